This is an optimization exercise on Yosys and OpenROAD, whose aim is small area, a short achievable clock period and few clock cycles, not a production implementation.
Only simulation tests tie the RTL to the original design; equivalence was not proved.
The runs stand in the order in which they began. Some may have run side by side, so a run need not build on the results above it, and the first need not be the original design.
The series may have gaps, and a smaller design here may also do less where the tests do not look.
Power is estimated from default activity; no workload was simulated.

==> flow/design.v <==
module alu(input [31:0] op1,op2,
           input [3:0] alu_op,
           output reg [31:0] result,          
           output  zero);                      
parameter [3:0] ALUOP_AND = 4'b0000;          
parameter [3:0] ALUOP_OR = 4'b0001;           
parameter [3:0] ALUOP_ADD = 4'b0010;          
parameter [3:0] ALUOP_SUB = 4'b0110;          
parameter [3:0] ALUOP_SLT = 4'b0100;          
parameter [3:0] ALUOP_SLR = 4'b1000;          
parameter [3:0] ALUOP_SLL = 4'b1001;          
parameter [3:0] ALUOP_SAR = 4'b1010;          
parameter [3:0] ALUOP_XOR = 4'b0101;          
always @(*) begin                             
case(alu_op)
ALUOP_AND : result = op1 & op2;
ALUOP_OR  : result = op1 | op2;
ALUOP_SUB : result = op1 - op2;
ALUOP_XOR : result = op1 ^ op2;
ALUOP_SLT : result = ($signed(op1) < $signed(op2))? 32'b1:32'b0;  
ALUOP_SLR : result = op1 >> op2[4:0];
ALUOP_SLL : result = op1 << op2[4:0];
ALUOP_SAR : result = $unsigned($signed(op1) >>> op2[4:0]);
ALUOP_ADD : result = op1 + op2;
default result = 32'bX;
endcase
end
assign zero = (result == 0)?1:0;
endmodule
module regfile
             #(parameter DATAWIDTH = 32)
              (input clk, write,
               input [4:0] readReg1,
               input [4:0] readReg2,
               input [4:0] writeReg,
               input [DATAWIDTH-1:0] writeData,
               output reg [DATAWIDTH-1:0] readData1,
               output reg [DATAWIDTH-1:0] readData2);
reg [DATAWIDTH-1:0] register[31:1];  
always @(posedge clk) 
begin 
     if(write && writeReg != 5'd0) begin
      register[writeReg] <= writeData;
     end
      readData1 <= (readReg1 == 5'd0) ? {DATAWIDTH{1'b0}} : register[readReg1];
      readData2 <= (readReg2 == 5'd0) ? {DATAWIDTH{1'b0}} : register[readReg2];
end
endmodule
module datapath
             #(parameter [31:0] INITIAL_PC = 32'h00400000)
              (input clk,rst,PCSrc,ALUSrc,RegWrite,MemToReg,loadPC,
               input [3:0] ALUCtrl,
               input [31:0] instr,
               input [31:0] dReadData,
               output zero,
               output reg [31:0] PC,
               output [31:0] dAddress,              
               output [31:0] dWriteData,
               output reg [31:0] WriteBackData);
parameter [2:0] R_type = 0;      
parameter [2:0] I_type = 1;      
parameter [2:0] S_type = 2;      
parameter [2:0] L_type = 3;      
parameter [2:0] B_type = 4;      
wire [31:0] RegRead1,RegRead2,branch_offset,result;         
reg [2:0] itype;
reg [31:0] immediate,op2;
always @(posedge clk)
begin
      if(rst)
        PC <= INITIAL_PC;     
      else if(loadPC) begin
              if(PCSrc)
                 PC <= PC + branch_offset;
              else
                 PC <= PC + 4;
         end
end
always @(*)
begin
 if(instr[6:0] == 7'b0110011)
    itype = 0;             
 else if(instr[6:0] == 7'b0100011)
    itype = 2;             
 else if(instr[6:0] == 7'b0000011)
    itype = 3;             
 else if(instr[6:0] == 7'b0010011)
    itype = 1;             
 else if(instr[6:0] == 7'b1100011)
    itype = 4;             
else 
     itype = 3'd7;          
end
regfile  R_F(clk,RegWrite,instr[19:15],instr[24:20],instr[11:7],WriteBackData,RegRead1,RegRead2);
always @(*) begin                            
  if(itype == L_type || itype == I_type)
                immediate = {{20{instr[31]}},instr[31:20]};
  else if(itype == S_type)
                immediate = {{20{instr[31]}},instr[31:25],instr[11:7]};
  else if(itype == B_type)
                immediate = {{20{instr[31]}},instr[31],instr[7],instr[30:25],instr[11:8]};               
  else
                immediate = 32'b0;
end
assign branch_offset = immediate << 1 ;
always @(*) begin
     case(ALUSrc)
          1'b1 : op2 = immediate;
          1'b0 : op2 = RegRead2;
          default : op2 = 32'bx;
     endcase
end
alu  A_L_U(RegRead1,op2,ALUCtrl,result,zero);
always @(*) begin
     case(MemToReg)
          1'b1 : WriteBackData = dReadData;
          1'b0 : WriteBackData = result;
          default : WriteBackData = 32'bx;
     endcase
end
assign dAddress = result;
assign dWriteData = RegRead2;
endmodule
module top_proc
             #(parameter INITIAL_PC = 32'h00400000)
              (input clk,rst,
               input [31:0] instr,
               input [31:0] dReadData,
               output [31:0] PC,
               output [31:0] dAddress,
               output [31:0] dWriteData,
               output reg MemWrite,MemRead);
parameter [2:0] IF = 3'b000;       
parameter [2:0] ID = 3'b001;       
parameter [2:0] EX = 3'b010;       
parameter [2:0] MEM = 3'b011;      
parameter [2:0] WB = 3'b100;       
parameter [2:0] R_type = 0;      
parameter [2:0] I_type = 1;      
parameter [2:0] S_type = 2;      
parameter [2:0] L_type = 3;      
parameter [2:0] B_type = 4;      
parameter [3:0] ALUOP_AND = 4'b0000;          
parameter [3:0] ALUOP_OR = 4'b0001;           
parameter [3:0] ALUOP_ADD = 4'b0010;          
parameter [3:0] ALUOP_SUB = 4'b0110;          
parameter [3:0] ALUOP_SLT = 4'b0100;          
parameter [3:0] ALUOP_SLR = 4'b1000;          
parameter [3:0] ALUOP_SLL = 4'b1001;          
parameter [3:0] ALUOP_SAR = 4'b1010;          
parameter [3:0] ALUOP_XOR = 4'b0101;          
wire zero;
wire [31:0] WriteBackData;
reg [2:0] current_state,next_state,itype;    
reg loadPC,PCSrc,MemToReg,RegWrite,ALUSrc;  
reg [3:0] ALUCtrl;
always @(posedge clk)                              
begin
       if(rst)
          current_state <= IF;
       else
          current_state <= next_state;
end
always @(*)                                                
begin
   case(current_state)
       IF :  next_state = ID;
       ID :  next_state = EX;
       EX : if(itype == L_type || itype == S_type)
             next_state = MEM;
            else 
             next_state = WB;    
       MEM : next_state = WB;
       WB : next_state = IF;
       default : next_state = IF;
    endcase
end
always @(*) 
 begin
     MemRead = 1'b0;
     MemWrite = 1'b0;
     RegWrite = 1'b0;
     MemToReg = 1'b0;
     loadPC = 1'b0;
     PCSrc = 1'b0;
     case(current_state)
        MEM : begin
                  if(itype == L_type) begin          
                             MemRead = 1'b1;
                             MemWrite = 1'b0;
                   end
                   else if(itype == S_type) begin
                              MemRead = 1'b0;
                              MemWrite = 1'b1;
                   end
                   else  begin
                              MemRead = 1'b0;
                              MemWrite = 1'b0;
                   end
               end
        WB : begin
                     loadPC = 1;
                     PCSrc = (itype == B_type && zero == 1)?1:0;
                     if(itype == L_type) begin
                           RegWrite = 1'b1;
                           MemToReg = 1'b1;
                     end             
                     else if(itype == R_type || itype == I_type) begin
                           RegWrite = 1'b1;
                           MemToReg = 1'b0;
                     end
                     else begin
                     RegWrite = 1'b0;
                     MemToReg = 1'b0;
                     end
              end  
        default : begin
                  end          
    endcase
end
always @(*)
begin
 if(instr[6:0] == 7'b0110011)
    itype = 0;             
 else if(instr[6:0] == 7'b0100011)
    itype = 2;             
 else if(instr[6:0] == 7'b0000011)
    itype = 3;             
 else if(instr[6:0] == 7'b0010011)
    itype = 1;             
 else if(instr[6:0] == 7'b1100011)
    itype = 4;             
else 
     itype = 3'd7;          
end
datapath D_P(clk,rst,PCSrc,ALUSrc,RegWrite,MemToReg,loadPC,ALUCtrl,instr,
                          dReadData,zero,PC,dAddress,dWriteData,WriteBackData);
always @(*)
begin
      if(itype == L_type || itype == S_type)
              ALUCtrl = ALUOP_ADD;
      else if(itype == B_type)
              ALUCtrl = ALUOP_SUB;
      else begin
            if(instr[14:12] == 3'b010)
              ALUCtrl = ALUOP_SLT;
             else if(instr[14:12] == 3'b100)
              ALUCtrl = ALUOP_XOR;
             else if(instr[14:12] == 3'b110)
              ALUCtrl = ALUOP_OR;
             else if(instr[14:12] == 3'b111)
              ALUCtrl = ALUOP_AND;
             else if(instr[14:12] == 3'b001)
              ALUCtrl = ALUOP_SLL;
             else if(instr[14:12] == 3'b101 && instr[31:25] == 7'b0)
              ALUCtrl = ALUOP_SLR;
             else if(instr[14:12] == 3'b101 && instr[31:25] == 7'b0100000)
              ALUCtrl = ALUOP_SAR;
             else if(instr[14:12] == 3'b000 && instr[31:25] == 7'b0100000)
              ALUCtrl = ALUOP_SUB;
             else 
              ALUCtrl = ALUOP_ADD;
      end
end
always @(*)
begin
        if(itype == R_type || itype == B_type)
            ALUSrc = 1'b0;
        else
            ALUSrc = 1'b1;
end
endmodule
==> flow/run.sh <==
#!/bin/bash
# synth_recipe.tcl (not shown) runs the flow's synth.tcl, then flattens the netlist and writes it again
# the make line also repeats each setting of config.mk as NAME=value (left out here)
make -C /OpenROAD-flow-scripts/flow DESIGN_CONFIG=/design/flow/config.mk WORK_HOME=/design/flow/orfs CLKGATE_MAP_FILE= SYNTH_SCRIPT=/design/flow/synth_recipe.tcl finish
==> flow/config.mk <==
export PLATFORM = sky130hd
export DESIGN_NAME = top_proc
export DESIGN_NICKNAME = top_proc
export VERILOG_FILES = /design/flow/design.v
export SDC_FILE = /design/flow/constraint.sdc
export NUM_CORES = 8
export LEC_CHECK = 0
export CAP_MARGIN = 20
export CORE_MARGIN = 2
export CORE_UTILIZATION = 40
export SLEW_MARGIN = 20
==> flow/constraint.sdc <==
create_clock -name core_clock -period 12.0 [get_ports {clk}]
set_input_delay 2.4000 -clock core_clock [delete_from_list [all_inputs] [get_ports {clk}]]
set_output_delay 2.4000 -clock core_clock [all_outputs]
set_load 0.01 [all_outputs]
==> results of run 1 <==
-- metal layers --
layer	global-route usage [%]	share of wire (%)
met3	4.48	8.9
met5	0	0.0035
met4	14.9	5.7
met1	37.9	38
met2	46.2	47
-- where the power goes --
| part | total (W) | internal, W | switching (W) |
|---|---|---|---|
| Clock | 0.00355 | 0.00204 | 0.00151 |
| Sequential | 0.00450 | 0.00440 | 0.0000974 |
| Combinational | 0.00177 | 0.000621 | 0.00115 |
-- cell type report --
cell class,instances,area share (%)
inverter,112,0.604
tap,2030,3.65
timing repair buffer,318,4.08
sequential,1090,45.6
clock inverter,54,0.994
antenna,4,0.0144
clock buffer,147,4.31
multi-input combinational,2919,40.7
-- cell usage after synthesis (all sizes together) (30+ instances only) --
cell type / number / share of area, %
edfxtp: 992 / 48
mux4: 564 / 21
nor2: 382 / 2.3
a21oi: 235 / 1.9
nand2: 222 / 1.4
clkbuf: 203 / 1.2
mux2i: 163 / 2.7
buf: 138 / 0.98
ha: 128 / 2.6
o21ai: 127 / 1.0
inv: 111 / 0.68
nand3: 107 / 0.87
nor3: 105 / 0.91
dfxtp: 98 / 3.2
a21o: 60 / 0.73
nor4: 59 / 0.60
a211oi: 55 / 0.67
a31oi: 49 / 0.50
o211ai: 43 / 0.53
nand4: 36 / 0.37
xnor2: 36 / 0.51
o31ai: 30 / 0.40
-- kinds of logic after synthesis --
group	after synthesis	share of synthesized area (%)
and+or+nand+nor	1108	8.65
DFF	1090	51.6
AOI/OAI and AO/OA	891	9.86
muxes	740	23.6
buffers and inverters	453	2.91
adders and majority gates	132	2.72
xor gates and xnor gates	47	0.670
other	1	0.00610
-- worst max-delay path by stage --
| stage | depth (start not counted) | from | slack, ps | end |
|---|---|---|---|---|
| final | 24 | instr[5] | 520 | dAddress[27] |
| after floorplan | 22 | instr[5] | 2320 | dAddress[27] |
| after global placement | 24 | instr[5] | 690 | dAddress[27] |
| after global routing | 24 | instr[5] | 100 | dAddress[27] |
| after CTS | 22 | instr[5] | 570 | dAddress[30] |
| after detailed placement | 22 | instr[5] | 600 | dAddress[30] |
-- worst max-delay path: stages --
cell	delay, ps
clkdlybuf4s50_1	780
inv_1	140
nor2_1	400
nand2_1	110
a21oi_1	180
nor2_1	60
nor2_1	240
inv_1	130
ha_1	350
nor3b_1	80
o41ai_1	490
a21o_1	250
a311oi_1	100
buf_4	190
a211o_1	340
a31oi_1	360
a221oi_1	130
buf_4	180
nor4b_1	140
o31ai_1	390
o211ai_1	140
o21ai_1	610
inv_1	290
clkdlybuf4s50_1	560
-- cells in the final DEF, fill, tap and decap left out, types with 57 or more instances in the layout --
| cell | Yosys | routed |
|---|---|---|
| dfxtp_1 | 98 | 98 |
| edfxtp_1 | 992 | 992 |
| nor2_1 | 382 | 344 |
| buf_4 | 5 | 157 |
| mux4_2 | 564 | 564 |
| nor3_1 | 101 | 98 |
| mux2i_1 | 163 | 163 |
| o21ai_0 | 122 | 115 |
| nand2_1 | 222 | 213 |
| ha_1 | 128 | 128 |
| inv_1 | 108 | 107 |
| clkbuf_16 | 0 | 110 |
| a21o_1 | 60 | 60 |
| nand3_1 | 107 | 106 |
| nor4_1 | 59 | 57 |
| a21oi_1 | 234 | 231 |
| clkdlybuf4s50_1 | 0 | 151 |
-- registers in the layout, summed over array words and instances, names as in the netlist --
signal and flops:
D_P.PC 31, D_P.R_F.register 992, D_P.R_F.readData1 32, current_state 3, D_P.R_F.readData2 32
-- per-stage QoR --
stage                     setup slack (ps)  hold WS, ps  power [W]  instances  util (%)
final                                  523          532    0.00982       6674      45.7
after floorplan                       2320          463    0.00554       4462         -
after detailed placement               602          518    0.00631       6469      43.3
after CTS                              571          527    0.00982       6670      45.7
after global placement                 692          519    0.00630       6468      43.2
after global routing                  98.6          573     0.0101       6670      45.7
==> flow_metrics.py, run 1 <==
metrics = {
    "timing": {
        "final_worst_path_period_need_ps": 11480,
        "grt_setup_unrepaired": "no",
        "slew_headroom_pct": 23.7,
        "worst_margin_pin_slew_ps": 1130,
        "clock-skew-final_ps": 65.7,
        "final_hold_viol_count": 0,
        "period_share_pct": 95.6,
        "fin_tns_setup_ps": 0,
        "max_freq_mhz": 87.1,
        "slew_violations": 0,
        "count_of_endpoints_failing_setup_in_the_final_report": 0,
    },
    "cts": {
        "cts.reportedPaths.clkPinSlew_ps": 60,
        "cts-resized-gates": 0,
        "hold_bufs_at_cts": 0,
        "cts_max_path_buffers": 3,
        "cts.sink_count": 1090,
        "clk_latency_ps": 760,
        "tritoncts": "yes",
        "ctsHtreeMaxLevel": 3,
        "tritoncts.num_buffers": 110,
        "clockRootBuffer": "clkbuf_16",
        "post_cts.repair.setup_buffers": 0,
    },
    "floorplan": {
        "floorplan.initialDensity_pct": 40.4,
        "fp-row-count": 143,
        "total_die_area_um2": 157000,
        "die_height_um": 396,
        "ioPinCount": 164,
        "chip_width_um": 396,
        "fp.coreArea_um2": 152000,
    },
    "grt": {
        "gr-usage-all-layers_pct": 28.8,
        "global_route.overflow_total": 0,
        "vias_in_the_first_global_route": 43364,
        "grt_pass1_wl_um": 323000,
        "grt_start_max_net_pins": 132,
        "antenna_found_initial": 3,
    },
    "critical_path": {
        "timing.critical_path.fanout_max": 13,
        "timing.critical_path.required_ps": 9600,
        "path_class": "in2out",
        "timing.critical_path.to_type": "output pin",
        "crit-reg2reg-capture": "D_P.PC[18]$_SDFFE_PP0N_",
        "cp_data_arrival_time_ps": 9080,
        "ff2ff_path_depth": 20,
        "r2r_start": "D_P.R_F.readData2[0]$_SDFF_PN0_",
        "setup.reg_to_reg.worst_slack_ps": 4810,
        "worstSetupStartpointType": "input pin",
    },
    "drt": {
        "wl_um": 229000,
        "drt-pass1-iter-count": 8,
        "wl_per_cell_um": 34.4,
        "route.detailed.drc": 0,
        "dr_total_vias": 44356,
        "final_antenna_net_count": 0,
        "drt_iter0_drc": 5718,
        "detail_route.vias_per_cell": 6.65,
    },
    "status": {
        "outcome": "complete, no violations",
    },
    "finish": {
        "ff_latch_area_um2": 31800,
        "stdcell_area_um2": 69600,
        "layout-drive-gt1-share_pct": 22.2,
        "area.growth.synth_to_final_pct": 13.2,
        "multi_input_comb_area_um2": 28400,
        "layout.nets": 4748,
        "fillerInstances": 13375,
    },
    "place": {
        "dp_hpwl_um": 143000,
        "gpl.final_weighted_congestion": 1.06,
        "placed_area_um2": 65900,
        "port_buffers": 162,
    },
    "synth": {
        "count_of_flip_flops_with_a_built_in_enable_after_synthesis": 992,
        "yosysWarnings": 4,
        "seq_area_frac_synth_pct": 51.6,
        "netlist-cell-type-count": 100,
        "share_of_flip_flops_with_an_asynchronous_set_or_reset_after_synthesis_pct": 0,
        "synth_seq_cells": 1090,
        "postSynthCellCount": 4462,
        "ys.flop_type": "edfxtp_1",
        "synth.cell_area_um2": 61500,
        "synth_area_per_cell_um2": 13.8,
    },
    "power": {
        "cellPowerDensity_nw_per_um2": 141,
        "max_vdd_drop_uv": 108,
        "total_leakage_power_nw": 23.4,
    },
    "hold_path": {
        "min_path_cells": 1,
        "type_of_the_tightest_min_delay_check": "reg2reg",
        "hold_start": "current_state[0]$_SDFF_PP0_",
        "holdPathEnd": "current_state[0]$_SDFF_PP0_",
    },
    "flow_run": {
        "cap_viol_max_count": 0,
    },
}
Testbench counts, summed over its fixed seeds: cycles 142,232.
==> run 2: changes to the inputs <==
==> flow/design.v (replaced) <==
module alu(input [31:0] op1,op2,
           input sub,                  
           input sel_add, sel_slt, sel_xor, sel_or, sel_and, sel_sll, sel_sr,
           input arith,                
           output [31:0] result);
wire [31:0] sum = op1 + (sub ? ~op2 : op2) + {31'b0, sub};
wire lt = (op1[31] ^ op2[31]) ? op1[31] : sum[31];
wire [31:0] shl = op1 << op2[4:0];
wire signed [32:0] sext = {arith & op1[31], op1};
wire [32:0] shr_x = sext >>> op2[4:0];
wire [31:0] shr = shr_x[31:0];
assign result = ({32{sel_add}} & sum)
              | ({32{sel_slt}} & {31'b0, lt})
              | ({32{sel_xor}} & (op1 ^ op2))
              | ({32{sel_or}}  & (op1 | op2))
              | ({32{sel_and}} & (op1 & op2))
              | ({32{sel_sll}} & shl)
              | ({32{sel_sr}}  & shr);
endmodule
module regfile
             #(parameter DATAWIDTH = 32)
              (input clk, write,
               input [4:0] readReg1,
               input [4:0] readReg2,
               input [4:0] writeReg,
               input [DATAWIDTH-1:0] writeData,
               output [DATAWIDTH-1:0] readData1,
               output [DATAWIDTH-1:0] readData2);
reg [DATAWIDTH-1:0] register[31:1];  
always @(posedge clk)
     if(write && writeReg != 5'd0)
          register[writeReg] <= writeData;
assign readData1 = (readReg1 == 5'd0) ? {DATAWIDTH{1'b0}} : register[readReg1];
assign readData2 = (readReg2 == 5'd0) ? {DATAWIDTH{1'b0}} : register[readReg2];
endmodule
module datapath
             #(parameter [31:0] INITIAL_PC = 32'h00400000)
              (input clk,rst,
               input [31:0] instr,
               input [31:0] dReadData,
               output reg [31:0] PC,
               output reg [31:0] dAddress,
               output reg [31:0] dWriteData,
               output reg MemWrite,MemRead);
localparam [6:0] OP_R = 7'b0110011, OP_I = 7'b0010011, OP_L = 7'b0000011,
                 OP_S = 7'b0100011, OP_B = 7'b1100011;
reg [31:0] pc_i;       
reg        v_i;        
reg        v_d;
reg [31:0] ir_d, pc_d;
reg        redir_d;    
reg        v_e, we_e, ld_e, st_e, br_e, pred_e;
reg [4:0]  rd_e;
reg [31:0] a_e, b_e, s_e, alt_e;
reg        sub_e, sel_add_e, sel_slt_e, sel_xor_e, sel_or_e, sel_and_e, sel_sll_e, sel_sr_e, arith_e;
reg        we_m, ld_m;
reg [4:0]  rd_m;
reg        we_w, ld_w;
reg [4:0]  rd_w;
reg [31:0] res_w;
wire [6:0] opc_d = ir_d[6:0];
wire d_r = opc_d == OP_R;
wire d_i = opc_d == OP_I;
wire d_l = opc_d == OP_L;
wire d_s = opc_d == OP_S;
wire d_b = opc_d == OP_B;
wire [4:0] rs1_d = ir_d[19:15];
wire [4:0] rs2_d = ir_d[24:20];
wire [4:0] rd_d  = ir_d[11:7];
wire [2:0] f3_d  = ir_d[14:12];
wire [6:0] f7_d  = ir_d[31:25];
wire use1_d = d_r | d_i | d_l | d_s | d_b;
wire use2_d = d_r | d_s | d_b;
wire wr_d   = (d_r | d_i | d_l) & (rd_d != 5'd0);
wire [31:0] imm_i = {{20{ir_d[31]}}, ir_d[31:20]};
wire [31:0] imm_s = {{20{ir_d[31]}}, ir_d[31:25], ir_d[11:7]};
wire [31:0] imm_b = {{19{ir_d[31]}}, ir_d[31], ir_d[7], ir_d[30:25], ir_d[11:8], 1'b0};
wire [31:0] imm_d = d_s ? imm_s : imm_i;
wire alu_d = d_r | d_i;
wire op_slt = alu_d & (f3_d == 3'b010);
wire op_xor = alu_d & (f3_d == 3'b100);
wire op_or  = alu_d & (f3_d == 3'b110);
wire op_and = alu_d & (f3_d == 3'b111);
wire op_sll = alu_d & (f3_d == 3'b001);
wire op_srl = alu_d & (f3_d == 3'b101) & (f7_d == 7'b0000000);
wire op_sra = alu_d & (f3_d == 3'b101) & (f7_d == 7'b0100000);
wire op_sub = alu_d & (f3_d == 3'b000) & (f7_d == 7'b0100000);
wire op_add = ~(op_slt | op_xor | op_or | op_and | op_sll | op_srl | op_sra);
wire pred_d   = d_b & ((rs1_d == rs2_d) | ir_d[31]);
wire [31:0] target_d = pc_d + imm_b;
wire [31:0] pc4_d    = pc_d + 32'd4;
wire        wen_w;
wire [31:0] wdata_w = ld_w ? dReadData : res_w;
wire [31:0] rf1, rf2;
assign wen_w = we_w;
regfile R_F(.clk(clk), .write(wen_w), .readReg1(rs1_d), .readReg2(rs2_d),
            .writeReg(rd_w), .writeData(wdata_w), .readData1(rf1), .readData2(rf2));
wire [31:0] alu_out;
alu A_L_U(.op1(a_e), .op2(b_e), .sub(sub_e),
          .sel_add(sel_add_e), .sel_slt(sel_slt_e), .sel_xor(sel_xor_e), .sel_or(sel_or_e),
          .sel_and(sel_and_e), .sel_sll(sel_sll_e), .sel_sr(sel_sr_e), .arith(arith_e),
          .result(alu_out));
wire eq_e = (a_e == s_e);
wire mispredict = v_e & br_e & (eq_e != pred_e);
wire f1_e = v_e & we_e & (rd_e == rs1_d);
wire f1_m = we_m & (rd_m == rs1_d);
wire f1_w = we_w & (rd_w == rs1_d);
wire f2_e = v_e & we_e & (rd_e == rs2_d);
wire f2_m = we_m & (rd_m == rs2_d);
wire f2_w = we_w & (rd_w == rs2_d);
wire [31:0] rs1_old = f1_m ? dAddress : f1_w ? wdata_w : rf1;
wire [31:0] rs2_old = f2_m ? dAddress : f2_w ? wdata_w : rf2;
wire [31:0] rs1_v   = f1_e ? alu_out : rs1_old;
wire [31:0] rs2_v   = f2_e ? alu_out : rs2_old;
wire stall_d = v_d & ((use1_d & ((f1_e & ld_e) | (f1_m & ld_m))) |
                      (use2_d & ((f2_e & ld_e) | (f2_m & ld_m))));
wire pred_redirect = v_d & pred_d & ~redir_d;
wire        redirect = mispredict | pred_redirect | (stall_d & v_i);
wire [31:0] new_pc   = mispredict ? alt_e : pred_redirect ? target_d : pc_i;
always @(posedge clk) begin
     if (rst) begin
          PC  <= INITIAL_PC;
          v_i <= 1'b0;
     end else begin
          PC  <= redirect ? new_pc : PC + 32'd4;
          v_i <= ~redirect;
     end
     pc_i <= PC;
end
always @(posedge clk) begin
     if (rst | mispredict)
          v_d <= 1'b0;
     else if (stall_d)
          redir_d <= redir_d | pred_redirect;
     else begin
          v_d     <= v_i & ~pred_redirect;
          ir_d    <= instr;
          pc_d    <= pc_i;
          redir_d <= 1'b0;
     end
end
always @(posedge clk) begin
     if (rst | mispredict | stall_d)
          v_e <= 1'b0;
     else
          v_e <= v_d;
     we_e      <= wr_d;
     ld_e      <= d_l;
     st_e      <= d_s;
     br_e      <= d_b;
     pred_e    <= pred_d;
     rd_e      <= rd_d;
     a_e       <= rs1_v;
     b_e       <= (d_r | d_b) ? rs2_v : imm_d;
     s_e       <= rs2_v;
     alt_e     <= pred_d ? pc4_d : target_d;
     sub_e     <= op_sub | op_slt;
     sel_add_e <= op_add | op_sub;
     sel_slt_e <= op_slt;
     sel_xor_e <= op_xor;
     sel_or_e  <= op_or;
     sel_and_e <= op_and;
     sel_sll_e <= op_sll;
     sel_sr_e  <= op_srl | op_sra;
     arith_e   <= op_sra;
end
always @(posedge clk) begin
     if (rst) begin
          MemRead  <= 1'b0;
          MemWrite <= 1'b0;
          we_m     <= 1'b0;
     end else begin
          MemRead  <= v_e & ld_e;
          MemWrite <= v_e & st_e;
          we_m     <= v_e & we_e;
     end
     ld_m       <= ld_e;
     rd_m       <= rd_e;
     dAddress   <= alu_out;
     dWriteData <= s_e;
end
always @(posedge clk) begin
     if (rst)
          we_w <= 1'b0;
     else
          we_w <= we_m;
     ld_w  <= ld_m;
     rd_w  <= rd_m;
     res_w <= dAddress;
end
endmodule
module top_proc
             #(parameter INITIAL_PC = 32'h00400000)
              (input clk,rst,
               input [31:0] instr,
               input [31:0] dReadData,
               output [31:0] PC,
               output [31:0] dAddress,
               output [31:0] dWriteData,
               output MemWrite,MemRead);
datapath #(.INITIAL_PC(INITIAL_PC)) D_P(
    .clk(clk), .rst(rst), .instr(instr), .dReadData(dReadData),
    .PC(PC), .dAddress(dAddress), .dWriteData(dWriteData),
    .MemWrite(MemWrite), .MemRead(MemRead));
endmodule
==> run 2 against run 1 <==
  * Still clean on timing, DRC and antenna
  * Sequential share of layout area rose by 3.2 points
  * Largest cell class unchanged
  * Clock skew fell by 35 ps
  * Sequential cell count rose by 303
  * Combinational power rose by 67%
  * Maximum frequency rose by 130%
  * Sequential power rose by 42%
  * Critical path depth fell by 18
==> flow_metrics.py, run 2 <==
metrics = {
    "status": {
        "outcome": "complete, no violations",
    },
    "grt": {
        "vias_in_the_first_global_route": 44461,
        "grt_start_max_net_pins": 130,
        "antenna_found_initial": 10,
        "global_route.overflow_total": 0,
        "grt_pass1_wl_um": 323000,
        "gr-usage-all-layers_pct": 25.0,
    },
    "hold_path": {
        "type_of_the_tightest_min_delay_check": "reg2reg",
    },
    "flow_run": {
        "cap_viol_max_count": 0,
    },
    "critical_path": {
        "worstSetupStartpointType": "input pin",
        "crit-reg2reg-capture": "D_P.ir_d[20]$_DFFE_PP_",
        "worst_path_most_repeated_cell": "inv_2",
        "setup.reg_to_reg.worst_slack_ps": 6990,
        "cpMaxStageDelayCell": "clkdlybuf4s50_1",
        "critPathCapture": "D_P.ir_d[20]$_DFFE_PP_",
        "setup.worst_path.start": "rst",
        "r2r_start": "D_P.a_e[1]$_DFF_P_",
        "path_class": "in2reg",
        "cpPeakStageDelay_ps": 820,
        "timing.critical_path.fanout_max": 47,
        "ff2ff_path_depth": 10,
        "cp_data_arrival_time_ps": 5500,
        "crit_chain": "clkdlybuf4s50_1 > or3_1 > inv_2 > nand2b_1 > inv_2 > buf_4",
        "timing.critical_path.to_type": "flip-flop",
        "timing.critical_path.required_ps": 12430,
    },
    "finish": {
        "postLayoutCoreUtil_pct": 45.5,
        "number_of_flip_flops_in_the_largest_register": 992,
        "largest_register": "D_P.R_F.register",
        "layout-drive-gt1-share_pct": 21.6,
        "layout.nets": 5080,
        "area.growth.synth_to_final_pct": 13.0,
        "mostFrequentLayoutCell": "edfxtp_1",
        "fillerInstances": 15240,
        "layout.cells.most_common_list": "edfxtp_1 (1,057), mux4_2 (595), dfxtp_1 (320), nor2_1 (295), nand2_1 (265)",
    },
    "synth": {
        "synth_area_per_cell_um2": 14.4,
        "synth_seq_cells": 1393,
        "netlist.top_cell.by_area": "edfxtp_1",
        "fraction_of_synthesized_cell_area_taken_by_the_top_area_cell_type_pct": 45.5,
        "synth.top_cells.by_area": "edfxtp_1 (45%), mux4_2 (19%), dfxtp_1 (9.6%), mux2i_1 (3.0%), ha_1 (2.3%)",
        "top_post_synthesis_cells_by_count": "edfxtp_1 (1,057), mux4_2 (595), dfxtp_1 (336)",
        "count_of_flip_flops_with_a_built_in_enable_after_synthesis": 1057,
        "yosys.cell_count.top_type": "edfxtp_1",
        "postSynthCellCount": 4837,
        "yosysWarnings": 2,
        "synth.cell_area_um2": 69800,
        "share_of_flip_flops_with_an_asynchronous_set_or_reset_after_synthesis_pct": 0,
        "ys.flop_type": "edfxtp_1",
        "netlist-cell-type-count": 78,
        "seq_area_frac_synth_pct": 55.1,
    },
    "drt": {
        "final_antenna_net_count": 0,
        "detail_route.vias_per_cell": 6.21,
        "dr_total_vias": 45500,
        "route.detailed.drc": 0,
        "wl_per_cell_um": 30.8,
        "wl_um": 226000,
        "drt-pass1-iter-count": 5,
        "drt_iter0_drc": 5461,
    },
    "floorplan": {
        "floorplan.initialDensity_pct": 40.2,
        "die_height_um": 422,
        "chip_width_um": 422,
        "fp.coreArea_um2": 174000,
        "fp-row-count": 153,
        "ioPinCount": 164,
        "total_die_area_um2": 178000,
    },
    "timing": {
        "final_worst_path_period_need_ps": 5070,
        "slew_violations": 0,
        "max_freq_mhz": 197,
        "final_hold_viol_count": 0,
        "fin_tns_setup_ps": 0,
        "period_share_pct": 42.3,
        "clock-skew-final_ps": 30.2,
        "slew_headroom_pct": 25.6,
        "count_of_endpoints_failing_setup_in_the_final_report": 0,
        "grt_setup_unrepaired": "no",
        "worst_margin_pin_slew_ps": 1110,
    },
    "cts": {
        "clockRootBuffer": "clkbuf_16",
        "clk_latency_ps": 810,
        "cts.sink_count": 1393,
        "hold_bufs_at_cts": 0,
        "tritoncts.num_buffers": 150,
        "tritoncts": "yes",
        "cts-resized-gates": 0,
        "post_cts.repair.setup_buffers": 0,
        "ctsHtreeMaxLevel": 4,
        "cts_max_path_buffers": 3,
        "cts.reportedPaths.clkPinSlew_ps": 60,
    },
    "power": {
        "max_vdd_drop_uv": 165,
        "total_leakage_power_nw": 26.8,
        "cellPowerDensity_nw_per_um2": 178,
        "power_w": 0.0141,
    },
    "place": {
        "gpl.final_weighted_congestion": 0.961,
        "dp_hpwl_um": 142000,
        "port_buffers": 163,
    },
}
-- run 2: changes by cell type after synthesis, sizes merged, moves of 58 or more --
cell	change
a211oi	+60
edfxtp	+65
o21ai	+60
nor2	-61
xor2	+114
mux2	+58
dfxtp	+238
-- run 2: critical path: cells and delay by family --
kind	cells	cell delay [ps]
buffers and inverters	4	2100
and+or+nand+nor	2	940
-- run 2: cell families (layout without fill, tap and decap cells) --
| kind of cell | after synthesis | count (layout) | synth area share [%] |
|---|---|---|---|
| muxes | 873 | 873 | 23.3 |
| AOI/OAI and AO/OA | 894 | 894 | 8.34 |
| adders and majority gates | 129 | 129 | 2.33 |
| buffers and inverters | 480 | 642 | 2.83 |
| xor gates and xnor gates | 203 | 203 | 2.57 |
| other | 0 | 2 | 0 |
| DFF | 1393 | 1393 | 55.1 |
| and+or+nand+nor | 865 | 865 | 5.54 |
-- run 2: per-stage QoR --
step	instance area, µm²	cells	setup slack [ps]	hold slack, ps
finish	78900	7326	6930	355
global route	78900	7324	6810	368
CTS	78900	7323	6980	354
detailed placement	73900	7057	6160	352
global placement	73900	7057	6220	350
floorplan	69800	4837	7030	348
-- run 2: per-layer routing --
metal / global-route usage [%] / share of wire, %
met3: 3.96 / 7.5
met5: 0 / 0.018
met2: 40.5 / 48
met1: 33.5 / 40
met4: 10.6 / 4.5
-- run 2: how the worst min path moves through the flow --
stage / start / endpoint / slack [ps] / cells past startpoint
2_1_floorplan: D_P.pc_d[0]$_DFFE_PP_ / D_P.alt_e[0]$_DFF_P_ / 350 / 0
3_3_place_gp: D_P.ld_m$_DFF_P_ / D_P.ld_w$_DFF_P_ / 350 / 0
3_5_place_dp: D_P.ld_m$_DFF_P_ / D_P.ld_w$_DFF_P_ / 350 / 0
4_1_cts: D_P.s_e[7]$_DFF_P_ / D_P.dWriteData[7]$_DFF_P_ / 350 / 0
5_1_grt: D_P.s_e[7]$_DFF_P_ / D_P.dWriteData[7]$_DFF_P_ / 370 / 0
6_report: D_P.s_e[7]$_DFF_P_ / D_P.dWriteData[7]$_DFF_P_ / 360 / 0
-- run 2: area by class of cell --
class / instances / area, µm² / area share, %
flip-flops and latches: 1393 / 38500 / 48.8
multi-input cells: 2964 / 29700 / 37.6
clock buffers: 196 / 4250 / 5.38
well taps: 2325 / 2910 / 3.69
repair buffers: 259 / 2420 / 3.07
clock inverters: 70 / 722 / 0.915
inverters: 117 / 439 / 0.556
diodes: 2 / 5.00 / 0.00634
-- run 2: power by group --
part	internal, W	switching (W)
clock network	0.00276	0.00197
logic	0.00109	0.00186
registers	0.00594	0.000449
total	0.00979	0.00428
Testbench counts for the RTL of run 2, summed over its fixed seeds: cycles 39,465.
==> run 3: changes to the inputs <==
--- a/flow/design.v
+++ b/flow/design.v
@@ -1,3 +1,5 @@
-module alu(input [31:0] op1,op2,
-           input sub,                  
+module alu(input [31:0] op1,
+           input [31:0] op2x,          
+           input [4:0]  shamt,         
+           input sub,
            input sel_add, sel_slt, sel_xor, sel_or, sel_and, sel_sll, sel_sr,
@@ -5,13 +7,39 @@
            output [31:0] result);
-wire [31:0] sum = op1 + (sub ? ~op2 : op2) + {31'b0, sub};
-wire lt = (op1[31] ^ op2[31]) ? op1[31] : sum[31];
-wire [31:0] shl = op1 << op2[4:0];
+wire [31:0] g0 = op1 & op2x;
+wire [31:0] p0 = op1 ^ op2x;
+wire [31:0] G [0:5];
+wire [31:0] P [0:5];
+assign G[0] = {g0[31:1], g0[0] | (p0[0] & sub)};
+assign P[0] = p0;
+genvar l, i;
+generate for (l = 0; l < 5; l = l + 1) begin : lv
+  for (i = 0; i < 32; i = i + 1) begin : bt
+    if (i >= (1 << l)) begin : pr
+      assign G[l+1][i] = G[l][i] | (P[l][i] & G[l][i - (1 << l)]);
+      assign P[l+1][i] = P[l][i] & P[l][i - (1 << l)];
+    end else begin : pa
+      assign G[l+1][i] = G[l][i];
+      assign P[l+1][i] = P[l][i];
+    end
+  end
+end endgenerate
+wire [31:0] carry = {G[5][30:0], sub};
+wire [31:0] add_hi = {32{sel_add}} & ~p0;
+wire [31:0] add_lo = {32{sel_add}} & p0;
+wire [31:0] sum_sel;
+generate for (i = 0; i < 32; i = i + 1) begin : sm
+  assign sum_sel[i] = carry[i] ? add_hi[i] : add_lo[i];
+end endgenerate
+wire slt_hi = sel_slt & op1[31] & op2x[31];
+wire slt_lo = sel_slt & (op1[31] | op2x[31]);
+wire lt_sel = carry[31] ? slt_hi : slt_lo;
+wire [31:0] shl = op1 << shamt;
 wire signed [32:0] sext = {arith & op1[31], op1};
-wire [32:0] shr_x = sext >>> op2[4:0];
+wire [32:0] shr_x = sext >>> shamt;
 wire [31:0] shr = shr_x[31:0];
-assign result = ({32{sel_add}} & sum)
-              | ({32{sel_slt}} & {31'b0, lt})
-              | ({32{sel_xor}} & (op1 ^ op2))
-              | ({32{sel_or}}  & (op1 | op2))
-              | ({32{sel_and}} & (op1 & op2))
+assign result = sum_sel
+              | {31'b0, lt_sel}
+              | ({32{sel_xor}} & p0)
+              | ({32{sel_or}}  & (op1 | op2x))
+              | ({32{sel_and}} & g0)
               | ({32{sel_sll}} & shl)
@@ -26,4 +54,4 @@
                input [DATAWIDTH-1:0] writeData,
-               output [DATAWIDTH-1:0] readData1,
-               output [DATAWIDTH-1:0] readData2);
+               output reg [DATAWIDTH-1:0] readData1,
+               output reg [DATAWIDTH-1:0] readData2);
 reg [DATAWIDTH-1:0] register[31:1];  
@@ -32,4 +60,11 @@
           register[writeReg] <= writeData;
-assign readData1 = (readReg1 == 5'd0) ? {DATAWIDTH{1'b0}} : register[readReg1];
-assign readData2 = (readReg2 == 5'd0) ? {DATAWIDTH{1'b0}} : register[readReg2];
+integer k;
+always @(*) begin
+     readData1 = {DATAWIDTH{1'b0}};
+     readData2 = {DATAWIDTH{1'b0}};
+     for (k = 1; k < 32; k = k + 1) begin
+          readData1 = readData1 | ({DATAWIDTH{readReg1 == k}} & register[k]);
+          readData2 = readData2 | ({DATAWIDTH{readReg2 == k}} & register[k]);
+     end
+end
 endmodule
@@ -52,4 +87,4 @@
 reg        v_e, we_e, ld_e, st_e, br_e, pred_e;
-reg [4:0]  rd_e;
-reg [31:0] a_e, b_e, s_e, alt_e;
+reg [4:0]  rd_e, sh_e;
+reg [31:0] a_e, bx_e, s_e, alt_e;
 reg        sub_e, sel_add_e, sel_slt_e, sel_xor_e, sel_or_e, sel_and_e, sel_sll_e, sel_sr_e, arith_e;
@@ -74,2 +109,3 @@
 wire wr_d   = (d_r | d_i | d_l) & (rd_d != 5'd0);
+wire b_rs2  = d_r | d_b;           
 wire [31:0] imm_i = {{20{ir_d[31]}}, ir_d[31:20]};
@@ -88,2 +124,3 @@
 wire op_add = ~(op_slt | op_xor | op_or | op_and | op_sll | op_srl | op_sra);
+wire sub_d  = op_sub | op_slt;
 wire pred_d   = d_b & ((rs1_d == rs2_d) | ir_d[31]);
@@ -91,10 +128,8 @@
 wire [31:0] pc4_d    = pc_d + 32'd4;
-wire        wen_w;
 wire [31:0] wdata_w = ld_w ? dReadData : res_w;
 wire [31:0] rf1, rf2;
-assign wen_w = we_w;
-regfile R_F(.clk(clk), .write(wen_w), .readReg1(rs1_d), .readReg2(rs2_d),
+regfile R_F(.clk(clk), .write(we_w), .readReg1(rs1_d), .readReg2(rs2_d),
             .writeReg(rd_w), .writeData(wdata_w), .readData1(rf1), .readData2(rf2));
 wire [31:0] alu_out;
-alu A_L_U(.op1(a_e), .op2(b_e), .sub(sub_e),
+alu A_L_U(.op1(a_e), .op2x(bx_e), .shamt(sh_e), .sub(sub_e),
           .sel_add(sel_add_e), .sel_slt(sel_slt_e), .sel_xor(sel_xor_e), .sel_or(sel_or_e),
@@ -110,6 +145,21 @@
 wire f2_w = we_w & (rd_w == rs2_d);
-wire [31:0] rs1_old = f1_m ? dAddress : f1_w ? wdata_w : rf1;
-wire [31:0] rs2_old = f2_m ? dAddress : f2_w ? wdata_w : rf2;
-wire [31:0] rs1_v   = f1_e ? alu_out : rs1_old;
-wire [31:0] rs2_v   = f2_e ? alu_out : rs2_old;
+wire s1_e  = f1_e;
+wire s1_m  = ~f1_e & f1_m;
+wire s1_ld = ~f1_e & ~f1_m & f1_w & ld_w;
+wire s1_rw = ~f1_e & ~f1_m & f1_w & ~ld_w;
+wire s1_rf = ~f1_e & ~f1_m & ~f1_w;
+wire s2_e  = f2_e;
+wire s2_m  = ~f2_e & f2_m;
+wire s2_ld = ~f2_e & ~f2_m & f2_w & ld_w;
+wire s2_rw = ~f2_e & ~f2_m & f2_w & ~ld_w;
+wire s2_rf = ~f2_e & ~f2_m & ~f2_w;
+wire [31:0] rs1_old = ({32{s1_m}} & dAddress) | ({32{s1_rw}} & res_w) | ({32{s1_rf}} & rf1);
+wire [31:0] rs2_old = ({32{s2_m}} & dAddress) | ({32{s2_rw}} & res_w) | ({32{s2_rf}} & rf2);
+wire [31:0] rs1_v = ({32{s1_e}} & alu_out) | ({32{s1_ld}} & dReadData) | rs1_old;
+wire [31:0] rs2_v = ({32{s2_e}} & alu_out) | ({32{s2_ld}} & dReadData) | rs2_old;
+wire        bx_e_alu = b_rs2 & s2_e;
+wire        bx_ld    = b_rs2 & s2_ld;
+wire [31:0] bx_old   = b_rs2 ? rs2_old : imm_d;
+wire [31:0] bx_pre   = ({32{bx_e_alu}} & alu_out) | ({32{bx_ld}} & dReadData) | bx_old;
+wire [31:0] bx_d     = bx_pre ^ {32{sub_d}};
 wire stall_d = v_d & ((use1_d & ((f1_e & ld_e) | (f1_m & ld_m))) |
@@ -132,9 +182,11 @@
           v_d <= 1'b0;
-     else if (stall_d)
+     else if (~stall_d)
+          v_d <= v_i & ~pred_redirect;
+     if (stall_d)
           redir_d <= redir_d | pred_redirect;
-     else begin
-          v_d     <= v_i & ~pred_redirect;
-          ir_d    <= instr;
-          pc_d    <= pc_i;
+     else
           redir_d <= 1'b0;
+     if (~stall_d) begin
+          ir_d <= instr;
+          pc_d <= pc_i;
      end
@@ -153,6 +205,6 @@
      a_e       <= rs1_v;
-     b_e       <= (d_r | d_b) ? rs2_v : imm_d;
+     bx_e      <= bx_d;
      s_e       <= rs2_v;
      alt_e     <= pred_d ? pc4_d : target_d;
-     sub_e     <= op_sub | op_slt;
+     sub_e     <= sub_d;
      sel_add_e <= op_add | op_sub;
@@ -165,2 +217,4 @@
      arith_e   <= op_sra;
+     if (op_sll | op_srl | op_sra)
+          sh_e <= bx_pre[4:0];
 end
==> flow/flow/run.sh (new file) <==
#!/bin/bash
# Layout flow: the standard ORFS flow, with repair_timing asked for more
# setup slack than the clock needs, so that it keeps improving the critical
# paths. The clock period and constraints are the design's own.
set -euo pipefail
bash standard.sh SETUP_SLACK_MARGIN=8 finish > flow_standard.log 2>&1
==> flow/standard.sh (new file) <==
#!/bin/bash
# synth_recipe.tcl (not shown) runs the flow's synth.tcl, then flattens the netlist and writes it again
# the make line also repeats each setting of config.mk as NAME=value (left out here)
make -C /OpenROAD-flow-scripts/flow DESIGN_CONFIG=/design/flow/config.mk WORK_HOME=/design/flow/orfs CLKGATE_MAP_FILE= SYNTH_SCRIPT=/design/flow/synth_recipe.tcl "${@:-finish}"
removed: flow/run.sh
==> run 3 against run 2 <==
  * Still clean on timing, DRC and antenna
  * Cell count is 5.4% higher
  * Routed wire length increased by 38%
  * Combinational power decreased by 42%
  * First-iteration DRC count rose by 120%
  * Maximum frequency rose by 23%
  * Critical endpoint is now D_P.bx_e[22]$_DFF_P_
  * Largest cell class unchanged
  * Highest routed layer unchanged
==> flow_metrics.py, run 3 <==
metrics = {
    "cts": {
        "ctsHtreeMaxLevel": 4,
        "clk_latency_ps": 850,
        "cts_max_path_buffers": 3,
        "hold_bufs_at_cts": 0,
        "cts.reportedPaths.clkPinSlew_ps": 70,
        "tritoncts": "yes",
        "clockRootBuffer": "clkbuf_16",
        "tritoncts.num_buffers": 147,
        "cts.sink_count": 1388,
    },
    "critical_path": {
        "path_class": "reg2reg",
        "cpPeakStageDelay_ps": 690,
        "ff2ff_path_depth": 12,
        "cp_data_arrival_time_ps": 4890,
        "setup.worst_path.start": "D_P.ir_d[23]$_DFFE_PN_",
        "r2r_start": "D_P.ir_d[23]$_DFFE_PN_",
        "logic_depth_of_the_worst_path_buffers_included": 12,
        "timing.critical_path.to_type": "flip-flop",
        "crit-reg2reg-capture": "D_P.bx_e[22]$_DFF_P_",
        "worstSetupStartpointType": "flip-flop",
        "cp.buffers_inverters": 3,
        "cpMaxStageDelayCell": "buf_4",
        "critPathCapture": "D_P.bx_e[22]$_DFF_P_",
        "timing.critical_path.required_ps": 12770,
        "timing.critical_path.fanout_max": 27,
        "crit_family": "simple AND/OR/NAND/NOR gates",
        "crit_chain": "buf_4 > nand3b_1 > nor2_4 > buf_4 > a22oi_1 > nand2_1 > nor4_1 > buf_4 > a21oi_1 > o31ai_1 > a21oi_1 > xor2_1",
        "setup.reg_to_reg.worst_slack_ps": 7890,
        "worst_path_most_repeated_cell": "buf_4",
    },
    "synth": {
        "yosys.area_share.xor_xnor_pct": 2.58,
        "yosys.area_share.simple_pct": 9.63,
        "largest_family_of_logic_cells_by_synthesized_area": "compound AO/OA/AOI/OAI gates",
        "synth.area.mux_share_pct": 4.54,
        "netlist-cell-type-count": 86,
        "synth.cell_area_um2": 64800,
        "synth.top_cells.by_area": "edfxtp_1 (49%), dfxtp_1 (10%), a22oi_1 (7.3%), mux4_2 (2.3%), a22o_1 (2.2%)",
        "netlist.top_cell.by_area": "edfxtp_1",
        "compound_gate_portion_of_the_synthesized_area_pct": 18.9,
        "postSynthCellCount": 5316,
        "yosysWarnings": 3,
        "seq_area_frac_synth_pct": 59.3,
        "synth_area_per_cell_um2": 12.2,
        "share_of_flip_flops_with_an_asynchronous_set_or_reset_after_synthesis_pct": 0,
        "synth_seq_cells": 1388,
        "ys.flop_type": "edfxtp_1",
        "fraction_of_synthesized_cell_area_taken_by_the_top_area_cell_type_pct": 49.2,
        "top_post_synthesis_cells_by_count": "edfxtp_1 (1,061), a22oi_1 (632), nand2_1 (348)",
        "yosys.cell_count.top_type": "edfxtp_1",
        "count_of_flip_flops_with_a_built_in_enable_after_synthesis": 1061,
        "synth_adder_area_share_pct": 1.88,
    },
    "grt": {
        "antenna_found_initial": 15,
        "grt_pass1_wl_um": 420000,
        "vias_in_the_first_global_route": 52544,
        "grt_start_max_net_pins": 62,
        "gr-usage-all-layers_pct": 36.6,
        "global_route.overflow_total": 0,
    },
    "finish": {
        "layout.cells.most_common_list": "edfxtp_1 (1,061), a22oi_1 (632), nand2_1 (346), dfxtp_1 (264), nand3_1 (215)",
        "largest_register": "D_P.R_F.register",
        "layout-drive-gt1-share_pct": 13.6,
        "number_of_flip_flops_in_the_largest_register": 992,
        "stdcell_area_um2": 75000,
        "layout.nets": 5597,
        "area.growth.synth_to_final_pct": 15.7,
        "fillerInstances": 14442,
        "mostFrequentLayoutCell": "edfxtp_1",
    },
    "drt": {
        "dr_total_vias": 56033,
        "route.detailed.drc": 0,
        "wl_per_cell_um": 40.3,
        "wl_um": 311000,
        "drt-pass1-iter-count": 13,
        "drt_iter0_drc": 12256,
        "final_antenna_net_count": 0,
        "detail_route.vias_per_cell": 7.26,
    },
    "power": {
        "max_vdd_drop_uv": 159,
        "total_leakage_power_nw": 26.0,
        "cellPowerDensity_nw_per_um2": 167,
        "power_w": 0.0125,
    },
    "timing": {
        "grt_setup_unrepaired": "yes",
        "final_hold_viol_count": 0,
        "fin_tns_setup_ps": 0,
        "worst_margin_pin_slew_ps": 1300,
        "slew_violations": 0,
        "final_worst_path_period_need_ps": 4110,
        "period_share_pct": 34.3,
        "max_freq_mhz": 243,
        "slew_headroom_pct": 13.2,
        "count_of_endpoints_failing_setup_in_the_final_report": 0,
        "clock-skew-final_ps": 45.0,
    },
    "floorplan": {
        "ioPinCount": 164,
        "die_height_um": 407,
        "chip_width_um": 407,
        "total_die_area_um2": 165000,
        "fp-row-count": 147,
        "floorplan.initialDensity_pct": 40.3,
        "fp.coreArea_um2": 161000,
    },
    "place": {
        "dp_hpwl_um": 181000,
        "placed_area_um2": 69600,
        "gpl.final_weighted_congestion": 1.01,
        "port_buffers": 163,
    },
    "hold_path": {
        "type_of_the_tightest_min_delay_check": "reg2reg",
        "hold_start": "D_P.ld_m$_DFF_P_",
    },
    "status": {
        "outcome": "complete, no violations",
    },
    "flow_run": {
        "cap_viol_max_count": 0,
    },
}
-- run 3: cell count changes after synthesis, sizes merged, moves of 125 or more --
cell,delta
a22oi,+611
a221oi,+125
mux2i,-143
a22o,+159
mux4,-521
nand3,+160
-- run 3: worst min-delay path by stage --
stage | to | cells after the start
2_1_floorplan | D_P.ld_w$_DFF_P_ | 0
3_3_place_gp | D_P.ld_w$_DFF_P_ | 0
3_5_place_dp | D_P.ld_w$_DFF_P_ | 0
4_1_cts | D_P.ld_w$_DFF_P_ | 0
5_1_grt | D_P.ld_w$_DFF_P_ | 0
6_report | D_P.ld_w$_DFF_P_ | 0
-- run 3: kinds of logic (layout without fill, tap and decap cells) --
group / after synthesis / count (layout)
AND/OR/NAND/NOR: 1284 / 1284
other: 0 / 6
multiplexers: 191 / 191
buffers and inverters: 518 / 756
adder cells (fa/ha/maj): 97 / 97
AO/OA/AOI/OAI: 1647 / 1647
flip-flops: 1388 / 1388
XOR/XNOR: 191 / 191
-- run 3: area by class of cell --
class,instances,area (µm²),area share (%)
diodes,6,15.0,0.0200
clock buffers,181,3970,5.30
clock inverters,88,937,1.25
inverters,129,488,0.651
multi-input cells,3410,25300,33.8
flip-flops and latches,1388,38500,51.4
well taps,2160,2700,3.60
repair buffers,357,3020,4.03
repair inverters,1,5.00,0.00668
-- run 3: timing repair --
| item | in CTS | in global routing |
|---|---|---|
| endpoints found under the hold margin | 0 | 0 |
| setup buffers | 11 | 21 |
| pin swaps | 2 | 5 |
| setup endpoints to repair | 158 | 46 |
| cloned | 0 | 1 |
| resized for setup | 190 | 42 |
-- run 3: metal layers --
metal / global-route usage, % / part of all wire (%)
met1: 48.9 / 36
met2: 48.3 / 38
met3: 16.6 / 18
met4: 21.2 / 7.6
met5: 0.446 / 0.14
-- run 3: worst register-to-register path: cells and delay by family, from the launching register on --
kind                      cells  cell delay, ps
xor gates and xnor gates      1             150
and+or+nand+nor               4            1230
buffers and inverters         3            1200
DFF                           1             330
AOI/OAI and AO/OA             4            1150
-- run 3: per-stage QoR --
| stage | hold slack [ps] | setup WS, ps | util, % | instances |
|---|---|---|---|---|
| after floorplan | 324 | 8160 | - | 5316 |
| after global placement | 342 | 7040 | 43.3 | 7411 |
| after detailed placement | 350 | 7000 | 43.3 | 7412 |
| after CTS | 358 | 7870 | 46.4 | 7692 |
| after global routing | 368 | 7840 | 46.6 | 7715 |
| final | 356 | 7890 | 46.6 | 7720 |
-- run 3: report_power, final --
part | leakage (nW) | switching [W] | total [W] | internal, W
Combinational | 11.2 | 0.00122 | 0.00172 | 0.000499
Clock | 2.40 | 0.00203 | 0.00474 | 0.00271
Sequential | 12.4 | 0.000283 | 0.00602 | 0.00574
Testbench counts for the RTL of run 3, summed over its fixed seeds: cycles 39,465.
==> run 4: changes to the inputs <==
--- a/flow/design.v
+++ b/flow/design.v
@@ -50,4 +50,6 @@
               (input clk, write,
-               input [4:0] readReg1,
-               input [4:0] readReg2,
+               input [3:0] read1_hi,
+               input [7:0] read1_lo,
+               input [3:0] read2_hi,
+               input [7:0] read2_lo,
                input [4:0] writeReg,
@@ -60,9 +62,20 @@
           register[writeReg] <= writeData;
-integer k;
+integer g, j;
+reg [DATAWIDTH-1:0] grp1 [0:3];
+reg [DATAWIDTH-1:0] grp2 [0:3];
 always @(*) begin
+     for (g = 0; g < 4; g = g + 1) begin
+          grp1[g] = {DATAWIDTH{1'b0}};
+          grp2[g] = {DATAWIDTH{1'b0}};
+          for (j = 0; j < 8; j = j + 1)
+               if (g * 8 + j != 0) begin
+                    grp1[g] = grp1[g] | ({DATAWIDTH{read1_lo[j]}} & register[g * 8 + j]);
+                    grp2[g] = grp2[g] | ({DATAWIDTH{read2_lo[j]}} & register[g * 8 + j]);
+               end
+     end
      readData1 = {DATAWIDTH{1'b0}};
      readData2 = {DATAWIDTH{1'b0}};
-     for (k = 1; k < 32; k = k + 1) begin
-          readData1 = readData1 | ({DATAWIDTH{readReg1 == k}} & register[k]);
-          readData2 = readData2 | ({DATAWIDTH{readReg2 == k}} & register[k]);
+     for (g = 0; g < 4; g = g + 1) begin
+          readData1 = readData1 | ({DATAWIDTH{read1_hi[g]}} & grp1[g]);
+          readData2 = readData2 | ({DATAWIDTH{read2_hi[g]}} & grp2[g]);
      end
@@ -85,6 +98,7 @@
 reg [31:0] ir_d, pc_d;
-reg        redir_d;    
+reg [3:0]  rs1_hi_d, rs2_hi_d;    
+reg [7:0]  rs1_lo_d, rs2_lo_d;
 reg        v_e, we_e, ld_e, st_e, br_e, pred_e;
 reg [4:0]  rd_e, sh_e;
-reg [31:0] a_e, bx_e, s_e, alt_e;
+reg [31:0] a_e, bx_e, s_e;    
 reg        sub_e, sel_add_e, sel_slt_e, sel_xor_e, sel_or_e, sel_and_e, sel_sll_e, sel_sr_e, arith_e;
@@ -109,3 +123,2 @@
 wire wr_d   = (d_r | d_i | d_l) & (rd_d != 5'd0);
-wire b_rs2  = d_r | d_b;           
 wire [31:0] imm_i = {{20{ir_d[31]}}, ir_d[31:20]};
@@ -130,3 +143,4 @@
 wire [31:0] rf1, rf2;
-regfile R_F(.clk(clk), .write(we_w), .readReg1(rs1_d), .readReg2(rs2_d),
+regfile R_F(.clk(clk), .write(we_w),
+            .read1_hi(rs1_hi_d), .read1_lo(rs1_lo_d), .read2_hi(rs2_hi_d), .read2_lo(rs2_lo_d),
             .writeReg(rd_w), .writeData(wdata_w), .readData1(rf1), .readData2(rf2));
@@ -137,3 +151,3 @@
           .result(alu_out));
-wire eq_e = (a_e == s_e);
+wire eq_e = (a_e == s_e);    
 wire mispredict = v_e & br_e & (eq_e != pred_e);
@@ -159,5 +173,6 @@
 wire [31:0] rs2_v = ({32{s2_e}} & alu_out) | ({32{s2_ld}} & dReadData) | rs2_old;
-wire        bx_e_alu = b_rs2 & s2_e;
-wire        bx_ld    = b_rs2 & s2_ld;
-wire [31:0] bx_old   = b_rs2 ? rs2_old : imm_d;
+wire [31:0] alt_d    = pred_d ? pc4_d : target_d;
+wire        bx_e_alu = d_r & s2_e;
+wire        bx_ld    = d_r & s2_ld;
+wire [31:0] bx_old   = d_b ? alt_d : d_r ? rs2_old : imm_d;
 wire [31:0] bx_pre   = ({32{bx_e_alu}} & alu_out) | ({32{bx_ld}} & dReadData) | bx_old;
@@ -166,5 +181,13 @@
                       (use2_d & ((f2_e & ld_e) | (f2_m & ld_m))));
-wire pred_redirect = v_d & pred_d & ~redir_d;
-wire        redirect = mispredict | pred_redirect | (stall_d & v_i);
-wire [31:0] new_pc   = mispredict ? alt_e : pred_redirect ? target_d : pc_i;
+reg  [18:0] hi_p1_i, hi_m1_i;      
+wire        i_br     = instr[6:0] == OP_B;
+wire        i_pred   = v_i & i_br & ((instr[19:15] == instr[24:20]) | instr[31]);
+wire [12:0] i_imm_lo = {instr[31], instr[7], instr[30:25], instr[11:8], 1'b0};
+wire [13:0] i_lo     = {1'b0, pc_i[12:0]} + {1'b0, i_imm_lo};
+wire [18:0] i_hi     = (i_lo[13] == instr[31]) ? pc_i[31:13] : i_lo[13] ? hi_p1_i : hi_m1_i;
+wire [31:0] i_target = {i_hi, i_lo[12:0]};
+wire        refetch  = stall_d & v_i;
+wire        take_i   = i_pred & ~mispredict & ~refetch;
+wire        redirect = mispredict | refetch | i_pred;
+wire [31:0] pc_other = mispredict ? bx_e : refetch ? pc_i : PC + 32'd4;
 always @(posedge clk) begin
@@ -174,6 +197,8 @@
      end else begin
-          PC  <= redirect ? new_pc : PC + 32'd4;
+          PC  <= take_i ? i_target : pc_other;
           v_i <= ~redirect;
      end
-     pc_i <= PC;
+     pc_i    <= PC;
+     hi_p1_i <= PC[31:13] + 19'd1;
+     hi_m1_i <= PC[31:13] - 19'd1;
 end
@@ -183,10 +208,10 @@
      else if (~stall_d)
-          v_d <= v_i & ~pred_redirect;
-     if (stall_d)
-          redir_d <= redir_d | pred_redirect;
-     else
-          redir_d <= 1'b0;
+          v_d <= v_i;
      if (~stall_d) begin
-          ir_d <= instr;
-          pc_d <= pc_i;
+          ir_d     <= instr;
+          pc_d     <= pc_i;
+          rs1_hi_d <= 4'b1 << instr[19:18];
+          rs1_lo_d <= 8'b1 << instr[17:15];
+          rs2_hi_d <= 4'b1 << instr[24:23];
+          rs2_lo_d <= 8'b1 << instr[22:20];
      end
@@ -207,3 +232,2 @@
      s_e       <= rs2_v;
-     alt_e     <= pred_d ? pc4_d : target_d;
      sub_e     <= sub_d;
==> flow/flow/run.sh (replaced) <==
#!/bin/bash
# Layout flow: the standard ORFS flow (standard.sh) with these changes to
# how the layout is made; the clock period and constraints are the design's.
#  - repair_timing asks for 8 ns of setup slack (more than the clock needs),
#    so it keeps improving the critical paths; cells may change footprint
#  - 60% core utilisation; clock tree sinks clustered by up to 30 within
#    100 um; port buffers are buf_2 cells
set -euo pipefail
bash standard.sh \
  SETUP_SLACK_MARGIN=8 \
  MATCH_CELL_FOOTPRINT=0 \
  CORE_UTILIZATION=60 \
  CTS_CLUSTER_SIZE=30 \
  CTS_CLUSTER_DIAMETER=100 \
  "BUFFER_PORTS_ARGS=-buffer_cell sky130_fd_sc_hd__buf_2" \
  finish > flow_standard.log 2>&1
==> run 4 against run 3 <==
  * Worst setup slack worse by 15 ps
  * Cell count is 8.4% lower
  * Sequential cell count is 28 higher
  * Core utilization is 18 points higher
==> flow_metrics.py, run 4 <==
metrics = {
    "timing": {
        "slew_violations": 0,
        "final_worst_path_period_need_ps": 4130,
        "count_of_endpoints_failing_setup_in_the_final_report": 0,
        "fin_tns_setup_ps": 0,
        "max_freq_mhz": 242,
        "fin_ws_ps": 7870,
        "grt_setup_unrepaired": "yes",
        "worst_margin_pin_slew_ps": 1110,
        "final_hold_viol_count": 0,
        "slew_headroom_pct": 26.1,
        "clock-skew-final_ps": 45.9,
        "period_share_pct": 34.4,
    },
    "finish": {
        "largest_register": "D_P.R_F.register",
        "mostFrequentLayoutCell": "edfxtp_1",
        "layout.nets": 5737,
        "layout-drive-gt1-share_pct": 11.2,
        "area.growth.synth_to_final_pct": 6.72,
        "number_of_flip_flops_in_the_largest_register": 992,
        "layout.cells.most_common_list": "edfxtp_1 (1,085), a22oi_1 (1,019), dfxtp_1 (301), nand2_1 (238), nand4_1 (230)",
        "stdcell_area_um2": 71900,
        "fillerInstances": 8545,
    },
    "synth": {
        "yosysWarnings": 5,
        "share_of_flip_flops_with_an_asynchronous_set_or_reset_after_synthesis_pct": 0,
        "top_post_synthesis_cells_by_count": "edfxtp_1 (1,085), a22oi_1 (1,019), clkbuf_1 (356)",
        "ys.flop_type": "edfxtp_1",
        "fraction_of_synthesized_cell_area_taken_by_the_top_area_cell_type_pct": 48.4,
        "netlist.top_cell.by_area": "edfxtp_1",
        "synth.top_cells.by_area": "edfxtp_1 (48%), a22oi_1 (11%), dfxtp_1 (9.8%), nand4_1 (2.1%), ha_1 (2.0%)",
        "synth.cell_area_um2": 67300,
        "seq_area_frac_synth_pct": 58.2,
        "yosys.cell_count.top_type": "edfxtp_1",
        "netlist-cell-type-count": 79,
        "synth_area_per_cell_um2": 11.9,
        "count_of_flip_flops_with_a_built_in_enable_after_synthesis": 1085,
        "synth_seq_cells": 1416,
        "postSynthCellCount": 5651,
    },
    "place": {
        "gpl.final_weighted_congestion": 1.06,
        "port_buffers": 163,
        "dp_hpwl_um": 161000,
        "placed_area_um2": 69600,
        "place_ws_ps": 6680,
    },
    "drt": {
        "final_antenna_net_count": 0,
        "drt-met1-wl_um": 94200,
        "dr_total_vias": 55064,
        "wl_um": 267000,
        "top_layer": "met5",
        "wl_met3_um": 45900,
        "route.detailed.drc": 0,
        "wl_per_cell_um": 37.8,
        "drt-pass1-iter-count": 10,
        "met2_wirelength_um": 109000,
        "detail_route.vias_per_cell": 7.79,
        "drt_iter0_drc": 10346,
    },
    "floorplan": {
        "fp.coreArea_um2": 111000,
        "floorplan.initialDensity_pct": 60.7,
        "chip_width_um": 339,
        "total_die_area_um2": 115000,
        "die_height_um": 339,
        "ioPinCount": 164,
        "fp-row-count": 122,
    },
    "cts": {
        "clk_latency_ps": 770,
        "tritoncts": "yes",
        "tritoncts.num_buffers": 55,
        "cts.reportedPaths.clkPinSlew_ps": 110,
        "cts_max_path_buffers": 3,
        "clockRootBuffer": "clkbuf_16",
        "ctsHtreeMaxLevel": 2,
        "cts.sink_count": 1416,
    },
    "power": {
        "total_leakage_power_nw": 24.4,
        "cellPowerDensity_nw_per_um2": 142,
        "max_vdd_drop_uv": 195,
    },
    "status": {
        "outcome": "complete, no violations",
    },
    "flow_run": {
        "cap_viol_max_count": 0,
    },
    "grt": {
        "grt_pass1_wl_um": 373000,
        "antenna_found_initial": 11,
        "grt_start_max_net_pins": 119,
        "vias_in_the_first_global_route": 50705,
        "gr-usage-all-layers_pct": 45.1,
        "global_route.overflow_total": 0,
    },
    "critical_path": {
        "setup.reg_to_reg.worst_slack_ps": 7930,
        "cp_data_arrival_time_ps": 4780,
        "timing.critical_path.fanout_max": 4,
        "worstSetupStartpointType": "input pin",
        "timing.critical_path.to_type": "flip-flop",
        "cpMaxStageDelayCell": "fa_2",
        "cpPeakStageDelay_ps": 380,
        "timing.critical_path.required_ps": 12650,
        "cp.buffers_inverters": 4,
        "crit_chain": "buf_8 > ha_4 > inv_2 > fa_2 > nor2b_4 > o21ai_4 > a21oi_4 > o211ai_1 > nand3b_1 > o211ai_1 > buf_4 > clkbuf_16 > mux2i_1 > mux2i_1 > nor2_1 > a211oi_1",
        "path_class": "in2reg",
        "crit_family": "compound AO/OA/AOI/OAI gates",
    },
    "hold_path": {
        "type_of_the_tightest_min_delay_check": "reg2reg",
    },
}
run 4: cell types whose count changed after synthesis, sizes merged, moves of 51 or more:
cell,delta
a21oi,+75
a221oi,-85
a22o,-154
a22oi,+387
clkbuf,+62
nand2,-109
nand3,-59
nand4,+135
nor2,-51
run 4: area by class of cell:
| type | count | area (µm²) | share of cell area (%) |
|---|---|---|---|
| Antenna cell | 3 | 7.51 | 0.0104 |
| Clock buffer | 68 | 1430 | 1.98 |
| Clock inverter | 10 | 159 | 0.221 |
| Inverter | 175 | 661 | 0.919 |
| Multi-Input combinational cell | 3594 | 26200 | 36.5 |
| Sequential cell | 1416 | 39200 | 54.6 |
| Tap cell | 1488 | 1860 | 2.59 |
| Timing Repair Buffer | 316 | 2270 | 3.16 |
| Timing Repair inverter | 1 | 5.00 | 0.00696 |
run 4: per-layer routing:
metal / up-vias / track usage [%]
met5: - / 0
met4: 16 / 22.7
met3: 956 / 15.3
met2: 5194 / 63.0
met1: 26647 / 62.7
li1: 22251 / -
run 4: metrics by stage:
stage	power [W]	std cells	util [%]	hold slack, ps
final	0.0102	7071	64.8	370
after global routing	0.0104	7068	64.8	373
after CTS	0.0101	7053	64.4	365
after detailed placement	0.00777	6963	62.7	347
after global placement	0.00775	6962	62.6	351
after floorplan	0.00696	5651	-	344
run 4: cells by family after synthesis:
kind of cell,after synthesis,share of synthesized area (%)
muxes,193,3.89
buffers and inverters,641,3.71
DFF,1416,58.2
and+or+nand+nor,1123,8.32
AOI/OAI and AO/OA,1918,20.5
adders and majority gates,112,2.10
xor gates and xnor gates,248,3.23
run 4: path summary, 6_finish.rpt:
path                                  from                     to  cells past startpoint
min reg2reg               D_P.ld_m$_DFF_P_       D_P.ld_w$_DFF_P_                      0
max reg2reg  D_P.rs1_lo_d[5]$_SDFFCE_PN0N_    D_P.a_e[24]$_DFF_P_                      9
max                               instr[8]  D_P.PC[19]$_SDFF_PP0_                     16
min                       D_P.ld_m$_DFF_P_       D_P.ld_w$_DFF_P_                      0
run 4: where the power goes:
group | leakage (nW) | internal (W) | switching (W)
Combinational | 10.9 | 0.000481 | 0.00126
Sequential | 12.7 | 0.00579 | 0.000256
Clock | 0.763 | 0.000871 | 0.00153
Total | 24.4 | 0.00715 | 0.00305
run 4: timing repair:
item	in CTS	in global routing
cloned	2	4
hold buffers	0	0
setup buffers	10	10
hold endpoints to repair	0	0
setup endpoints to repair	83	62
resized for setup	73	57
pin swaps	16	19
Testbench counts for the RTL of run 4, summed over its fixed seeds: cycles 37,429.
==> run 5: changes to the inputs <==
--- a/flow/design.v
+++ b/flow/design.v
@@ -82,2 +82,29 @@
 end
+endmodule
+module add13(input [12:0] a, b, output [12:0] s, output c);
+wire [12:0] G [0:4];
+wire [12:0] P [0:4];
+assign G[0] = a & b;
+assign P[0] = a ^ b;
+genvar l, i;
+generate for (l = 0; l < 4; l = l + 1) begin : lv
+  for (i = 0; i < 13; i = i + 1) begin : bt
+    if (i >= (1 << l)) begin : pr
+      assign G[l+1][i] = G[l][i] | (P[l][i] & G[l][i - (1 << l)]);
+      assign P[l+1][i] = P[l][i] & P[l][i - (1 << l)];
+    end else begin : pa
+      assign G[l+1][i] = G[l][i];
+      assign P[l+1][i] = P[l][i];
+    end
+  end
+end endgenerate
+assign s = P[0] ^ {G[4][11:0], 1'b0};
+assign c = G[4][12];
+endmodule
+module pcnext(input take, c, input [18:0] hi_c1, hi_c0, input [12:2] lo_t,
+              input [31:2] other, output [31:2] y);
+assign y = take ? {c ? hi_c1 : hi_c0, lo_t} : other;
+endmodule
+module ipred(input v, input [31:0] w, output p);
+assign p = v & (w[6:0] == 7'b1100011) & ((w[19:15] == w[24:20]) | w[31]);
 endmodule
@@ -182,20 +209,24 @@
 reg  [18:0] hi_p1_i, hi_m1_i;      
-wire        i_br     = instr[6:0] == OP_B;
-wire        i_pred   = v_i & i_br & ((instr[19:15] == instr[24:20]) | instr[31]);
+wire        i_pred;
+ipred I_PRED(.v(v_i), .w(instr), .p(i_pred));
 wire [12:0] i_imm_lo = {instr[31], instr[7], instr[30:25], instr[11:8], 1'b0};
-wire [13:0] i_lo     = {1'b0, pc_i[12:0]} + {1'b0, i_imm_lo};
-wire [18:0] i_hi     = (i_lo[13] == instr[31]) ? pc_i[31:13] : i_lo[13] ? hi_p1_i : hi_m1_i;
-wire [31:0] i_target = {i_hi, i_lo[12:0]};
+wire [12:0] i_lo;
+wire        i_c13;                   
+add13 I_ADD(.a(pc_i[12:0]), .b(i_imm_lo), .s(i_lo), .c(i_c13));
 wire        refetch  = stall_d & v_i;
-wire        take_i   = i_pred & ~mispredict & ~refetch;
+wire        take_i   = i_pred & ~rst & ~mispredict & ~refetch;
 wire        redirect = mispredict | refetch | i_pred;
-wire [31:0] pc_other = mispredict ? bx_e : refetch ? pc_i : PC + 32'd4;
-always @(posedge clk) begin
-     if (rst) begin
-          PC  <= INITIAL_PC;
+wire [31:0] pc_other = rst ? INITIAL_PC : mispredict ? bx_e : refetch ? pc_i : PC + 32'd4;
+wire [18:0] hi_c1    = instr[31] ? pc_i[31:13] : hi_p1_i;
+wire [18:0] hi_c0    = instr[31] ? hi_m1_i : pc_i[31:13];
+wire [31:0] pc_nx;
+pcnext PC_NX(.take(take_i), .c(i_c13), .hi_c1(hi_c1), .hi_c0(hi_c0), .lo_t(i_lo[12:2]),
+             .other(pc_other[31:2]), .y(pc_nx[31:2]));
+assign pc_nx[1:0] = take_i ? i_lo[1:0] : pc_other[1:0];
+always @(posedge clk) begin
+     PC <= pc_nx;
+     if (rst)
           v_i <= 1'b0;
-     end else begin
-          PC  <= take_i ? i_target : pc_other;
+     else
           v_i <= ~redirect;
-     end
      pc_i    <= PC;
==> flow/flow/run.sh (replaced) <==
#!/bin/bash
# Layout flow: the standard ORFS flow (standard.sh, with its synthesis
# script synth_recipe.tcl) with these changes to how the layout is made; the
# clock period and constraints are the design's.
#  - synthesis: no full/half-adder cell extraction (ADDER_MAP_FILE empty), and
#    the three small fetch modules (add13, pcnext, ipred) are mapped on their
#    own before the design is flattened, so the late instruction input stays
#    near the end of the next-PC logic; the registers are the same as the
#    standard synthesis's
#  - repair_timing asks for 8.5 ns of setup slack (more than the clock needs),
#    so it keeps improving the critical paths; cells may change footprint
#  - 60% core utilisation; clock tree sinks clustered by up to 25 within
#    100 um; port buffers are buf_2 cells
set -euo pipefail
bash standard.sh \
  ADDER_MAP_FILE= \
  "SYNTH_KEEP_MODULES=add13 pcnext ipred" \
  SETUP_SLACK_MARGIN=8.5 \
  MATCH_CELL_FOOTPRINT=0 \
  CORE_UTILIZATION=60 \
  CTS_CLUSTER_SIZE=25 \
  CTS_CLUSTER_DIAMETER=100 \
  "BUFFER_PORTS_ARGS=-buffer_cell sky130_fd_sc_hd__buf_2" \
  finish > flow_standard.log 2>&1
==> run 5 against run 4 <==
  * Non-clock buffer count is 148 higher
  * Area after synthesis hardly changed
  * Count of clock-buffer cells in the layout is 14 higher
  * Synthesized cell count hardly changed
  * Via count is 3.2% higher
  * Clock power is 11% higher
  * Sequential share of layout area is 2.0 points lower
  * Maximum frequency is 11% higher
  * Register-to-register slack better by 370 ps
  * Design area is 4.5% higher
  * First-iteration DRC count is 8.0% higher
  * Critical path type is now reg2out
  * Critical endpoint is now PC[0]
  * Largest power group unchanged
==> flow_metrics.py, run 5 <==
metrics = {
    "synth": {
        "synth.cell_area_um2": 67400,
        "netlist-cell-type-count": 102,
        "yosysWarnings": 6,
        "fraction_of_synthesized_cell_area_taken_by_the_top_area_cell_type_pct": 48.4,
        "ys.flop_type": "edfxtp_1",
        "top_post_synthesis_cells_by_count": "edfxtp_1 (1,087), a22oi_1 (962), clkbuf_1 (354)",
        "postSynthCellCount": 5652,
        "yosys.cell_count.top_type": "edfxtp_1",
        "seq_area_frac_synth_pct": 58.2,
        "share_of_flip_flops_with_an_asynchronous_set_or_reset_after_synthesis_pct": 0,
        "synth.top_cells.by_area": "edfxtp_1 (48%), a22oi_1 (11%), dfxtp_1 (9.8%), mux4_2 (2.5%), xor2_1 (2.0%)",
        "count_of_flip_flops_with_a_built_in_enable_after_synthesis": 1087,
        "synth_area_per_cell_um2": 11.9,
        "synth_seq_cells": 1416,
        "netlist.top_cell.by_area": "edfxtp_1",
    },
    "floorplan": {
        "ioPinCount": 164,
        "fp-row-count": 122,
        "floorplan.initialDensity_pct": 60.7,
        "chip_width_um": 339,
        "fp.coreArea_um2": 111000,
        "die_height_um": 339,
        "total_die_area_um2": 115000,
    },
    "timing": {
        "slew_violations": 0,
        "final_hold_viol_count": 0,
        "fin_tns_setup_ps": 0,
        "final_worst_path_period_need_ps": 3720,
        "worst_margin_pin_slew_ps": 1120,
        "clock-skew-final_ps": 37.4,
        "slew_headroom_pct": 25.1,
        "grt_setup_unrepaired": "yes",
        "max_freq_mhz": 269,
        "period_share_pct": 31.0,
        "count_of_endpoints_failing_setup_in_the_final_report": 0,
    },
    "cts": {
        "tritoncts": "yes",
        "clockRootBuffer": "clkbuf_16",
        "cts.reportedPaths.clkPinSlew_ps": 110,
        "cts.sink_count": 1416,
        "clk_latency_ps": 710,
        "cts_max_path_buffers": 3,
        "tritoncts.num_buffers": 68,
        "ctsHtreeMaxLevel": 3,
    },
    "power": {
        "power_w": 0.0108,
        "cellPowerDensity_nw_per_um2": 143,
        "total_leakage_power_nw": 24.2,
        "max_vdd_drop_uv": 142,
    },
    "finish": {
        "layout.cells.most_common_list": "edfxtp_1 (1,087), a22oi_1 (957), nand2_1 (331), a21oi_1 (239), nor2_1 (236)",
        "largest_register": "D_P.R_F.register",
        "layout-drive-gt1-share_pct": 18.2,
        "fillerInstances": 8157,
        "area.growth.synth_to_final_pct": 11.5,
        "layout.nets": 5727,
        "stdcell_area_um2": 75100,
        "number_of_flip_flops_in_the_largest_register": 992,
        "mostFrequentLayoutCell": "edfxtp_1",
    },
    "drt": {
        "route.detailed.drc": 0,
        "wl_um": 280000,
        "detail_route.vias_per_cell": 7.91,
        "drt-pass1-iter-count": 12,
        "final_antenna_net_count": 0,
        "wl_per_cell_um": 39.0,
        "dr_total_vias": 56828,
        "drt_iter0_drc": 11178,
    },
    "critical_path": {
        "path_class": "reg2out",
        "cp.buffers_inverters": 1,
        "cpPeakStageDelay_ps": 460,
        "crit_chain": "buf_2",
        "timing.critical_path.required_ps": 9600,
        "cpMaxStageDelayCell": "edfxtp_1",
        "worstSetupStartpointType": "flip-flop",
        "crit_family": "flip-flops",
        "timing.critical_path.to_type": "output pin",
        "cp_data_arrival_time_ps": 1320,
        "timing.critical_path.fanout_max": 2,
    },
    "grt": {
        "global_route.overflow_total": 0,
        "grt_pass1_wl_um": 384000,
        "vias_in_the_first_global_route": 52329,
        "antenna_found_initial": 9,
        "gr-max-usage-layer": "met1",
        "grt.met1_usage_pct": 64.4,
        "globalRouteMet3Util_pct": 16.1,
        "met2_use_gr_pct": 63.4,
        "gr-usage-all-layers_pct": 46.3,
        "grt_start_max_net_pins": 129,
    },
    "hold_path": {
        "type_of_the_tightest_min_delay_check": "reg2reg",
    },
    "place": {
        "dp_hpwl_um": 159000,
        "port_buffers": 163,
        "gpl.final_weighted_congestion": 1.05,
        "placed_area_um2": 69600,
    },
    "status": {
        "outcome": "complete, no violations",
    },
    "flow_run": {
        "cap_viol_max_count": 0,
    },
}
-- run 5: cell types whose count changed after synthesis, moves of 34 or more --
| cell | delta |
|---|---|
| inv_1 | -123 |
| ha_1 | -110 |
| nand4_1 | -110 |
| nand2_1 | +105 |
| a41oi_1 | +91 |
| nand3_1 | -74 |
| a22oi_1 | -57 |
| a31oi_1 | +57 |
| buf_1 | +51 |
| xor2_1 | +50 |
| a211oi_1 | -39 |
| nor4_1 | +37 |
| o22ai_1 | +34 |
-- run 5: what timing repair did --
| action | in CTS | in global routing |
|---|---|---|
| buffers inserted | 85 | 45 |
| gates resized for setup | 411 | 140 |
| hold buffers | 0 | 0 |
| cloned | 16 | 16 |
| setup endpoints to repair | 323 | 254 |
| pin swaps | 26 | 43 |
-- run 5: worst paths after layout --
kind / cells after the start / end / slack, ps / start
max reg2reg: 8 / D_P.a_e[4]$_DFF_P_ / 8300 / D_P.rs1_lo_d[4]$_SDFFCE_PN0N_
min reg2reg: 0 / D_P.ld_w$_DFF_P_ / 370 / D_P.ld_m$_DFF_P_
max: 1 / PC[0] / 8280 / D_P.PC[0]$_DFFE_PP_
min: 0 / D_P.ld_w$_DFF_P_ / 370 / D_P.ld_m$_DFF_P_
-- run 5: per-stage QoR --
step	util (%)	instances	hold WS [ps]	setup slack, ps
floorplan	-	5654	346	7740
detailed placement	62.7	6915	352	6800
global placement	62.7	6913	351	6800
finish	67.7	7180	368	8280
global route	67.7	7175	381	8220
CTS	66.5	7109	368	8270
-- run 5: modules after synthesis, one instance, submodules excluded --
module	copies in the design	flip-flops and latches	cells	cell area (µm²)
add13	1	0	91	643
ipred	1	0	10	93.8
pcnext	1	0	75	536
top_proc	1	1416	5476	66100
-- run 5: cells by family after synthesis --
logic type,after synthesis,share of synthesized area (%)
AO/OA/AOI/OAI,2009,21.5
adder cells (fa/ha/maj),24,0.362
buffers and inverters,590,3.45
flip-flops,1416,58.2
AND/OR/NAND/NOR,1108,7.99
XOR/XNOR,287,3.73
other,1,0.00556
multiplexers,217,4.75
-- run 5: final cells by class --
| class | instances | area [µm²] | area share [%] |
|---|---|---|---|
| clock inverter | 11 | 134 | 0.178 |
| clock buffer | 82 | 1780 | 2.36 |
| antenna | 8 | 20.0 | 0.0266 |
| multi-input combinational | 3656 | 27100 | 36.1 |
| timing repair buffer | 464 | 4460 | 5.94 |
| sequential | 1416 | 39500 | 52.6 |
| tap | 1488 | 1860 | 2.48 |
| inverter | 55 | 214 | 0.285 |
-- run 5: report_power, final --
part / total, W / internal (W) / switching [W]
clock: 0.00266 / 0.00108 / 0.00159
sequential: 0.00603 / 0.00579 / 0.000240
combinational: 0.00207 / 0.000655 / 0.00142
total: 0.0108 / 0.00752 / 0.00324
-- run 5: layer usage --
metal / part of all wire (%) / up-vias
li1: - / 22561
met1: 35 / 27401
met2: 40 / 5665
met3: 18 / 1188
met4: 7.4 / 13
met5: 0.056 / -
Testbench counts for the RTL of run 5, summed over its fixed seeds: cycles 37,429.
==> run 6: changes to the inputs <==
--- a/flow/design.v
+++ b/flow/design.v
@@ -180,8 +180,3 @@
 wire mispredict = v_e & br_e & (eq_e != pred_e);
-wire f1_e = v_e & we_e & (rd_e == rs1_d);
-wire f1_m = we_m & (rd_m == rs1_d);
-wire f1_w = we_w & (rd_w == rs1_d);
-wire f2_e = v_e & we_e & (rd_e == rs2_d);
-wire f2_m = we_m & (rd_m == rs2_d);
-wire f2_w = we_w & (rd_w == rs2_d);
+reg f1_e, f1_m, f1_w, f2_e, f2_m, f2_w;
 wire s1_e  = f1_e;
@@ -240,2 +235,17 @@
           v_d <= v_i;
+     if (stall_d) begin
+          f1_e <= 1'b0;
+          f1_m <= f1_e;
+          f1_w <= f1_m;
+          f2_e <= 1'b0;
+          f2_m <= f2_e;
+          f2_w <= f2_m;
+     end else begin
+          f1_e <= v_d & wr_d & (instr[19:15] == rd_d);
+          f1_m <= v_e & we_e & (instr[19:15] == rd_e);
+          f1_w <= we_m & (instr[19:15] == rd_m);
+          f2_e <= v_d & wr_d & (instr[24:20] == rd_d);
+          f2_m <= v_e & we_e & (instr[24:20] == rd_e);
+          f2_w <= we_m & (instr[24:20] == rd_m);
+     end
      if (~stall_d) begin
--- a/flow/flow/run.sh
+++ b/flow/flow/run.sh
@@ -9,3 +9,3 @@
 #    standard synthesis's
-#  - repair_timing asks for 8.5 ns of setup slack (more than the clock needs),
+#  - repair_timing asks for 8.3 ns of setup slack (more than the clock needs),
 #    so it keeps improving the critical paths; cells may change footprint
@@ -17,3 +17,3 @@
   "SYNTH_KEEP_MODULES=add13 pcnext ipred" \
-  SETUP_SLACK_MARGIN=8.5 \
+  SETUP_SLACK_MARGIN=8.3 \
   MATCH_CELL_FOOTPRINT=0 \
==> run 6 against run 5 <==
  * Sequential share of layout area up 1.1 points
  * Maximum frequency decreased by 2.1%
  * Non-clock buffer count shrank 85
  * Synthesized cell count increased by 0.85%
  * Combinational power fell by 11%
  * Largest power group unchanged
  * Power shrank 1.8%
  * Area after synthesis is 0.60% higher
  * Routed wire length is 1.3% lower
  * Core utilization fell by 2.2 points
  * Still clean
  * Via count is 0.60% lower
  * Critical path depth rose by 12
  * Count of clock-buffer cells in the layout is 8 higher
==> flow_metrics.py, run 6 <==
metrics = {
    "cts": {
        "tritoncts.num_buffers": 68,
        "cts_max_path_buffers": 3,
        "clk_latency_ps": 710,
        "tritoncts": "yes",
        "clockRootBuffer": "clkbuf_16",
        "cts.reportedPaths.clkPinSlew_ps": 100,
        "hold_bufs_at_cts": 0,
        "ctsHtreeMaxLevel": 3,
        "cts.sink_count": 1422,
    },
    "flow_run": {
        "cap_viol_max_count": 0,
    },
    "synth": {
        "yosysWarnings": 6,
        "seq_area_frac_synth_pct": 58.0,
        "synth.cell_area_um2": 67800,
        "top_post_synthesis_cells_by_count": "edfxtp_1 (1,087), a22oi_1 (971), clkbuf_1 (384)",
        "share_of_flip_flops_with_an_asynchronous_set_or_reset_after_synthesis_pct": 0,
        "yosys.cell_count.top_type": "edfxtp_1",
        "synth_area_per_cell_um2": 11.9,
        "postSynthCellCount": 5700,
        "netlist.top_cell.by_area": "edfxtp_1",
        "ys.flop_type": "edfxtp_1",
        "synth_seq_cells": 1422,
        "count_of_flip_flops_with_a_built_in_enable_after_synthesis": 1087,
        "fraction_of_synthesized_cell_area_taken_by_the_top_area_cell_type_pct": 48.1,
        "synth.top_cells.by_area": "edfxtp_1 (48%), a22oi_1 (11%), dfxtp_1 (9.9%), xnor2_1 (2.5%), a21oi_1 (2.3%)",
        "netlist-cell-type-count": 99,
    },
    "hold_path": {
        "hold_start": "D_P.s_e[10]$_DFF_P_",
        "min_path_cells": 0,
        "holdPathEnd": "D_P.dWriteData[10]$_DFF_P_",
        "type_of_the_tightest_min_delay_check": "reg2reg",
    },
    "grt": {
        "grt_start_max_net_pins": 129,
        "global_route.overflow_total": 0,
        "antenna_found_initial": 12,
        "grt_pass1_wl_um": 382000,
        "vias_in_the_first_global_route": 52115,
        "gr-usage-all-layers_pct": 45.9,
    },
    "finish": {
        "stdcell_area_um2": 73600,
        "layout.cells.most_common_list": "edfxtp_1 (1,087), a22oi_1 (971), a21oi_1 (305), nand2_1 (274), nor2_1 (255)",
        "postLayoutCoreUtil_pct": 65.5,
        "largest_register": "D_P.R_F.register",
        "layout.nets": 5682,
        "layout-drive-gt1-share_pct": 15.4,
        "area.growth.synth_to_final_pct": 8.57,
        "mostFrequentLayoutCell": "edfxtp_1",
        "final-instance-count-excl-fill": 7150,
        "number_of_flip_flops_in_the_largest_register": 992,
    },
    "floorplan": {
        "total_die_area_um2": 116000,
        "fp-row-count": 123,
        "ioPinCount": 164,
        "floorplan.initialDensity_pct": 60.4,
        "die_height_um": 340,
        "fp.coreArea_um2": 112000,
        "chip_width_um": 340,
    },
    "power": {
        "power.share.switching_pct": 29.8,
        "clkPwrFrac_pct": 25.2,
        "netSwitchingPower_w": 0.00315,
        "cellPowerDensity_nw_per_um2": 144,
        "cell_internal_pwr_w": 0.00743,
        "combPwrFrac_pct": 17.5,
        "pwr-share-seq_pct": 57.3,
        "total_leakage_power_nw": 23.5,
        "max_vdd_drop_uv": 169,
    },
    "critical_path": {
        "crit_chain": "buf_4 > xnor2_1 > nand4_1 > nor4_1 > nand2_1 > xnor2_1 > and3_2 > clkbuf_8 > a211oi_4 > a21oi_2 > nor2_1 > nor2_1 > a21oi_1",
        "crit-reg2reg-capture": "D_P.PC[15]$_DFF_P_",
        "cpMaxStageDelayCell": "a21oi_2",
        "ff2ff_path_depth": 13,
        "cp_data_arrival_time_ps": 4370,
        "r2r_start": "D_P.a_e[12]$_DFF_P_",
        "setup.reg_to_reg.worst_slack_ps": 8200,
        "timing.critical_path.required_ps": 12570,
        "worstSetupStartpointType": "flip-flop",
        "timing.critical_path.to_type": "flip-flop",
        "cpPeakStageDelay_ps": 490,
        "path_class": "reg2reg",
        "timing.critical_path.fanout_max": 66,
    },
    "place": {
        "dp_hpwl_um": 164000,
        "numPlacedInstances": 6976,
        "gpl.final_weighted_congestion": 1.04,
        "port_buffers": 163,
        "placed_area_um2": 70000,
    },
    "timing": {
        "count_of_endpoints_failing_setup_in_the_final_report": 0,
        "worst_margin_pin_slew_ps": 1170,
        "clock-skew-final_ps": 48.5,
        "period_share_pct": 31.7,
        "max_freq_mhz": 263,
        "final_worst_path_period_need_ps": 3800,
        "finalHoldWorstSlack_ps": 370,
        "grt_setup_unrepaired": "yes",
        "fin_tns_setup_ps": 0,
        "slew_violations": 0,
        "slew_headroom_pct": 21.8,
        "final_hold_viol_count": 0,
    },
    "drt": {
        "dr_total_vias": 56486,
        "drt_iter0_drc": 10292,
        "detail_route.vias_per_cell": 7.90,
        "route.detailed.drc": 0,
        "final_antenna_net_count": 0,
        "wl_um": 277000,
        "drt-pass1-iter-count": 10,
        "wl_per_cell_um": 38.7,
    },
    "status": {
        "outcome": "complete, no violations",
    },
}
## run 6: critical path: cells and delay by family (launching register included)
kind	cells	cell delay [ps]
xor gates and xnor gates	2	520
and+or+nand+nor	6	1190
DFF	1	320
buffers and inverters	2	810
AOI/OAI and AO/OA	3	710
## run 6: cell type report
cell class | instances | area (µm²)
fill | 8403 | 38700
tap | 1500 | 1880
antenna | 5 | 12.5
timing repair buffer | 379 | 2970
sequential | 1422 | 39600
inverter | 61 | 238
clock inverter | 9 | 159
clock buffer | 90 | 1780
multi-input combinational | 3684 | 27000
## run 6: power groups by stage
stage	sequential (W)	combinational (W)	clock, W
CTS	0.00604	0.00173	0.00265
global route	0.00606	0.00191	0.00282
global placement	0.00613	0.00167	0
finish	0.00606	0.00185	0.00267
detailed placement	0.00613	0.00169	0
floorplan	0.00600	0.000983	0
## run 6: worst max path at each step
stage / from / endpoint / slack (ps) / depth (start not counted)
floorplan: instr[25] / D_P.PC[20]$_DFF_P_ / 7740 / 11
global placement: instr[8] / D_P.PC[18]$_DFF_P_ / 7220 / 9
detailed placement: instr[8] / D_P.PC[19]$_DFF_P_ / 7180 / 9
CTS: D_P.rs2_hi_d[1]$_SDFFCE_PP0N_ / D_P.sh_e[0]$_DFFE_PP_ / 8210 / 12
global route: D_P.rs2_lo_d[6]$_SDFFCE_PN0N_ / D_P.sh_e[0]$_DFFE_PP_ / 8170 / 13
finish: D_P.a_e[12]$_DFF_P_ / D_P.PC[15]$_DFF_P_ / 8200 / 13
## run 6: routing by layer
metal	vias to the layer above	global-route usage, %	share of wire, %
met3	1116	15.2	17
met5	-	0.204	0.038
met2	5470	64.1	41
met4	12	25.4	7.3
li1	22571	-	-
met1	27317	63.2	35
## run 6: logic make-up after synthesis
family          share of synthesized area [%]
compound gates                           21.4
flops                                    58.0
simple gates                             7.96
buf+inv                                  3.50
xor+xnor                                 3.81
mux                                      4.91
fa+ha+maj                               0.356
other cells                           0.00553
## run 6: Yosys stat by module, one instance, submodules excluded
| module | area [µm²] | cells inside | copies in the design | flops+latches |
|---|---|---|---|---|
| top_proc | 66500 | 5524 | 1 | 1422 |
| add13 | 643 | 91 | 1 | 0 |
| pcnext | 536 | 75 | 1 | 0 |
| ipred | 93.8 | 10 | 1 | 0 |
## run 6: what timing repair did
action | CTS | global route
setup buffers | 24 | 33
cloned | 5 | 8
resized for setup | 209 | 100
setup endpoints to repair | 203 | 95
pin swaps | 17 | 22
## run 6: metrics by stage
step                      setup slack [ps]  total power [W]
after floorplan                       7740          0.00699
after global placement                7220          0.00780
after detailed placement              7180          0.00782
after CTS                             8210           0.0104
after global routing                  8170           0.0108
final                                 8200           0.0106
Testbench counts for the RTL of run 6, summed over its fixed seeds: cycles 37,429.
==> run 7: changes to the inputs <==
--- a/flow/design.v
+++ b/flow/design.v
@@ -107,2 +107,6 @@
 endmodule
+module altsel(input p, c, input [31:0] pcv, input [18:0] hi_c1, hi_c0, input [12:0] lo,
+              output [31:0] y);
+assign y = p ? pcv : {c ? hi_c1 : hi_c0, lo};
+endmodule
 module ipred(input v, input [31:0] w, output p);
@@ -124,3 +128,4 @@
 reg        v_d;
-reg [31:0] ir_d, pc_d;
+reg [31:0] ir_d;
+reg [31:0] alt_d;    
 reg [3:0]  rs1_hi_d, rs2_hi_d;    
@@ -152,3 +157,2 @@
 wire [31:0] imm_s = {{20{ir_d[31]}}, ir_d[31:25], ir_d[11:7]};
-wire [31:0] imm_b = {{19{ir_d[31]}}, ir_d[31], ir_d[7], ir_d[30:25], ir_d[11:8], 1'b0};
 wire [31:0] imm_d = d_s ? imm_s : imm_i;
@@ -166,4 +170,2 @@
 wire pred_d   = d_b & ((rs1_d == rs2_d) | ir_d[31]);
-wire [31:0] target_d = pc_d + imm_b;
-wire [31:0] pc4_d    = pc_d + 32'd4;
 wire [31:0] wdata_w = ld_w ? dReadData : res_w;
@@ -195,3 +197,2 @@
 wire [31:0] rs2_v = ({32{s2_e}} & alu_out) | ({32{s2_ld}} & dReadData) | rs2_old;
-wire [31:0] alt_d    = pred_d ? pc4_d : target_d;
 wire        bx_e_alu = d_r & s2_e;
@@ -217,2 +218,4 @@
 wire [31:0] pc_nx;
+wire [31:0] alt_i;
+altsel ALT_I(.p(i_pred), .c(i_c13), .pcv(PC), .hi_c1(hi_c1), .hi_c0(hi_c0), .lo(i_lo), .y(alt_i));
 pcnext PC_NX(.take(take_i), .c(i_c13), .hi_c1(hi_c1), .hi_c0(hi_c0), .lo_t(i_lo[12:2]),
@@ -252,3 +255,3 @@
           ir_d     <= instr;
-          pc_d     <= pc_i;
+          alt_d    <= alt_i;
           rs1_hi_d <= 4'b1 << instr[19:18];
--- a/flow/flow/run.sh
+++ b/flow/flow/run.sh
@@ -5,3 +5,3 @@
 #  - synthesis: no full/half-adder cell extraction (ADDER_MAP_FILE empty), and
-#    the three small fetch modules (add13, pcnext, ipred) are mapped on their
+#    the four small fetch modules (add13, pcnext, ipred, altsel) are mapped on their
 #    own before the design is flattened, so the late instruction input stays
@@ -16,3 +16,3 @@
   ADDER_MAP_FILE= \
-  "SYNTH_KEEP_MODULES=add13 pcnext ipred" \
+  "SYNTH_KEEP_MODULES=add13 pcnext ipred altsel" \
   SETUP_SLACK_MARGIN=8.3 \
==> run 7 against run 6 <==
  * Die area is 3.3% lower
  * Critical endpoint is now D_P.alt_d[7]$_DFFE_PN_
  * Core utilization barely moved
  * Sequential power about the same
  * Synthesized cell count is 4.6% lower
  * Largest cell class unchanged
  * Register-to-register slack barely moved
  * Power decreased by 1.1%
  * Still clean
  * Largest power group unchanged
==> flow_metrics.py, run 7 <==
metrics = {
    "synth": {
        "yosysWarnings": 6,
        "synth.top_cells.by_area": "edfxtp_1 (50%), a22oi_1 (12%), dfxtp_1 (10%), xnor2_1 (2.2%), clkbuf_1 (2.2%)",
        "seq_area_frac_synth_pct": 60.0,
        "fraction_of_synthesized_cell_area_taken_by_the_top_area_cell_type_pct": 49.8,
        "share_of_flip_flops_with_an_asynchronous_set_or_reset_after_synthesis_pct": 0,
        "yosys.cell_count.top_type": "edfxtp_1",
        "synth_area_per_cell_um2": 12.1,
        "count_of_flip_flops_with_a_built_in_enable_after_synthesis": 1087,
        "ys.flop_type": "edfxtp_1",
        "synth.cell_area_um2": 65500,
        "synth_seq_cells": 1422,
        "netlist-cell-type-count": 93,
        "postSynthCellCount": 5435,
        "top_post_synthesis_cells_by_count": "edfxtp_1 (1,087), a22oi_1 (1,004), clkbuf_1 (379)",
        "netlist.top_cell.by_area": "edfxtp_1",
    },
    "critical_path": {
        "cpMaxStageDelayCell": "o31ai_4",
        "timing.critical_path.to_type": "flip-flop",
        "path_class": "in2reg",
        "cp_data_arrival_time_ps": 4300,
        "crit_chain": "buf_8 > a22oi_2 > a31oi_4 > buf_6 > o31ai_4 > a21oi_2 > maj3_2 > xnor2_2 > mux2_4",
        "crit_family": "compound AO/OA/AOI/OAI gates",
        "cpPeakStageDelay_ps": 360,
        "timing.critical_path.fanout_max": 5,
        "worstSetupStartpointType": "input pin",
        "timing.critical_path.required_ps": 12450,
        "cp.buffers_inverters": 2,
    },
    "status": {
        "outcome": "complete, no violations",
    },
    "grt": {
        "global_route.overflow_total": 0,
        "vias_in_the_first_global_route": 49304,
        "gr-usage-all-layers_pct": 45.2,
        "globalRouteMet3Util_pct": 14.6,
        "grt_start_max_net_pins": 100,
        "grt_pass1_wl_um": 361000,
        "antenna_found_initial": 10,
        "met2_use_gr_pct": 63.3,
        "grt.met1_usage_pct": 63.3,
        "gr-max-usage-layer": "met1",
    },
    "finish": {
        "fillerInstances": 8155,
        "postLayoutCoreUtil_pct": 65.5,
        "number_of_flip_flops_in_the_largest_register": 992,
        "area.growth.synth_to_final_pct": 8.50,
        "layout-drive-gt1-share_pct": 14.7,
        "final-instance-count-excl-fill": 6813,
        "mostFrequentLayoutCell": "edfxtp_1",
        "largest_register": "D_P.R_F.register",
        "layout.cells.most_common_list": "edfxtp_1 (1,087), a22oi_1 (1,004), nand2_1 (279), a21oi_1 (250), dfxtp_1 (249)",
        "layout.nets": 5442,
    },
    "power": {
        "cellPowerDensity_nw_per_um2": 147,
        "cell_internal_pwr_w": 0.00739,
        "pwr-share-seq_pct": 58.1,
        "max_vdd_drop_uv": 180,
        "netSwitchingPower_w": 0.00307,
        "power_w": 0.0105,
        "total_leakage_power_nw": 23.1,
        "power.share.switching_pct": 29.3,
        "combPwrFrac_pct": 16.7,
        "clkPwrFrac_pct": 25.2,
    },
    "timing": {
        "period_share_pct": 32.0,
        "final_hold_viol_count": 0,
        "fin_tns_setup_ps": 0,
        "slew_headroom_pct": 20.9,
        "clock-skew-final_ps": 45.0,
        "grt_setup_unrepaired": "yes",
        "count_of_endpoints_failing_setup_in_the_final_report": 0,
        "final_worst_path_period_need_ps": 3840,
        "fin_ws_ps": 8160,
        "slew_violations": 0,
        "worst_margin_pin_slew_ps": 1190,
        "max_freq_mhz": 260,
    },
    "cts": {
        "cts_max_path_buffers": 3,
        "cts.sink_count": 1422,
        "cts.reportedPaths.clkPinSlew_ps": 100,
        "clk_latency_ps": 700,
        "tritoncts.num_buffers": 67,
        "clockRootBuffer": "clkbuf_16",
        "tritoncts": "yes",
        "ctsHtreeMaxLevel": 3,
        "hold_bufs_at_cts": 0,
    },
    "floorplan": {
        "chip_width_um": 335,
        "total_die_area_um2": 112000,
        "die_height_um": 335,
        "floorplan.initialDensity_pct": 60.4,
        "ioPinCount": 164,
        "fp.coreArea_um2": 109000,
        "fp-row-count": 121,
    },
    "drt": {
        "wl_per_cell_um": 38.3,
        "dr_total_vias": 53159,
        "drt-pass1-iter-count": 9,
        "drt_iter0_drc": 10733,
        "detail_route.vias_per_cell": 7.80,
        "route.detailed.drc": 0,
        "wl_um": 261000,
        "final_antenna_net_count": 0,
    },
    "place": {
        "gpl.final_weighted_congestion": 1.03,
        "port_buffers": 163,
        "place_ws_ps": 6560,
        "numPlacedInstances": 6665,
        "dp_hpwl_um": 150000,
    },
    "flow_run": {
        "cap_viol_max_count": 0,
    },
    "hold_path": {
        "type_of_the_tightest_min_delay_check": "reg2reg",
    },
}
-- run 7: area by class of cell --
class	instances	area, µm²	area share (%)
Sequential cell	1422	39500	55.6
Clock buffer	84	1780	2.51
Tap cell	1414	1770	2.49
Timing Repair Buffer	357	2780	3.91
Clock inverter	7	97.6	0.137
Antenna cell	1	2.50	0.00352
Inverter	63	238	0.334
Multi-Input combinational cell	3465	24900	35.0
-- run 7: worst register-to-register path, stage by stage, from the launching register on --
cell and delay, ps:
dfxtp_1 320, buf_4 420, or3_2 670, buf_4 590, a21oi_1 380, a221oi_2 490, nand2_1 100, a221o_1 360
a221oi_2 230, xnor2_1 100
-- run 7: power groups by stage --
stage                     clock network (W)  registers (W)  logic (W)
after floorplan                           0        0.00604   0.000921
after global placement                    0        0.00615    0.00159
after detailed placement                  0        0.00616    0.00161
after CTS                           0.00262        0.00605    0.00163
after global routing                0.00279        0.00608    0.00181
final                               0.00263        0.00608    0.00175
-- run 7: Yosys stat by module (local to each module, per instance) --
module / copies in the design / flops+latches / area, µm²
pcnext: 1 / 0 / 536
ipred: 1 / 0 / 93.8
altsel: 1 / 0 / 621
top_proc: 1 / 1422 / 63600
add13: 1 / 0 / 643
-- run 7: logic make-up after synthesis --
kind of cell,after synthesis,share of synthesized area [%]
xor gates and xnor gates,252,3.37
buffers and inverters,552,3.34
muxes,245,4.52
and+or+nand+nor,1017,7.46
other,1,0.00572
adders and majority gates,18,0.283
DFF,1422,60.0
AOI/OAI and AO/OA,1928,21.0
-- run 7: stage by stage --
stage | hold slack [ps] | cell area [µm²]
6_report | 374 | 71100
5_1_grt | 381 | 71100
3_5_place_dp | 350 | 67900
4_1_cts | 371 | 70500
2_1_floorplan | 350 | 65700
3_3_place_gp | 354 | 67800
-- run 7: path summary, 6_finish.rpt --
| kind | start | to | slack, ps | depth (start not counted) |
|---|---|---|---|---|
| max | instr[9] | D_P.alt_d[7]$_DFFE_PN_ | 8160 | 9 |
| min reg2reg | D_P.ld_m$_DFF_P_ | D_P.ld_w$_DFF_P_ | 370 | 0 |
| min | D_P.ld_m$_DFF_P_ | D_P.ld_w$_DFF_P_ | 370 | 0 |
| max reg2reg | D_P.f2_e$_SDFF_PP0_ | D_P.bx_e[24]$_DFF_P_ | 8190 | 9 |
-- run 7: metal layers --
metal,up-vias,share of wire (%)
met1,25862,36
met5,-,0.026
met4,10,6.2
met3,854,17
li1,21460,-
met2,4973,41
-- run 7: timing repair --
action,4_1_cts,5_1_grt
cloned,7,2
setup endpoints to repair,198,178
gates resized for setup,189,85
pin swaps,17,33
buffers inserted,21,26
Testbench counts for the RTL of run 7, summed over its fixed seeds: cycles 37,429.
==> run 8: changes to the inputs <==
--- a/flow/design.v
+++ b/flow/design.v
@@ -83,2 +83,6 @@
 endmodule
+module pfx1(input gh, ph, gl, pl, output g, p);
+assign g = gh | (ph & gl);
+assign p = ph & pl;
+endmodule
 module add13(input [12:0] a, b, output [12:0] s, output c);
@@ -92,4 +96,4 @@
     if (i >= (1 << l)) begin : pr
-      assign G[l+1][i] = G[l][i] | (P[l][i] & G[l][i - (1 << l)]);
-      assign P[l+1][i] = P[l][i] & P[l][i - (1 << l)];
+      pfx1 C(.gh(G[l][i]), .ph(P[l][i]), .gl(G[l][i - (1 << l)]), .pl(P[l][i - (1 << l)]),
+             .g(G[l+1][i]), .p(P[l+1][i]));
     end else begin : pa
==> flow/flow/run.sh (replaced) <==
#!/bin/bash
# Layout flow: the standard ORFS flow (standard.sh, with its synthesis
# script synth_recipe.tcl) with these changes to how the layout is made; the
# clock period and constraints are the design's.
#  - synthesis: no full/half-adder cell extraction (ADDER_MAP_FILE empty), and
#    the small fetch modules (add13 and its pfx1 cells, pcnext, ipred, altsel)
#    are mapped on their own before the design is flattened, so the late
#    instruction input stays near the end of the next-PC logic; the registers
#    are the same as the standard synthesis's
#  - repair_timing asks for 8.3 ns of setup slack (more than the clock needs),
#    so it keeps improving the critical paths; cells may change footprint
#  - 60% core utilisation, placement density 0.70; clock tree sinks clustered
#    by up to 25 within 100 um; port buffers are buf_2 cells
set -euo pipefail
bash standard.sh \
  ADDER_MAP_FILE= \
  "SYNTH_KEEP_MODULES=add13 pcnext ipred altsel pfx1" \
  SETUP_SLACK_MARGIN=8.3 \
  MATCH_CELL_FOOTPRINT=0 \
  CORE_UTILIZATION=60 \
  PLACE_DENSITY=0.70 \
  CTS_CLUSTER_SIZE=25 \
  CTS_CLUSTER_DIAMETER=100 \
  "BUFFER_PORTS_ARGS=-buffer_cell sky130_fd_sc_hd__buf_2" \
  finish > flow_standard.log 2>&1
==> run 8 against run 7 <==
  * Routed wire length is 1.1% lower
  * Non-clock buffer count increased by 5
  * Design area grew 0.48%
  * Core utilization up 0.23 points
  * Highest routed layer unchanged
  * Worst setup slack improved by 72 ps
  * Count of clock-buffer cells in the layout increased by 6
  * Synthesized cell count grew 0.18%
==> flow_metrics.py, run 8 <==
metrics = {
    "critical_path": {
        "timing.critical_path.fanout_max": 91,
        "worstSetupStartpointType": "flip-flop",
        "cp_data_arrival_time_ps": 4340,
        "setup.reg_to_reg.worst_slack_ps": 8230,
        "timing.critical_path.to_type": "flip-flop",
        "timing.critical_path.required_ps": 12570,
        "r2r_start": "D_P.rs2_lo_d[1]$_SDFFCE_PP0N_",
        "ff2ff_path_depth": 11,
        "crit-reg2reg-capture": "D_P.bx_e[8]$_DFF_P_",
        "path_class": "reg2reg",
        "setup.worst_path.start": "D_P.rs2_lo_d[1]$_SDFFCE_PP0N_",
    },
    "timing": {
        "fin_tns_setup_ps": 0,
        "max_freq_mhz": 265,
        "period_share_pct": 31.4,
        "count_of_endpoints_failing_setup_in_the_final_report": 0,
        "clock-skew-final_ps": 26.9,
        "slew_violations": 0,
        "final_worst_path_period_need_ps": 3770,
        "slew_headroom_pct": 19.7,
        "final_hold_viol_count": 0,
        "worst_margin_pin_slew_ps": 1200,
        "grt_setup_unrepaired": "yes",
    },
    "place": {
        "numPlacedInstances": 6675,
        "dp_hpwl_um": 152000,
        "gpl.final_weighted_congestion": 1.03,
        "port_buffers": 163,
    },
    "floorplan": {
        "chip_width_um": 335,
        "fp.coreArea_um2": 109000,
        "floorplan.initialDensity_pct": 60.4,
        "die_height_um": 335,
        "ioPinCount": 164,
        "total_die_area_um2": 112000,
        "fp-row-count": 121,
    },
    "finish": {
        "largest_register": "D_P.R_F.register",
        "final-instance-count-excl-fill": 6843,
        "layout.nets": 5466,
        "fillerInstances": 8144,
        "multi_input_comb_area_um2": 25100,
        "number_of_flip_flops_in_the_largest_register": 992,
        "layout.cells.most_common_list": "edfxtp_1 (1,087), a22oi_1 (1,004), nand2_1 (270), a21oi_1 (254), dfxtp_1 (236)",
        "ff_latch_area_um2": 39600,
        "mostFrequentLayoutCell": "edfxtp_1",
        "layout-drive-gt1-share_pct": 15.0,
        "area.growth.synth_to_final_pct": 8.86,
    },
    "cts": {
        "hold_bufs_at_cts": 0,
        "cts_max_path_buffers": 3,
        "tritoncts": "yes",
        "ctsHtreeMaxLevel": 3,
        "cts.sink_count": 1422,
        "tritoncts.num_buffers": 67,
        "cts.reportedPaths.clkPinSlew_ps": 110,
        "clockRootBuffer": "clkbuf_16",
        "clk_latency_ps": 700,
    },
    "synth": {
        "synth_area_per_cell_um2": 12.1,
        "postSynthCellCount": 5445,
        "synth.cell_area_um2": 65600,
        "yosysWarnings": 6,
    },
    "grt": {
        "met2_use_gr_pct": 61.6,
        "grt_start_max_net_pins": 109,
        "grt.met1_usage_pct": 63.3,
        "grt_pass1_wl_um": 358000,
        "gr-max-usage-layer": "met1",
        "global_route.overflow_total": 0,
        "vias_in_the_first_global_route": 49301,
        "globalRouteMet3Util_pct": 13.7,
        "antenna_found_initial": 10,
        "gr-usage-all-layers_pct": 44.6,
    },
    "drt": {
        "drt_iter0_drc": 10866,
        "wl_per_cell_um": 37.7,
        "route.detailed.drc": 0,
        "dr_total_vias": 53706,
        "wl_um": 258000,
        "final_antenna_net_count": 0,
        "detail_route.vias_per_cell": 7.85,
        "drt-pass1-iter-count": 9,
    },
    "power": {
        "cellPowerDensity_nw_per_um2": 147,
        "max_vdd_drop_uv": 126,
        "total_leakage_power_nw": 23.6,
    },
    "hold_path": {
        "type_of_the_tightest_min_delay_check": "reg2reg",
        "holdPathEnd": "D_P.dWriteData[12]$_DFF_P_",
        "hold_start": "D_P.s_e[12]$_DFF_P_",
        "min_path_cells": 0,
    },
    "flow_run": {
        "cap_viol_max_count": 0,
    },
    "status": {
        "outcome": "complete, no violations",
    },
}
run 8: cell count changes in the layout (fill, tap and decap cells not counted), moves of 9 or more:
cell	delta
a21o_1	+36
a21oi_2	-10
a221oi_1	-11
a221oi_2	+10
and2_1	+35
buf_2	+12
dfxtp_1	-13
dfxtp_4	+16
nand2_1	-9
xnor2_1	-11
run 8: final cells by class:
cell class	count	share of cell area [%]
antenna	2	0.00700
clock buffer	90	2.56
clock inverter	6	0.124
inverter	62	0.338
multi-input combinational	3485	35.1
sequential	1422	55.4
tap	1414	2.48
timing repair buffer	362	3.96
run 8: where the power goes:
part	switching (W)	internal (W)	total, W
registers	0.000273	0.00582	0.00609
logic	0.00123	0.000513	0.00174
clock network	0.00157	0.00109	0.00266
total	0.00307	0.00742	0.0105
run 8: stage by stage:
step | utilization [%] | total power [W] | instance area (µm²) | hold slack, ps | setup WS [ps]
finish | 65.7 | 0.0105 | 71500 | 378 | 8230
global route | 65.7 | 0.0107 | 71400 | 388 | 8210
CTS | 64.8 | 0.0103 | 70500 | 380 | 8250
detailed placement | 62.5 | 0.00775 | 68000 | 364 | 7000
global placement | 62.5 | 0.00773 | 67900 | 360 | 7050
floorplan | - | 0.00696 | 65800 | 350 | 7990
run 8: worst max-delay path by stage:
stage                                         end  cells past startpoint
after CTS                     D_P.bx_e[0]$_DFF_P_                     11
after global placement    D_P.alt_d[26]$_DFFE_PN_                     10
after detailed placement  D_P.alt_d[24]$_DFFE_PN_                     10
final                         D_P.bx_e[8]$_DFF_P_                     11
after global routing          D_P.bx_e[0]$_DFF_P_                     12
after floorplan           D_P.alt_d[29]$_DFFE_PN_                      9
run 8: worst max-delay path: stages, from the launching register on:
cell,delay (ps)
edfxtp_1,390
buf_12,390
buf_4,660
a22oi_1,210
nand4_1,150
a22oi_1,120
a21oi_1,650
a221o_1,270
o22ai_1,80
a21oi_1,340
a21oi_1,90
xnor2_1,170
run 8: metal layers:
metal	wire length, µm	vias to the layer above
li1	-	21530
met1	91300	25939
met2	106000	5310
met3	44500	911
met4	16300	16
met5	115	-
run 8: timing repair:
action                                  4_1_cts  5_1_grt
setup buffers                                13       39
endpoints found under the setup margin      204      142
gates cloned                                  8        7
pin swaps                                     4        7
gates resized for setup                     165      122
Testbench counts for the RTL of run 8, summed over its fixed seeds: cycles 37,429.
==> run 9: changes to the inputs <==
--- a/flow/flow/run.sh
+++ b/flow/flow/run.sh
@@ -9,5 +9,5 @@
 #    are the same as the standard synthesis's
-#  - repair_timing asks for 8.3 ns of setup slack (more than the clock needs),
+#  - repair_timing asks for 8.4 ns of setup slack (more than the clock needs),
 #    so it keeps improving the critical paths; cells may change footprint
-#  - 60% core utilisation, placement density 0.70; clock tree sinks clustered
+#  - 60% core utilisation; clock tree sinks clustered
 #    by up to 25 within 100 um; port buffers are buf_2 cells
@@ -17,6 +17,5 @@
   "SYNTH_KEEP_MODULES=add13 pcnext ipred altsel pfx1" \
-  SETUP_SLACK_MARGIN=8.3 \
+  SETUP_SLACK_MARGIN=8.4 \
   MATCH_CELL_FOOTPRINT=0 \
   CORE_UTILIZATION=60 \
-  PLACE_DENSITY=0.70 \
   CTS_CLUSTER_SIZE=25 \
==> run 9 against run 8 <==
  * Still clean
  * Area after synthesis stayed put
  * Global-route usage rose by 1.3 points
  * Count of clock-buffer cells in the layout grew 1
  * Clock power up 3%
  * Synthesized cell count stayed put
  * Worst setup slack got worse by 6.7 ps
  * Combinational power increased by about 10%
  * Cell count increased by 1.1%
  * Routed wire length increased by 2.7%
  * First-iteration DRC count decreased by 7.4%
  * Critical endpoint is now PC[0]
==> flow_metrics.py, run 9 <==
metrics = {
    "cts": {
        "clk_latency_ps": 710,
        "tritoncts": "yes",
        "ctsHtreeMaxLevel": 3,
        "cts.sink_count": 1422,
        "cts.reportedPaths.clkPinSlew_ps": 110,
        "cts_max_path_buffers": 3,
        "clockRootBuffer": "clkbuf_16",
        "tritoncts.num_buffers": 69,
    },
    "timing": {
        "count_of_endpoints_failing_setup_in_the_final_report": 0,
        "final_hold_viol_count": 0,
        "worst_margin_pin_slew_ps": 1260,
        "final_worst_path_period_need_ps": 3780,
        "fin_tns_setup_ps": 0,
        "max_freq_mhz": 265,
        "slew_headroom_pct": 15.5,
        "clock-skew-final_ps": 32.9,
        "grt_setup_unrepaired": "yes",
        "slew_violations": 0,
        "finalHoldWorstSlack_ps": 372,
        "period_share_pct": 31.5,
    },
    "grt": {
        "vias_in_the_first_global_route": 50408,
        "gr-usage-all-layers_pct": 45.9,
        "global_route.overflow_total": 0,
        "grt_start_max_net_pins": 101,
        "grt_pass1_wl_um": 366000,
        "antenna_found_initial": 6,
    },
    "synth": {
        "yosysWarnings": 6,
        "synth.cell_area_um2": 65600,
        "postSynthCellCount": 5445,
        "synth_area_per_cell_um2": 12.1,
    },
    "flow_run": {
        "cap_viol_max_count": 0,
    },
    "critical_path": {
        "r2r_start": "D_P.rs2_lo_d[4]$_SDFFCE_PN0N_",
        "worstSetupStartpointType": "flip-flop",
        "ff2ff_path_depth": 12,
        "setup.worst_path.start": "D_P.PC[0]$_DFFE_PP_",
        "setup.reg_to_reg.worst_slack_ps": 8260,
        "timing.critical_path.fanout_max": 2,
        "crit_chain": "buf_2",
        "crit_family": "flip-flops",
        "cp_data_arrival_time_ps": 1380,
        "path_class": "reg2out",
        "cp.buffers_inverters": 1,
        "timing.critical_path.to_type": "output pin",
        "cpMaxStageDelayCell": "edfxtp_1",
        "logic_depth_of_the_worst_path_buffers_included": 1,
        "timing.critical_path.required_ps": 9600,
        "cpPeakStageDelay_ps": 480,
    },
    "finish": {
        "number_of_flip_flops_in_the_largest_register": 992,
        "layout.cells.most_common_list": "edfxtp_1 (1,087), a22oi_1 (1,003), nand2_1 (269), a21oi_1 (241), dfxtp_1 (226)",
        "area.growth.synth_to_final_pct": 11.3,
        "final-instance-count-excl-fill": 6919,
        "ff_latch_area_um2": 39700,
        "layout-drive-gt1-share_pct": 16.9,
        "layout.nets": 5538,
        "mostFrequentLayoutCell": "edfxtp_1",
        "fillerInstances": 8008,
        "multi_input_comb_area_um2": 25400,
        "largest_register": "D_P.R_F.register",
    },
    "floorplan": {
        "die_height_um": 335,
        "total_die_area_um2": 112000,
        "ioPinCount": 164,
        "fp-row-count": 121,
        "floorplan.initialDensity_pct": 60.4,
        "chip_width_um": 335,
        "fp.coreArea_um2": 109000,
    },
    "status": {
        "outcome": "complete, no violations",
    },
    "drt": {
        "route.detailed.drc": 0,
        "wl_um": 265000,
        "final_antenna_net_count": 0,
        "wl_per_cell_um": 38.3,
        "drt-pass1-iter-count": 7,
        "drt_iter0_drc": 10065,
        "dr_total_vias": 54013,
        "detail_route.vias_per_cell": 7.81,
    },
    "power": {
        "clkPwrFrac_pct": 25.5,
        "cell_internal_pwr_w": 0.00758,
        "total_leakage_power_nw": 24.2,
        "combPwrFrac_pct": 17.9,
        "power_w": 0.0107,
        "cellPowerDensity_nw_per_um2": 147,
        "netSwitchingPower_w": 0.00315,
        "power.share.switching_pct": 29.4,
        "max_vdd_drop_uv": 164,
        "pwr-share-seq_pct": 56.6,
    },
    "place": {
        "gpl.final_weighted_congestion": 1.06,
        "dp_hpwl_um": 151000,
        "port_buffers": 163,
        "numPlacedInstances": 6688,
    },
    "hold_path": {
        "min_path_cells": 0,
        "type_of_the_tightest_min_delay_check": "reg2reg",
        "hold_start": "D_P.ld_m$_DFF_P_",
    },
}
run 9: timing repair:
| action | in CTS | in global routing |
|---|---|---|
| setup endpoints to repair | 232 | 181 |
| cloned | 13 | 6 |
| hold buffers | 0 | 0 |
| pin swaps | 6 | 21 |
| setup buffers | 81 | 26 |
| resized for setup | 334 | 145 |
run 9: metrics by stage:
step                utilization [%]  instance area (µm²)  setup WS (ps)
floorplan                         -                65800           7990
global placement               62.5                68000           6790
detailed placement             62.6                68000           6780
CTS                            66.3                72100           8250
global route                   67.2                73000           8210
finish                         67.2                73000           8220
run 9: cell type report:
type                       count  share of cell area, %
antenna                        3                 0.0103
clock buffer                  91                   2.56
clock inverter                10                  0.214
inverter                      62                  0.320
multi-input combinational   3485                   34.7
sequential                  1422                   54.3
tap                         1414                   2.42
timing repair buffer         432                   5.43
run 9: path summary, 6_finish.rpt:
kind	end
hold / removal	D_P.ld_w$_DFF_P_
hold reg to reg	D_P.ld_w$_DFF_P_
setup reg to reg	D_P.bx_e[31]$_DFF_P_
setup / recovery	PC[0]
run 9: metal layers:
metal  routed length, µm  vias to the layer above  GRT usage, %
li1                    -                    21696             -
met1               94300                    26226          63.4
met2              110000                     5071          64.8
met3               43700                     1008          14.7
met4               17300                       12          24.0
met5                 106                        -         0.304
run 9: power by group through the flow:
stage	Clock, W	Sequential (W)	Combinational, W
6_report	0.00273	0.00607	0.00192
5_1_grt	0.00289	0.00607	0.00199
4_1_cts	0.00272	0.00605	0.00178
3_5_place_dp	0	0.00617	0.00160
3_3_place_gp	0	0.00616	0.00158
2_1_floorplan	0	0.00603	0.000924

## afterwards: timing with drivers on the ports
In the flow no input, the clock included, has a driving cell. The finished layouts below were timed again as built, in two steps.
Step 1: set_driving_cell puts a clkbuf_16 on clk and a buf_2 on each other input, an assumption about the parent block.
Step 2 times the ports against the registers' clock, not the clock port: input delays grow and output delays shrink by t, the midpoint of the rising clock arrivals with the driver on.
a / b / c = ideal ports / drivers / drivers and shift; a / b = the first two.
run | t, ns | setup WS [ns] | clock arrival spread, ns | worst register clock-pin slew, ns
run 1 | 0.808 | 0.523 / 0.489 / 0.489 | 0.067 / 0.066 | 0.07 / 0.07
run 2 | 0.880 | 6.928 / 6.957 / 6.077 | 0.037 / 0.038 | 0.07 / 0.07
run 3 | 0.903 | 7.888 / 7.888 / 7.115 | 0.046 / 0.047 | 0.07 / 0.07
run 4 | 0.827 | 7.873 / 7.905 / 7.078 | 0.047 / 0.046 | 0.12 / 0.12
run 5 | 0.763 | 8.277 / 8.202 / 7.550 | 0.037 / 0.038 | 0.11 / 0.11
run 6 | 0.762 | 8.198 / 8.198 / 7.570 | 0.051 / 0.051 | 0.11 / 0.11
run 7 | 0.753 | 8.155 / 8.170 / 7.417 | 0.049 / 0.050 | 0.12 / 0.12
run 8 | 0.764 | 8.227 / 8.179 / 7.643 | 0.029 / 0.029 | 0.11 / 0.11
run 9 | 0.774 | 8.220 / 8.139 / 7.615 | 0.035 / 0.035 | 0.12 / 0.12
After both steps setup and hold are still met in every run listed. For run 2, which loses most, drivers alone change the setup slack by +0.029 ns; drivers and shift together by -0.851 ns.
